What follows belongs to an exercise in optimizing a design on an open flow for small area; a production flow would make more cautious choices. Where RTL was checked, it was by simulation tests only, not by an equivalence proof against the original. Order is by start time. A run may have started before the one above it ended, and the first run may already hold edits. The series may have gaps, and a smaller design here may also do less where the tests do not look. Function not checked in runs 3 to 10, 12 and 17: the RTL went through the layout flow alone. No driver is modelled on the clock port, so clock power and skew are understated where the tree is cut down; a real chip needs a root buffer or a tree. Power is estimated from default activity; no workload was simulated.

==> flow/design.v <==
module saat
 # (
    parameter BIR_SANIYE = 26'd12_000,
    parameter SIFIRLA = 26'd0
   )
   (
    input sys_clk,
    input rst_n,
    input button_1,
    input button_2,
    output reg[2:0] led,
    output reg[7:0] segment, 
    output reg[3:0] digit    
   );
reg [26:0] counter_clk;
reg [14:0] counter_digit_yenileme;
reg [26:0] counter_zamani_guncelleme;
reg clk_digit_yenileme;
wire [7:0] karakter [0:19];
reg [7:0] saniye;
reg [7:0] dakika;
reg [7:0] saat;
wire digit_yenile = (counter_digit_yenileme == BIR_SANIYE / 1000) && !clk_digit_yenileme;
assign karakter[0] = 8'b00111111;  
assign karakter[1] = 8'b00000110;  
assign karakter[2] = 8'b01011011;  
assign karakter[3] = 8'b01001111;  
assign karakter[4] = 8'b01100110;  
assign karakter[5] = 8'b01101101;  
assign karakter[6] = 8'b01111101;  
assign karakter[7] = 8'b00000111;  
assign karakter[8] = 8'b01111111;  
assign karakter[9] = 8'b01101111;  
assign karakter[10] = 8'b10111111;  
assign karakter[11] = 8'b10000110;  
assign karakter[12] = 8'b11011011;  
assign karakter[13] = 8'b11001111;  
assign karakter[14] = 8'b11100110;  
assign karakter[15] = 8'b11101101;  
assign karakter[16] = 8'b11111101;  
assign karakter[17] = 8'b10000111;  
assign karakter[18] = 8'b11111111;  
assign karakter[19] = 8'b11101111;  
always @(posedge sys_clk) begin
  if(!rst_n) begin
    counter_clk <= SIFIRLA;
    counter_zamani_guncelleme <= SIFIRLA;
    saniye <= 0;
    dakika <= 0;
    saat <= 0;
  end
  else begin
    if(!button_1 && !button_2) begin
        counter_clk <= SIFIRLA;
        saniye <= 0;
        dakika <= 0;
        saat <= 0;
    end
    else if(counter_clk < BIR_SANIYE / 600) begin
        counter_clk <= {counter_clk + 8'h1};
    end
    else begin
        counter_clk <= SIFIRLA;
        saniye <= {saniye + 8'h1};
    end
    if(saniye > 59) begin
        saniye <= 0;
        dakika <= {dakika + 8'h1};
    end
    if(dakika > 59) begin
        dakika <= 0;
        saat <= {saat + 8'h1};
    end
    if(saat > 23) begin
        saat <= 0;
    end
    if(!button_1) begin
        if(counter_zamani_guncelleme < BIR_SANIYE) begin
            counter_zamani_guncelleme <= {counter_zamani_guncelleme + 8'h1};
        end
        else begin
            counter_zamani_guncelleme <= SIFIRLA;
            saat <= {saat + 8'h1};
        end
    end
    if(!button_2) begin
        if(counter_zamani_guncelleme < BIR_SANIYE) begin
            counter_zamani_guncelleme <= {counter_zamani_guncelleme + 8'h1};
        end
        else begin
            counter_zamani_guncelleme <= SIFIRLA;
            dakika <= {dakika + 8'h1};
        end
    end
  end
end
always @(posedge sys_clk) begin
  if(!rst_n) begin
    segment <= 8'b00000000;
    digit <= 4'b1111;
  end
  else if(digit_yenile) begin
    if(digit == 4'b1110) begin
        if(dakika % 10 == 0)
            segment <= karakter[0];
        else if(dakika % 10 == 1)
            segment <= karakter[1];
        else if(dakika % 10 == 2)
            segment <= karakter[2];
        else if(dakika % 10 == 3)
            segment <= karakter[3];
        else if(dakika % 10 == 4)
            segment <= karakter[4];
        else if(dakika % 10 == 5)
            segment <= karakter[5];
        else if(dakika % 10 == 6)
            segment <= karakter[6];
        else if(dakika % 10 == 7)
            segment <= karakter[7];
        else if(dakika % 10 == 8)
            segment <= karakter[8];
        else if(dakika % 10 == 9)
            segment <= karakter[9];
        digit <= 4'b1101;
    end
    else if(digit == 4'b1101) begin
        if(0 <= dakika && dakika < 10)
            segment <= karakter[0];
        else if(10 <= dakika &&  dakika < 20)
            segment <= karakter[1];
        else if(20 <= dakika &&  dakika < 30)
            segment <= karakter[2];
        else if(30 <= dakika &&  dakika < 40)
            segment <= karakter[3];
        else if(40 <= dakika &&  dakika < 50)
            segment <= karakter[4];
        else if(50 <= dakika &&  dakika < 60)
            segment <= karakter[5];
        digit <= 4'b1011;
    end
    else if(digit == 4'b1011) begin
        if(saat % 10 == 0)
            segment <= karakter[10];
        else if(saat % 10 == 1)
            segment <= karakter[11];
        else if(saat % 10 == 2)
            segment <= karakter[12];
        else if(saat % 10 == 3)
            segment <= karakter[13];
        else if(saat % 10 == 4)
            segment <= karakter[14];
        else if(saat % 10 == 5)
            segment <= karakter[15];
        else if(saat % 10 == 6)
            segment <= karakter[16];
        else if(saat % 10 == 7)
            segment <= karakter[17];
        else if(saat % 10 == 8)
            segment <= karakter[18];
        else if(saat % 10 == 9)
            segment <= karakter[19];
        digit <= 4'b0111;
    end
    else if(digit == 4'b0111) begin
        if(0 <= saat && saat < 10)
            segment <= karakter[0];
        else if(10 <= saat &&  saat < 20)
            segment <= karakter[1];
        else if(20 <= saat &&  saat < 30)
            segment <= karakter[2];
        digit <= 4'b1110;
    end
    else
        digit <= 4'b1110;
  end
end
always @(posedge sys_clk) begin
    if(!rst_n) begin
        led <= 3'b000;
    end
    else if(!button_1 || !button_2) begin
        led <= 3'b000;
    end
    else begin
        led <= 3'b111;
    end
end
always @(posedge sys_clk) begin
  if(!rst_n) begin
    counter_digit_yenileme <= 0;
    clk_digit_yenileme <= 1'b0;
  end
  else begin
    counter_digit_yenileme <= {counter_digit_yenileme + 8'h1};
    if(counter_digit_yenileme == BIR_SANIYE / 1000) begin
        clk_digit_yenileme <= ~clk_digit_yenileme;
        counter_digit_yenileme <= 0;
    end
  end
end
endmodule
==> flow/run.sh <==
#!/bin/bash
# synth_recipe.tcl (not shown) runs the flow's synth.tcl, then flattens the netlist and writes it again
# the make line also repeats each setting of config.mk as NAME=value (left out here)
make -C /OpenROAD-flow-scripts/flow DESIGN_CONFIG=/design/flow/config.mk WORK_HOME=/design/flow/orfs CLKGATE_MAP_FILE= SYNTH_SCRIPT=/design/flow/synth_recipe.tcl finish
==> flow/config.mk <==
export PLATFORM = sky130hd
export DESIGN_NAME = saat
export DESIGN_NICKNAME = saat
export VERILOG_FILES = /design/flow/design.v
export SDC_FILE = /design/flow/constraint.sdc
export NUM_CORES = 4
export LEC_CHECK = 0
export CAP_MARGIN = 20
export CORE_MARGIN = 2
export CORE_UTILIZATION = 40
export SLEW_MARGIN = 20
==> flow/constraint.sdc <==
create_clock -name core_clock -period 10.0 [get_ports {sys_clk}]
set_input_delay 2.0000 -clock core_clock [delete_from_list [all_inputs] [get_ports {sys_clk}]]
set_output_delay 2.0000 -clock core_clock [all_outputs]
set_load 0.01 [all_outputs]
==> results of run 1 <==
-- path summary, 6_finish.rpt --
kind,endpoint,slack (ps),from
worst min register to register,counter_clk[0],450,counter_clk[0]
worst min-delay path,counter_clk[0],450,counter_clk[0]
worst max-delay path,segment[1],4690,saat[6]
worst max register to register,segment[1],4690,saat[6]
-- synth_stat cells (all sizes together) (5+ instances only) --
master | n | area, um2
nor2 | 115 | 442
dfxtp | 107 | 2140
nand2 | 78 | 293
a21oi | 53 | 269
o21ai | 53 | 280
nand3 | 38 | 195
xnor2 | 33 | 289
inv | 26 | 97.6
xor2 | 24 | 210
and3 | 23 | 150
buf | 23 | 153
clkbuf | 23 | 86.3
a31oi | 19 | 125
nand4 | 18 | 113
nor3 | 18 | 118
or3 | 17 | 106
nor2b | 16 | 105
a211oi | 15 | 140
ha | 15 | 188
nor4 | 14 | 93.8
mux2i | 13 | 130
o211ai | 13 | 97.6
nand2b | 10 | 62.6
and2 | 7 | 43.8
a2111oi | 6 | 77.6
nor3b | 6 | 45.0
o2111ai | 6 | 58.8
o31ai | 6 | 45.0
or4 | 6 | 45.0
a21o | 5 | 37.5
and4 | 5 | 43.8
-- power breakdown --
group	internal [mW]	switching [mW]
clock	0.172	0.159
combinational	0.0188	0.0250
sequential	0.435	0.00791
-- layout by cell type (no fill, tap or decap), types with 5 or more instances in the layout --
master           instances
ha_1                    15
nand4_1                 18
o31ai_1                  6
xnor2_1                 33
a211oi_1                11
a21o_1                   5
mux2i_1                 13
clkbuf_16                9
o211ai_1                13
a31oi_1                 18
nand2b_1                10
o21ai_1                  9
nor4_1                  13
clkdlybuf4s50_1         18
inv_1                   23
and3_1                  21
nand2_1                 78
nor3b_1                  6
or3_1                   17
o2111ai_1                5
a21oi_1                 52
nor2b_1                 14
nand3_1                 37
or4_1                    6
dfxtp_1                107
xor2_1                  24
o21ai_0                 42
nor3_1                  15
and2_1                   6
nor2_1                 113
and4_1                   5
conb_1                  24
-- routing by layer --
layer | share of wire | track usage | up-vias
met5 | 0 | 0 | -
met4 | 0.017 | 0.0515 | 0
met3 | 0.049 | 0.0381 | 23
met2 | 0.44 | 0.278 | 165
met1 | 0.50 | 0.260 | 2981
li1 | - | - | 3264
-- final cells by class --
cell class,instances,area [um2]
fillers,1718,9620
multi-input cells,738,4670
flip-flops and latches,107,2140
well taps,225,282
clock buffers,10,229
repair buffers,21,203
inverters,27,101
clock inverters,6,50.0
-- flip-flops by register name (all words and copies together), names as in the netlist --
name / count
led: 1
saniye: 8
counter_zamani_guncelleme: 27
saat: 8
counter_clk: 27
clk_digit_yenileme: 1
dakika: 8
counter_digit_yenileme: 15
digit: 4
segment: 8
-- critical path: stages (launching register included) --
cell,delay [ps]
dfxtp_1,800
nor2_1,210
inv_1,100
ha_1,340
nor2b_2,480
a21boi_1,160
o22a_1,300
nor3_4,550
mux2i_1,170
a211o_1,330
a211o_1,350
a2111oi_4,440
a21oi_1,120
a311o_1,430
nor2_4,250
mux2i_1,220
-- per-stage QoR --
| stage | utilization | power, mW | area [um2] |
|---|---|---|---|
| after floorplan | - | 0.484 | 7150 |
| after global placement | 0.428 | 0.496 | 7400 |
| after detailed placement | 0.428 | 0.496 | 7400 |
| after CTS | 0.444 | 0.829 | 7670 |
| after global routing | 0.444 | 0.852 | 7670 |
| final | 0.444 | 0.817 | 7670 |
-- cell families after synthesis --
| family | share of synthesized area |
|---|---|
| muxes | 0.0221 |
| adders and majority gates | 0.0294 |
| DFF | 0.303 |
| other | 0.000531 |
| buffers and inverters | 0.0482 |
| xor gates and xnor gates | 0.0770 |
| and+or+nand+nor | 0.284 |
| AOI/OAI and AO/OA | 0.235 |
==> flow_summary.json, run 1 <==
{
  "status": "finished clean",
  "n_antenna_cell": 0,
  "ys_seq_area_frac": 0.303,
  "grt.total_usage": 0.182,
  "post-route-min-period_ps": 5310,
  "antenna_found_initial": 0,
  "hold_class": "flip-flop to flip-flop",
  "endpoint_kind": "flip-flop",
  "drc": 0,
  "yosys_warnings": 1,
  "vias_per_cell": 5.67,
  "rows": 48,
  "tritoncts": "yes",
  "ys_types": 99,
  "io_buffers": 18,
  "rsz0062_at_grt": "false",
  "reg2reg_depth": 15,
  "cts_setup_buffers": 0,
  "postSynthAreaPerCell_um2": 7.89,
  "powerDensity_nw_per_um2": 106,
  "dp_hpwl_um": 12400,
  "grt_pass1_vias": 5651,
  "vias": 6433,
  "crit_arrival_ps": 5580,
  "ys_seq_elements": 107,
  "fin_setup_tns_ps": 0,
  "place_ws_ps": 4740,
  "cap_violations": 0,
  "synth_edf_count": 0,
  "holdPathStages": 1,
  "skew_ps": 4.52,
  "whs_ps": 453,
  "postSynthCellCount": 895,
  "io-pin-count": 19,
  "cts-root-buf": "clkbuf_16",
  "worstMarginPinSlew_ps": 1050,
  "grt-ovfl-total": 0,
  "grt_pass1_wl_um": 28000,
  "synth_area_um2": 7060,
  "die_w_um": 137,
  "die_y_um": 137,
  "cts_buffers": 9,
  "start_util": 0.408,
  "fin_crit_sh": 0.531,
  "grt_max_degree": 34,
  "clockBufferDepth": 2,
  "insertion_delay_ps": 340,
  "dp.cells": 1118,
  "maxSlewHeadroom": 0.301,
  "hold_buffers": 0,
  "drv_slew": 0,
  "core_region_area_um2": 17300,
  "worst_setup_path_start_kind": "flip-flop",
  "ir_drop_uv": 80.6,
  "criticalPathCategory": "flip-flop to flip-flop",
  "ys_async_sr_fraction": 0,
  "cts_sinks": 107,
  "power_leakage_nw": 2.75,
  "drt_iter0_markers": 483,
  "clk_pin_slew_ps": 70,
  "ctsResizeCount": 0,
  "nets": 923,
  "totalWireLength_um": 16900,
  "gp_congestion": 0.899,
  "area_growth_pct": 8.64,
  "worst_slack_ps": 4690,
  "avgRoutedWirePerCell_um": 14.9,
  "cp_max_fo": 25,
  "hold_violations": 0,
  "stdcell_count": 1134,
  "drtPass1Iterations": 5,
  "ant_nets": 0,
  "htreeDepth": 3,
  "ys.flop_type": "dfxtp_1",
  "required_ps": 10270,
  "fmax_ghz": 0.188,
  "dieArea_um2": 18700,
  "drive_gt1_frac": 0.0649,
  "setup_violations": 0
}
==> run 2: changes to the inputs <==
==> flow/design.v (replaced) <==
module saat
 # (
    parameter BIR_SANIYE = 12_000
   )
   (
    input sys_clk,
    input rst_n,
    input button_1,
    input button_2,
    output reg [2:0] led,
    output [7:0] segment,
    output reg [3:0] digit
   );
localparam CC_END = BIR_SANIYE / 600;
localparam RC_END = BIR_SANIYE / 1000;
function [13:0] lfsr;
  input integer w;
  input integer n;
  integer i;
  reg fb;
  begin
    lfsr = 0;
    for (i = 0; i < n; i = i + 1) begin
      case (w)
        5:  fb = ~(lfsr[4] ^ lfsr[2]);
        11: fb = ~(lfsr[10] ^ lfsr[8]);
        default: fb = ~(lfsr[13] ^ lfsr[12] ^ lfsr[11] ^ lfsr[1]);
      endcase
      lfsr = {lfsr[12:0], fb} & ((14'd1 << w) - 1);
    end
  end
endfunction
localparam [10:0] T_OVF = lfsr(11, 60 * (CC_END + 1));
localparam [13:0] Z_END = lfsr(14, BIR_SANIYE);
localparam [4:0]  R_END = lfsr(5, 2 * RC_END + 1);
localparam [4:0]  R_REF = lfsr(5, RC_END);
reg [10:0] t;
reg [13:0] z;
reg [4:0]  r;
reg [2:0] mt;
reg [3:0] mu;
reg [1:0] ht;
reg [3:0] hu;
reg [3:0] code;
wire b1 = ~button_1;
wire b2 = ~button_2;
wire both = b1 & b2;
wire any = b1 | b2;
wire s_ovf = (t == T_OVF);
wire z_end = (z == Z_END);
wire m_ovf = mt[2] & mt[1];
wire h_ovf = ht[1] & hu[2];
wire m_btn = b2 & z_end;
wire h_btn = b1 & z_end;
wire m_inc = m_btn | (~m_ovf & s_ovf);
wire m_clr = ~m_btn & (m_ovf | (both & ~s_ovf));
wire h_inc = h_btn | (~h_ovf & m_ovf);
wire h_clr = ~h_btn & (h_ovf | (both & ~m_ovf));
wire refresh = (r == R_REF);
wire t_fb = ~(t[10] ^ t[8]);
wire z_fb = ~(z[13] ^ z[12] ^ z[11] ^ z[1]);
wire r_fb = ~(r[4] ^ r[2]);
always @(posedge sys_clk) begin
  if (!rst_n) begin
    t <= 0; z <= 0; r <= 0;
    mt <= 0; mu <= 0; ht <= 0; hu <= 0;
    digit <= 4'b1111;
    code <= 4'd15;
    led <= 3'b000;
  end else begin
    led <= {3{~any}};
    if (both) t <= 0;
    else if (s_ovf) t <= (CC_END > 0) ? 11'd1 : 11'd0;
    else t <= {t[9:0], t_fb};
    if (any) begin
      if (z_end) z <= 0;
      else z <= {z[12:0], z_fb};
    end
    if (r == R_END) r <= 0;
    else r <= {r[3:0], r_fb};
    if (m_clr) begin
      mt <= 0; mu <= 0;
    end else if (m_inc) begin
      if (mu == 4'd9) begin mu <= 0; mt <= mt + 1'b1; end
      else mu <= mu + 1'b1;
    end
    if (h_clr) begin
      ht <= 0; hu <= 0;
    end else if (h_inc) begin
      if (hu == 4'd9) begin hu <= 0; ht <= ht + 1'b1; end
      else hu <= hu + 1'b1;
    end
    if (refresh) begin
      digit <= {digit[2:0], ~&digit[2:0]};
      case (digit)
        4'b1110: code <= mu;
        4'b1101: if (~m_ovf) code <= {1'b0, mt};
        4'b1011: code <= hu;
        4'b0111: code <= {2'b00, ht};
        default: ;
      endcase
    end
  end
end
localparam [15:0] SA = 16'b0000_0011_1110_1101;
localparam [15:0] SB = 16'b0000_0011_1001_1111;
localparam [15:0] SC = 16'b0000_0011_1111_1011;
localparam [15:0] SD = 16'b0000_0011_0110_1101;
localparam [15:0] SE = 16'b0000_0001_0100_0101;
localparam [15:0] SF = 16'b0000_0011_0111_0001;
localparam [15:0] SG = 16'b0000_0011_0111_1100;
wire [6:0] seg = {SG[code], SF[code], SE[code], SD[code], SC[code], SB[code], SA[code]};
assign segment = {~digit[3], seg};
endmodule
==> run 2 against run 1 <==
Highest routed layer unchanged. Hold slack gained 11 ps. Setup slack better by 1400 ps. Cell count is 67% lower. Synthesized cell count fell by 67%. Clock power shrank 64%. Clock-buffer cell count is 4 lower. Routed wire length shrank 72%. Design area down 64%. Global-route usage shrank 4.2 points. Sequential cell count shrank 55. Core utilization up 2.3 points.
==> flow_summary.json, run 2 <==
{
  "status": "finished clean",
  "skew_ps": 10.9,
  "reg.largest.list": "z: 14 flops, t: 11 flops, r: 5 flops",
  "cap_violations": 0,
  "synth_area_um2": 2520,
  "drtPass1Iterations": 4,
  "power_mw": 0.353,
  "n_antenna_cell": 0,
  "rsz0062_at_grt": "false",
  "crit_arrival_ps": 1920,
  "r2r-end": "mu[3]",
  "p_switching_mw": 0.0839,
  "endpoint_kind": "output pin",
  "core_region_area_um2": 5990,
  "synth_top_family_by_area": "simple AND/OR/NAND/NOR gates",
  "criticalPathCategory": "flip-flop to output pin",
  "fin_setup_tns_ps": 0,
  "rows": 28,
  "ys_seq_elements": 52,
  "fin_crit_sh": 0.392,
  "ys_seq_area_frac": 0.414,
  "swShare": 0.238,
  "die_w_um": 83.3,
  "reg2reg_depth": 5,
  "synth-compound-area-share": 0.210,
  "powerDensity_nw_per_um2": 126,
  "most-common-layout-cells": "dfxtp_1 (52), nand2_1 (36), a21oi_1 (21)",
  "ir_drop_uv": 59.2,
  "avgRoutedWirePerCell_um": 12.6,
  "io-pin-count": 19,
  "holdCritStartpoint": "t[6]",
  "synthMuxAreaShare": 0.00398,
  "clockBufferDepth": 2,
  "timing.rr.start": "t[1]",
  "drv_slew": 0,
  "gp_congestion": 0.815,
  "whs_ps": 463,
  "final_area_um2": 2800,
  "final_common_cell": "dfxtp_1",
  "yosysMostFrequentCell": "dfxtp_1",
  "synth_area_leaders": "dfxtp_1 (41%), nand2_1 (5.4%), a21oi_1 (4.2%)",
  "antenna_found_initial": 0,
  "yosysTopAreaCell": "dfxtp_1",
  "setup_violations": 0,
  "ys.flop_type": "dfxtp_1",
  "clk_pin_slew_ps": 90,
  "synth_edf_count": 0,
  "die_y_um": 83.3,
  "hold_violations": 0,
  "grt_max_degree": 26,
  "hold_buffers": 0,
  "fmax_ghz": 0.255,
  "insertion_delay_ps": 310,
  "cts_buffers": 5,
  "grt_pass1_wl_um": 8160,
  "drt_iter0_markers": 111,
  "synth_common_cells": "dfxtp_1 (52), nand2_1 (36), a21oi_1 (21), o21ai_0 (20), nor2_1 (14)",
  "power_leakage_nw": 1.02,
  "ant_nets": 0,
  "vias_per_cell": 5.39,
  "drive_gt1_frac": 0.0461,
  "synth-simple-area-share": 0.259,
  "clock_power_share": 0.338,
  "critPathLaunch": "code[1]",
  "largest_reg_flops": 14,
  "yosys_warnings": 1,
  "cts-root-buf": "clkbuf_8",
  "place_ws_ps": 5800,
  "cp_max_fo": 7,
  "nets": 315,
  "post-route-min-period_ps": 3920,
  "dieArea_um2": 6940,
  "htreeDepth": 2,
  "ctsResizeCount": 0,
  "totalWireLength_um": 4780,
  "combPwrFrac": 0.053,
  "required_ps": 8000,
  "ys_async_sr_fraction": 0,
  "postSynthAreaPerCell_um2": 8.53,
  "worst_setup_path_start_kind": "flip-flop",
  "cts_sinks": 52,
  "top_register": "z",
  "synth_xor_area_frac": 0.0278,
  "grt-ovfl-total": 0,
  "holdPathStages": 1,
  "nFillCells": 577,
  "worst_slack_ps": 6080,
  "io_buffers": 18,
  "grt.total_usage": 0.141,
  "start_util": 0.420,
  "p_seq_frac": 0.610,
  "ys_types": 52,
  "synthAdderAreaFrac": 0.0398,
  "tritoncts": "yes",
  "hold_end": "t[7]",
  "intPower_mw": 0.269,
  "drc": 0,
  "grt_pass1_vias": 1739,
  "area_growth_pct": 11.1,
  "cts_setup_buffers": 0,
  "placed_area_um2": 2710,
  "worstMarginPinSlew_ps": 793,
  "hold_class": "flip-flop to flip-flop",
  "synth_top_area_frac": 0.414,
  "maxSlewHeadroom": 0.467,
  "rrSetupSlack_ps": 8050,
  "postSynthCellCount": 295,
  "vias": 2044,
  "dp_hpwl_um": 3510
}
run 2: cell types whose count changed after synthesis, sizes merged, moves of 23 or more:
cell   previous run  this run
nor2            115        14
o21ai            53        21
xnor2            33         7
nand2            78        36
dfxtp           107        52
nand3            38        13
a21oi            53        21
xor2             24         1
run 2: power groups by stage:
stage / sequential, mW / clock [mW] / combinational (mW)
2_1_floorplan: 0.218 / 0 / 0.0144
3_3_place_gp: 0.220 / 0 / 0.0188
3_5_place_dp: 0.220 / 0 / 0.0188
4_1_cts: 0.215 / 0.125 / 0.0188
5_1_grt: 0.216 / 0.133 / 0.0209
6_report: 0.215 / 0.119 / 0.0186
run 2: cell type report:
cell class              count  area [um2]  share of cell area
flip-flops and latches     52        1040               0.372
clock buffers               6        72.6              0.0260
repair buffers             18         180              0.0644
inverters                   9        33.8              0.0121
well taps                  75        93.8              0.0336
clock inverters             2        13.8             0.00492
multi-input cells         217        1360               0.487
run 2: critical path, stage by stage (launching register included):
cell and delay [ps]:
dfxtp_1 440, inv_1 120, ha_1 310, a21oi_1 60, o21ai_0 150, clkdlybuf4s50_1 550
run 2: cells by family after synthesis:
kind of cell             Yosys count
flip-flops                        52
adder cells (fa/ha/maj)            8
AO/OA/AOI/OAI                     82
XOR/XNOR                           8
AND/OR/NAND/NOR                  118
buffers and inverters             26
multiplexers                       1
run 2: how the worst max path moves through the flow:
stage | endpoint | slack [ps] | cells after the start
final | segment[3] | 6080 | 5
after global routing | hu[0] | 5890 | 4
after CTS | segment[3] | 6050 | 5
after detailed placement | hu[0] | 5800 | 4
after global placement | hu[0] | 5870 | 4
after floorplan | ht[0] | 6760 | 5
run 2: through the flow:
stage | utilization | cells
finish | 0.467 | 379
global route | 0.467 | 379
CTS | 0.467 | 379
detailed placement | 0.452 | 371
global placement | 0.452 | 371
floorplan | - | 295
run 2: per-layer routing:
layer,vias up,share of wire,track usage
met2,27,0.42,0.194
met4,0,0.014,0.0447
met3,5,0.033,0.0318
met5,-,0,0
li1,1074,-,-
met1,938,0.53,0.214
==> run 3: changes to the inputs <==
--- a/flow/design.v
+++ b/flow/design.v
@@ -9,7 +9,7 @@
     input button_2,
     output reg [2:0] led,
     output [7:0] segment,
-    output reg [3:0] digit
+    output [3:0] digit
    );
 localparam CC_END = BIR_SANIYE / 600;
 localparam RC_END = BIR_SANIYE / 1000;
@@ -41,7 +41,10 @@
 reg [3:0] mu;
 reg [1:0] ht;
 reg [3:0] hu;
+reg       init;
+reg [1:0] p;
 reg [3:0] code;
+assign digit = init ? 4'b1111 : ~(4'b0001 << p);
 wire b1 = ~button_1;
 wire b2 = ~button_2;
 wire both = b1 & b2;
@@ -64,7 +67,8 @@
   if (!rst_n) begin
     t <= 0; z <= 0; r <= 0;
     mt <= 0; mu <= 0; ht <= 0; hu <= 0;
-    digit <= 4'b1111;
+    init <= 1'b1;
+    p <= 0;
     code <= 4'd15;
     led <= 3'b000;
   end else begin
@@ -91,14 +95,16 @@
       else hu <= hu + 1'b1;
     end
     if (refresh) begin
-      digit <= {digit[2:0], ~&digit[2:0]};
-      case (digit)
-        4'b1110: code <= mu;
-        4'b1101: if (~m_ovf) code <= {1'b0, mt};
-        4'b1011: code <= hu;
-        4'b0111: code <= {2'b00, ht};
-        default: ;
-      endcase
+      init <= 1'b0;
+      if (!init) begin
+        p <= p + 1'b1;
+        case (p)
+          2'd0: code <= mu;
+          2'd1: if (~m_ovf) code <= {1'b0, mt};
+          2'd2: code <= hu;
+          2'd3: code <= {2'b00, ht};
+        endcase
+      end
     end
   end
 end
==> flow/flow/run.sh (new file) <==
#!/bin/bash
# Own layout flow: the standard synthesis, then the combinational logic between
# the registers re-mapped by ABC for area (registers, their names and cells
# untouched), then the standard layout from floorplan to finish.
set -euo pipefail
cd "$(dirname "$0")/.."
W=$(pwd)
R=$W/orfs/results/$FLOW_PLATFORM/saat/base
YOSYS=$FLOW_HOME/../tools/install/yosys/bin/yosys
LIB=$FLOW_HOME/platforms/$FLOW_PLATFORM/lib/sky130_fd_sc_hd__tt_025C_1v80.lib

bash standard.sh synth > "$W/flow_synth.log" 2>&1
cp "$R/1_2_yosys.v" "$W/std_synth.v"

DONT_USE=$(sed -n '/^export DONT_USE_CELLS/,/^$/p' "$FLOW_HOME/platforms/$FLOW_PLATFORM/config.mk" \
  | tr ' \\' '\n\n' | grep '^sky130_fd_sc_hd__' | sed 's/^/-dont_use /' | tr '\n' ' ')

best=""
best_area=""
for s in flow/abc_a.script flow/abc_b.script flow/abc_c.script; do
  n=$(basename "$s" .script)
  cat > "$W/remap_$n.ys" <<EOY
read_liberty -ignore_miss_func $LIB
read_verilog $W/std_synth.v
hierarchy -top $FLOW_TOP
setattr -mod -set keep_hierarchy 1 sky130_fd_sc_hd__dfxtp_1 sky130_fd_sc_hd__conb_1
flatten
select $FLOW_TOP
rename -hide w:*.*
opt
abc -liberty $LIB $DONT_USE -script $W/$s
opt_clean -purge
hilomap -singleton -hicell sky130_fd_sc_hd__conb_1 HI -locell sky130_fd_sc_hd__conb_1 LO
insbuf -buf sky130_fd_sc_hd__buf_1 A X
splitnets
opt_clean -purge
tee -o $W/remap_$n.stat stat -liberty $LIB
write_verilog -noattr -noexpr -nohex -nodec -selected $W/remap_$n.v
EOY
  if "$YOSYS" -s "$W/remap_$n.ys" > "$W/remap_$n.log" 2>&1; then
    a=$(grep "Chip area" "$W/remap_$n.stat" | awk '{print $NF}')
    echo "$n $a" >> "$W/remap_areas.txt"
    if [[ -z "$best" ]] || awk "BEGIN{exit !($a < $best_area)}"; then
      best=$n; best_area=$a
    fi
  fi
done

if [[ -n "$best" ]]; then
  cp "$W/remap_$best.v" "$R/1_2_yosys.v"
  rm -f "$R/1_synth.odb" "$R/1_synth.sdc"
fi
echo "chosen: ${best:-standard} ${best_area}" >> "$W/remap_areas.txt"

bash standard.sh > "$W/flow_layout.log" 2>&1
==> flow/flow/abc_a.script (new file) <==
strash
dc2
dch -f
amap
==> flow/flow/abc_b.script (new file) <==
strash
dc2
&get -n
&dch -f
&nf -a
&put
==> flow/flow/abc_c.script (new file) <==
strash
dch -f
map -a
==> flow/standard.sh (new file) <==
#!/bin/bash
# synth_recipe.tcl (not shown) runs the flow's synth.tcl, then flattens the netlist and writes it again
# the make line also repeats each setting of config.mk as NAME=value (left out here)
make -C /OpenROAD-flow-scripts/flow DESIGN_CONFIG=/design/flow/config.mk WORK_HOME=/design/flow/orfs CLKGATE_MAP_FILE= SYNTH_SCRIPT=/design/flow/synth_recipe.tcl "${@:-finish}"
removed: flow/run.sh
==> run 3 against run 2 <==
Critical path depth is 1 lower. Routed wire length decreased by 13%. Combinational power down 27%. Setup slack improved by 99 ps.
==> flow_summary.json, run 3 <==
{
  "holdPathStages": 2,
  "fmax_ghz": 0.262,
  "hold_class": "flip-flop to flip-flop",
  "timing.rr.start": "t[6]",
  "avgRoutedWirePerCell_um": 12.8,
  "required_ps": 8000,
  "powerDensity_nw_per_um2": 138,
  "gp_congestion": 0.777,
  "ir_drop_uv": 67.7,
  "grt_pass1_wl_um": 7070,
  "grt_max_degree": 18,
  "die_y_um": 76.8,
  "critPathLaunch": "code[1]",
  "clk_pin_slew_ps": 90,
  "area_growth_pct": 16.8,
  "endpoint_kind": "output pin",
  "ctsResizeCount": 0,
  "drv_slew": 0,
  "rsz0062_at_grt": "false",
  "die_w_um": 76.8,
  "crit_arrival_ps": 1820,
  "skew_ps": 7.22,
  "worst_setup_path_start_kind": "flip-flop",
  "nets": 256,
  "fin_setup_tns_ps": 0,
  "postSynthAreaPerCell_um2": 9.29,
  "synth_area_um2": 2120,
  "clockBufferDepth": 2,
  "rrSetupSlack_ps": 7710,
  "grt_pass1_vias": 1453,
  "io-pin-count": 19,
  "top_register": "z",
  "dp_hpwl_um": 2920,
  "setup_violations": 0,
  "cts_buffers": 5,
  "drc": 0,
  "final_area_um2": 2470,
  "drtPass1Iterations": 4,
  "drt_iter0_markers": 88,
  "fin_crit_sh": 0.382,
  "cap_violations": 0,
  "hold_buffers": 0,
  "io_buffers": 18,
  "reg2reg_depth": 6,
  "totalWireLength_um": 4150,
  "htreeDepth": 2,
  "final_common_cell": "dfxtp_1",
  "holdCritStartpoint": "mt[2]",
  "cp_max_fo": 8,
  "yosys_warnings": 1,
  "cts-root-buf": "clkbuf_8",
  "worstMarginPinSlew_ps": 743,
  "most-common-layout-cells": "dfxtp_1 (51), clkdlybuf4s50_1 (18), nand2_1 (17)",
  "tritoncts": "yes",
  "n_antenna_cell": 0,
  "vias": 1711,
  "criticalPathCategory": "flip-flop to output pin",
  "dieArea_um2": 5890,
  "largest_reg_flops": 14,
  "grt-ovfl-total": 0,
  "maxSlewHeadroom": 0.499,
  "ant_nets": 0,
  "cts_sinks": 51,
  "reg.largest.list": "z: 14 flops, t: 11 flops, r: 5 flops",
  "insertion_delay_ps": 310,
  "grt.total_usage": 0.146,
  "antenna_found_initial": 0,
  "core_region_area_um2": 5110,
  "power_mw": 0.341,
  "rows": 26,
  "status": "finished clean",
  "power_leakage_nw": 0.896,
  "placed_area_um2": 2390,
  "hold_violations": 0,
  "post-route-min-period_ps": 3820,
  "cts_setup_buffers": 0,
  "postSynthCellCount": 228,
  "drive_gt1_frac": 0.0356,
  "start_util": 0.415,
  "vias_per_cell": 5.30
}
run 3: critical path: stages, from the launching register on:
cell and delay (ps):
dfxtp_1 480, nor2_1 140, a21o_1 200, o21ai_0 140
clkdlybuf4s50_1 560
run 3: worst paths after layout:
kind | endpoint
setup reg to reg | mt[2]
hold reg to reg | mt[2]
hold / removal | mt[2]
setup / recovery | segment[3]
run 3: routing by layer:
metal | share of wire | vias up | global-route usage
met1 | 0.54 | 789 | 0.214
met2 | 0.42 | 24 | 0.207
met5 | 0 | - | 0
met4 | 0.0051 | 0 | 0.0436
met3 | 0.031 | 2 | 0.0388
li1 | - | 896 | -
run 3: layout make-up:
cell class                 instances  area [um2]
tap                               70        87.6
inverter                           7        26.3
sequential                        51        1020
multi-input combinational        168        1060
clock buffer                       6        72.6
fill                             499        2630
clock inverter                     2        16.3
timing repair buffer              19         188
run 3: stage by stage:
| stage | setup WS, ps | cells | hold WS (ps) | utilization |
|---|---|---|---|---|
| final | 6180 | 323 | 467 | 0.485 |
| after global routing | 5990 | 323 | 493 | 0.485 |
| after CTS | 6170 | 323 | 465 | 0.485 |
| after detailed placement | 6240 | 315 | 450 | 0.467 |
| after global placement | 6260 | 315 | 452 | 0.467 |
| after floorplan | 6890 | 228 | 427 | - |
run 3: where the power goes:
part           switching (mW)  total, mW  internal (mW)
Clock                  0.0678      0.118         0.0503
Combinational         0.00738     0.0136        0.00619
Sequential            0.00285      0.209          0.206
Total                  0.0781      0.341          0.262
==> run 4: changes to the inputs <==
==> flow/design.v (replaced) <==
module saat
 # (
    parameter BIR_SANIYE = 12_000,
    parameter [10:0] M_T = 0,
    parameter [13:0] M_Z = 0,
    parameter [4:0]  M_R = 0,
    parameter [2:0]  M_MT = 0,
    parameter [3:0]  M_MU = 0,
    parameter [1:0]  M_HT = 0,
    parameter [3:0]  M_HU = 0,
    parameter [3:0]  M_C = 0,
    parameter [1:0]  M_P = 0,
    parameter        M_I = 0,
    parameter        M_L = 0
   )
   (
    input sys_clk,
    input rst_n,
    input button_1,
    input button_2,
    output [2:0] led,
    output [7:0] segment,
    output [3:0] digit
   );
localparam CC_END = BIR_SANIYE / 600;
localparam RC_END = BIR_SANIYE / 1000;
function [13:0] lfsr;
  input integer w;
  input integer n;
  integer i;
  reg fb;
  begin
    lfsr = 0;
    for (i = 0; i < n; i = i + 1) begin
      case (w)
        5:  fb = ~(lfsr[4] ^ lfsr[2]);
        11: fb = ~(lfsr[10] ^ lfsr[8]);
        default: fb = ~(lfsr[13] ^ lfsr[12] ^ lfsr[11] ^ lfsr[1]);
      endcase
      lfsr = {lfsr[12:0], fb} & ((14'd1 << w) - 1);
    end
  end
endfunction
localparam [10:0] T_OVF = lfsr(11, 60 * (CC_END + 1));
localparam [10:0] T_ONE = (CC_END > 0) ? 11'd1 : 11'd0;
localparam [13:0] Z_END = lfsr(14, BIR_SANIYE);
localparam [4:0]  R_END = lfsr(5, 2 * RC_END + 1);
localparam [4:0]  R_REF = lfsr(5, RC_END);
reg [10:0] t_q;
reg [13:0] z_q;
reg [4:0]  r_q;
reg [2:0]  mt_q;
reg [3:0]  mu_q;
reg [1:0]  ht_q;
reg [3:0]  hu_q;
reg [3:0]  c_q;
reg [1:0]  p_q;
reg        i_q;
reg        l_q;
wire [10:0] t  = t_q ^ M_T;
wire [13:0] z  = z_q ^ M_Z;
wire [4:0]  r  = r_q ^ M_R;
wire [2:0]  mt = mt_q ^ M_MT;
wire [3:0]  mu = mu_q ^ M_MU;
wire [1:0]  ht = ht_q ^ M_HT;
wire [3:0]  hu = hu_q ^ M_HU;
wire [3:0]  c  = c_q ^ M_C;
wire [1:0]  p  = p_q ^ M_P;
wire        init = i_q ^ M_I;
wire        l  = l_q ^ M_L;
wire b1 = ~button_1;
wire b2 = ~button_2;
wire both = b1 & b2;
wire any = b1 | b2;
wire s_ovf = (t == T_OVF);
wire z_end = (z == Z_END);
wire m_ovf = mt[2] & mt[1];
wire h_ovf = ht[1] & hu[2];
wire m_btn = b2 & z_end;
wire h_btn = b1 & z_end;
wire m_inc = m_btn | (~m_ovf & s_ovf);
wire m_clr = ~m_btn & (m_ovf | (both & ~s_ovf));
wire h_inc = h_btn | (~h_ovf & m_ovf);
wire h_clr = ~h_btn & (h_ovf | (both & ~m_ovf));
wire refresh = (r == R_REF);
wire t_fb = ~(t[10] ^ t[8]);
wire z_fb = ~(z[13] ^ z[12] ^ z[11] ^ z[1]);
wire r_fb = ~(r[4] ^ r[2]);
reg [10:0] t_n;
reg [13:0] z_n;
reg [4:0]  r_n;
reg [2:0]  mt_n;
reg [3:0]  mu_n;
reg [1:0]  ht_n;
reg [3:0]  hu_n;
reg [3:0]  c_n;
reg [1:0]  p_n;
reg        i_n;
always @* begin
  if (both) t_n = 0;
  else if (s_ovf) t_n = T_ONE;
  else t_n = {t[9:0], t_fb};
  z_n = z;
  if (any) begin
    if (z_end) z_n = 0;
    else z_n = {z[12:0], z_fb};
  end
  if (r == R_END) r_n = 0;
  else r_n = {r[3:0], r_fb};
  mt_n = mt; mu_n = mu;
  if (m_clr) begin
    mt_n = 0; mu_n = 0;
  end else if (m_inc) begin
    if (mu == 4'd9) begin mu_n = 0; mt_n = mt + 1'b1; end
    else mu_n = mu + 1'b1;
  end
  ht_n = ht; hu_n = hu;
  if (h_clr) begin
    ht_n = 0; hu_n = 0;
  end else if (h_inc) begin
    if (hu == 4'd9) begin hu_n = 0; ht_n = ht + 1'b1; end
    else hu_n = hu + 1'b1;
  end
  i_n = init; p_n = p; c_n = c;
  if (refresh) begin
    i_n = 1'b0;
    if (!init) begin
      p_n = p + 1'b1;
      case (p)
        2'd0: c_n = mu;
        2'd1: if (~m_ovf) c_n = {1'b0, mt};
        2'd2: c_n = hu;
        2'd3: c_n = {2'b00, ht};
      endcase
    end
  end
end
always @(posedge sys_clk) begin
  if (!rst_n) begin
    t_q <= M_T; z_q <= M_Z; r_q <= M_R;
    mt_q <= M_MT; mu_q <= M_MU; ht_q <= M_HT; hu_q <= M_HU;
    c_q <= 4'd15 ^ M_C; p_q <= M_P; i_q <= 1'b1 ^ M_I;
    l_q <= M_L;
  end else begin
    t_q <= t_n ^ M_T; z_q <= z_n ^ M_Z; r_q <= r_n ^ M_R;
    mt_q <= mt_n ^ M_MT; mu_q <= mu_n ^ M_MU; ht_q <= ht_n ^ M_HT; hu_q <= hu_n ^ M_HU;
    c_q <= c_n ^ M_C; p_q <= p_n ^ M_P; i_q <= i_n ^ M_I;
    l_q <= ~any ^ M_L;
  end
end
assign led = {3{l}};
assign digit = init ? 4'b1111 : ~(4'b0001 << p);
localparam [15:0] SA = 16'b0000_0011_1110_1101;
localparam [15:0] SB = 16'b0000_0011_1001_1111;
localparam [15:0] SC = 16'b0000_0011_1111_1011;
localparam [15:0] SD = 16'b0000_0011_0110_1101;
localparam [15:0] SE = 16'b0000_0001_0100_0101;
localparam [15:0] SF = 16'b0000_0011_0111_0001;
localparam [15:0] SG = 16'b0000_0011_0111_1100;
assign segment = {~digit[3], SG[c], SF[c], SE[c], SD[c], SC[c], SB[c], SA[c]};
endmodule
--- a/flow/flow/run.sh
+++ b/flow/flow/run.sh
@@ -52,4 +52,4 @@
 fi
 echo "chosen: ${best:-standard} ${best_area}" >> "$W/remap_areas.txt"
 
-bash standard.sh > "$W/flow_layout.log" 2>&1
+bash standard.sh "BUFFER_PORTS_ARGS=-buffer_cell sky130_fd_sc_hd__buf_1" "CTS_ARGS=-sink_clustering_enable -repair_clock_nets -dont_use_dummy_load" finish > "$W/flow_layout.log" 2>&1
==> run 4 against run 3 <==
Sequential share of layout area up 4.4 points. Power shrank 5.2%. Routed wire length fell by 11%. Clock skew rose by 11 ps. Sequential power barely moved. Still clean on timing, DRC and antenna. Highest routed layer unchanged.
==> flow_summary.json, run 4 <==
{
  "status": "finished clean",
  "worstMarginPinSlew_ps": 655,
  "swShare": 0.208,
  "drive_gt1_frac": 0.0298,
  "hold_violations": 0,
  "use_met3": 0.0361,
  "p_switching_mw": 0.0671,
  "gp_congestion": 0.712,
  "die_w_um": 75.1,
  "fin_crit_sh": 0.340,
  "yosys_warnings": 1,
  "skew_ps": 17.8,
  "clock_power_share": 0.319,
  "clockBufferDepth": 2,
  "grt_use_met2": 0.216,
  "setup_violations": 0,
  "post-route-util": 0.467,
  "synth_area_um2": 2020,
  "avgRoutedWirePerCell_um": 12.2,
  "cts_setup_buffers": 0,
  "grt_pass1_vias": 1406,
  "core_region_area_um2": 4790,
  "crit_path_cell_trace": "nor2b_1 -> nand2b_1 -> buf_1",
  "ant_nets": 0,
  "endpoint_kind": "output pin",
  "rsz0062_at_grt": "false",
  "post-route-min-period_ps": 3400,
  "reg.largest.list": "z_q: 14 flops, t_q: 11 flops, r_q: 5 flops",
  "final_common_cell": "dfxtp_1",
  "fmax_ghz": 0.294,
  "required_ps": 8000,
  "top_register": "z_q",
  "cp_max_fo": 10,
  "drtPass1Iterations": 4,
  "vias": 1553,
  "start_util": 0.422,
  "most-common-layout-cells": "dfxtp_1 (51), nor2_1 (18), buf_1 (18)",
  "power_mw": 0.323,
  "intPower_mw": 0.256,
  "rows": 25,
  "cts-root-buf": "clkbuf_8",
  "largest_reg_flops": 14,
  "power_leakage_nw": 0.820,
  "p_seq_frac": 0.645,
  "grt-ovfl-total": 0,
  "n_antenna_cell": 0,
  "worst_setup_path_start_kind": "flip-flop",
  "clk_pin_slew_ps": 90,
  "drv_slew": 0,
  "gr-max-usage-layer": "met2",
  "criticalPathCategory": "flip-flop to output pin",
  "grt_max_degree": 18,
  "io_buffers": 18,
  "area_growth_pct": 10.7,
  "ctsResizeCount": 0,
  "insertion_delay_ps": 290,
  "grt_use_met1": 0.215,
  "drt_iter0_markers": 132,
  "hold_class": "flip-flop to flip-flop",
  "cts_buffers": 5,
  "cts_sinks": 51,
  "cpMaxStageDelayCell": "dfxtp_1",
  "io-pin-count": 19,
  "maxSlewHeadroom": 0.563,
  "antenna_found_initial": 0,
  "dp_hpwl_um": 2650,
  "crit_path_max_incr_delay_ps": 510,
  "nets": 241,
  "cap_violations": 0,
  "tritoncts": "yes",
  "hold_buffers": 0,
  "grt.total_usage": 0.150,
  "totalWireLength_um": 3700,
  "postSynthCellCount": 214,
  "fin_setup_tns_ps": 0,
  "dieArea_um2": 5630,
  "die_y_um": 75.1,
  "drc": 0,
  "vias_per_cell": 5.14,
  "htreeDepth": 2,
  "postSynthAreaPerCell_um2": 9.44,
  "ir_drop_uv": 56.4,
  "crit_arrival_ps": 1400,
  "grt_pass1_wl_um": 6470,
  "combPwrFrac": 0.036,
  "powerDensity_nw_per_um2": 144
}
==> run 4: worst max-delay path: cells and delay by family, from the launching register on <==
family	cells	cell delay (ps)
buffers and inverters	1	140
flip-flops	1	510
AND/OR/NAND/NOR	2	460
==> run 4: final timing paths <==
kind / start / to / slack [ps] / depth (start not counted)
max: p_q[0] / digit[1] / 6600 / 3
min: t_q[1] / t_q[2] / 440 / 1
max reg2reg: z_q[11] / hu_q[2] / 7870 / 6
min reg2reg: t_q[1] / t_q[2] / 440 / 1
==> run 4: per-stage QoR <==
step | instances | setup WS (ps) | instance area, um2 | hold WS, ps
2_1_floorplan | 214 | 6890 | 2020 | 414
4_1_cts | 302 | 6580 | 2240 | 442
3_5_place_dp | 297 | 6400 | 2170 | 432
6_report | 302 | 6600 | 2240 | 442
3_3_place_gp | 297 | 6440 | 2170 | 433
5_1_grt | 302 | 6450 | 2240 | 486
==> run 4: cell type report <==
cell class | instances | area (um2)
Fill cell | 468 | 2550
Sequential cell | 51 | 1020
Multi-Input combinational cell | 156 | 972
Tap cell | 67 | 83.8
Timing Repair Buffer | 19 | 75.1
Clock buffer | 5 | 68.8
Inverter | 4 | 15.0
==> run 4: power by group through the flow <==
| stage | Sequential (mW) | Combinational, mW | Clock [mW] |
|---|---|---|---|
| 5_1_grt | 0.209 | 0.0136 | 0.116 |
| 4_1_cts | 0.208 | 0.0120 | 0.108 |
| 3_3_place_gp | 0.213 | 0.0118 | 0 |
| 6_report | 0.208 | 0.0118 | 0.103 |
| 2_1_floorplan | 0.212 | 0.00811 | 0 |
| 3_5_place_dp | 0.213 | 0.0119 | 0 |
==> run 4: layer usage <==
metal,wire length [um],vias up
li1,-,820
met1,1920,713
met2,1630,16
met3,92,4
met4,48,0
met5,0,-
==> run 5: changes to the inputs <==
--- a/flow/flow/run.sh
+++ b/flow/flow/run.sh
@@ -52,4 +52,4 @@
 fi
 echo "chosen: ${best:-standard} ${best_area}" >> "$W/remap_areas.txt"
 
-bash standard.sh "BUFFER_PORTS_ARGS=-buffer_cell sky130_fd_sc_hd__buf_1" "CTS_ARGS=-sink_clustering_enable -repair_clock_nets -dont_use_dummy_load" finish > "$W/flow_layout.log" 2>&1
+bash standard.sh "BUFFER_PORTS_ARGS=-buffer_cell sky130_fd_sc_hd__buf_1" "CTS_ARGS=-sink_clustering_enable -repair_clock_nets -dont_use_dummy_load -buf_list sky130_fd_sc_hd__clkbuf_8 -sink_clustering_size 60 -sink_clustering_max_diameter 200" finish > "$W/flow_layout.log" 2>&1
==> run 5 against run 4 <==
Still clean. First-iteration DRC count did not move. Routed wire length is the same. Register-to-register slack hardly changed. Clock skew is the same. Combinational power about the same. Design area unchanged. Critical endpoint unchanged. Largest power group unchanged.
==> flow_summary.json, run 5 <==
{
  "swShare": 0.208,
  "vias_per_cell": 5.14,
  "fin_setup_tns_ps": 0,
  "grt_use_met2": 0.216,
  "fmax_ghz": 0.294,
  "drive_gt1_frac": 0.0298,
  "die_y_um": 75.1,
  "reg2reg_depth": 6,
  "synth_area_um2": 2020,
  "final_common_cell": "dfxtp_1",
  "gp_congestion": 0.712,
  "ant_nets": 0,
  "cp_top_family": "flip-flops",
  "vias": 1553,
  "cts_sinks": 51,
  "crit_path_max_incr_delay_ps": 510,
  "r2r-end": "hu_q[2]",
  "yosys_warnings": 1,
  "most-common-layout-cells": "dfxtp_1 (51), nor2_1 (18), buf_1 (18)",
  "cpMaxStageDelayCell": "dfxtp_1",
  "antenna_found_initial": 0,
  "grt_pass1_wl_um": 6470,
  "n_antenna_cell": 0,
  "p_switching_mw": 0.0671,
  "core_region_area_um2": 4790,
  "grt_use_met1": 0.215,
  "criticalPathCategory": "flip-flop to output pin",
  "grt-ovfl-total": 0,
  "powerDensity_nw_per_um2": 144,
  "reg.largest.list": "z_q: 14 flops, t_q: 11 flops, r_q: 5 flops",
  "clk_pin_slew_ps": 90,
  "ir_drop_uv": 56.4,
  "rsz0062_at_grt": "false",
  "intPower_mw": 0.256,
  "rows": 25,
  "endpoint": "digit[1]",
  "start_util": 0.422,
  "largest_reg_flops": 14,
  "htreeDepth": 2,
  "crit_arrival_ps": 1400,
  "combPwrFrac": 0.036,
  "required_ps": 8000,
  "timing.rr.start": "z_q[11]",
  "nets": 241,
  "critPathLaunch": "p_q[0]",
  "endpoint_kind": "output pin",
  "skew_ps": 17.8,
  "ctsResizeCount": 0,
  "use_met3": 0.0361,
  "grt_pass1_vias": 1406,
  "fin_crit_sh": 0.340,
  "cts-root-buf": "clkbuf_8",
  "postSynthCellCount": 214,
  "worst_setup_path_start_kind": "flip-flop",
  "dp_hpwl_um": 2650,
  "cp_max_fo": 10,
  "post-route-min-period_ps": 3400,
  "grt.total_usage": 0.150,
  "postSynthAreaPerCell_um2": 9.44,
  "avgRoutedWirePerCell_um": 12.2,
  "cap_violations": 0,
  "insertion_delay_ps": 290,
  "path_buf_inv": 1,
  "area_growth_pct": 10.7,
  "cts_setup_buffers": 0,
  "status": "finished clean",
  "drt_iter0_markers": 132,
  "nFillCells": 468,
  "power_leakage_nw": 0.820,
  "crit_path_cell_trace": "nor2b_1 -> nand2b_1 -> buf_1",
  "totalWireLength_um": 3700,
  "cts_buffers": 5,
  "setup_violations": 0,
  "p_seq_frac": 0.645,
  "io_buffers": 18,
  "hold_class": "flip-flop to flip-flop",
  "drv_slew": 0,
  "clock_power_share": 0.319,
  "gr-max-usage-layer": "met2",
  "hold_violations": 0,
  "grt_max_degree": 18,
  "rrSetupSlack_ps": 7870,
  "hold_buffers": 0,
  "worstMarginPinSlew_ps": 655,
  "top_register": "z_q",
  "maxSlewHeadroom": 0.563,
  "drtPass1Iterations": 4,
  "die_w_um": 75.1,
  "cp.depth": 3,
  "io-pin-count": 19,
  "dieArea_um2": 5630,
  "post-route-util": 0.467,
  "tritoncts": "yes",
  "drc": 0,
  "clockBufferDepth": 2
}
run 5: worst min-delay path by stage:
stage	startpoint	end	slack, ps	cells past startpoint
floorplan	r_q[0]	r_q[1]	410	2
global placement	r_q[0]	r_q[1]	430	2
detailed placement	r_q[0]	r_q[1]	430	2
CTS	t_q[1]	t_q[2]	440	1
global route	t_q[1]	t_q[2]	490	1
finish	t_q[1]	t_q[2]	440	1
run 5: cell type report:
class	instances	area, um2	area share
multi-input combinational	156	972	0.435
tap	67	83.8	0.0375
sequential	51	1020	0.457
timing repair buffer	19	75.1	0.0336
inverter	4	15.0	0.00672
clock buffer	5	68.8	0.0308
run 5: worst register-to-register path, cell delays in order (launching register included):
cell and delay (ps):
dfxtp_1 350, nor4b_1 360, nand4_1 210, o21ai_0 420, and2_0 370, and3_1 250
nor3_1 50
run 5: routing by layer:
layer / up-vias / part of all wire
met5: - / 0
met4: 0 / 0.013
met3: 4 / 0.025
met2: 16 / 0.44
met1: 713 / 0.52
li1: 820 / -
run 5: power groups by stage:
stage / combinational, mW / clock (mW) / sequential, mW
final: 0.0118 / 0.103 / 0.208
after global routing: 0.0136 / 0.116 / 0.209
after CTS: 0.0120 / 0.108 / 0.208
after detailed placement: 0.0119 / 0 / 0.213
after global placement: 0.0118 / 0 / 0.213
after floorplan: 0.00811 / 0 / 0.212
run 5: through the flow:
step	instances	total power, mW	setup slack (ps)	cell area, um2	hold slack (ps)
floorplan	214	0.220	6890	2020	414
global placement	297	0.225	6440	2170	433
detailed placement	297	0.225	6400	2170	432
CTS	302	0.328	6580	2240	442
global route	302	0.338	6450	2240	486
finish	302	0.323	6600	2240	442
==> run 6: changes to the inputs <==
--- a/flow/flow/run.sh
+++ b/flow/flow/run.sh
@@ -52,4 +52,4 @@
 fi
 echo "chosen: ${best:-standard} ${best_area}" >> "$W/remap_areas.txt"
 
-bash standard.sh "BUFFER_PORTS_ARGS=-buffer_cell sky130_fd_sc_hd__buf_1" "CTS_ARGS=-sink_clustering_enable -repair_clock_nets -dont_use_dummy_load -buf_list sky130_fd_sc_hd__clkbuf_8 -sink_clustering_size 60 -sink_clustering_max_diameter 200" finish > "$W/flow_layout.log" 2>&1
+bash standard.sh "BUFFER_PORTS_ARGS=-buffer_cell sky130_fd_sc_hd__buf_1" "CTS_ARGS=-repair_clock_nets -dont_use_dummy_load -buf_list sky130_fd_sc_hd__clkbuf_16" finish > "$W/flow_layout.log" 2>&1
==> run 6 against run 5 <==
Still clean. Non-clock buffer count is the same. Cell count is the same. Sequential cell count is the same. Synthesized cell count is the same. Clock skew shrank 7.8 ps. Register-to-register slack gained 20 ps. Maximum frequency grew 0.29%. Via count shrank 0.84%. Sequential share of layout area shrank 1.1 points. Core utilization grew 1.2 points. Critical endpoint unchanged.
==> flow_summary.json, run 6 <==
{
  "start_util": 0.422,
  "grt-ovfl-total": 0,
  "ir_drop_uv": 83.5,
  "crit_arrival_ps": 1390,
  "final_common_cell": "dfxtp_1",
  "timing.rr.start": "z_q[11]",
  "dieArea_um2": 5630,
  "powerDensity_nw_per_um2": 162,
  "crit_path_max_incr_delay_ps": 500,
  "hold_class": "flip-flop to flip-flop",
  "top_register": "z_q",
  "postSynthCellCount": 214,
  "post-route-min-period_ps": 3390,
  "worstMarginPinSlew_ps": 654,
  "power_mw": 0.372,
  "dp.cells": 297,
  "criticalPathCategory": "flip-flop to output pin",
  "htreeDepth": 2,
  "crit_path_cell_trace": "nor2b_1 -> nand2b_1 -> buf_1",
  "cp_top_family": "flip-flops",
  "cts_buffers": 5,
  "stdcell_count": 302,
  "required_ps": 8000,
  "drtPass1Iterations": 4,
  "reg.largest.list": "z_q: 14 flops, t_q: 11 flops, r_q: 5 flops",
  "rrSetupSlack_ps": 7890,
  "vias_per_cell": 5.10,
  "fin_setup_tns_ps": 0,
  "io-pin-count": 19,
  "core_region_area_um2": 4790,
  "reg2reg_depth": 6,
  "drive_gt1_frac": 0.0298,
  "n_antenna_cell": 0,
  "cts-root-buf": "clkbuf_16",
  "grt.total_usage": 0.150,
  "vias": 1540,
  "gp_congestion": 0.712,
  "yosys_warnings": 1,
  "cp.depth": 3,
  "dp_hpwl_um": 2650,
  "cp_max_fo": 10,
  "insertion_delay_ps": 280,
  "power_leakage_nw": 0.845,
  "whs_ps": 444,
  "largest_reg_flops": 14,
  "regArea_um2": 1020,
  "ant_nets": 0,
  "r2r-end": "mu_q[3]",
  "skew_ps": 10.0,
  "fmax_ghz": 0.295,
  "hold_buffers": 0,
  "drc": 0,
  "multi_input_area_um2": 972,
  "endpoint": "digit[1]",
  "antenna_found_initial": 0,
  "nets": 241,
  "tritoncts": "yes",
  "post-route-util": 0.479,
  "status": "finished clean",
  "die_w_um": 75.1,
  "worst_slack_ps": 6610,
  "totalWireLength_um": 3680,
  "cts_sinks": 51,
  "clk_pin_slew_ps": 60,
  "grt_pass1_vias": 1402,
  "clockBufferDepth": 2,
  "area_growth_pct": 13.5,
  "grt_pass1_wl_um": 6470,
  "endpoint_kind": "output pin",
  "setup_violations": 0,
  "avgRoutedWirePerCell_um": 12.2,
  "grt_max_degree": 18,
  "rsz0062_at_grt": "false",
  "cap_violations": 0,
  "synth_area_um2": 2020,
  "nFillCells": 458,
  "rows": 25,
  "final_area_um2": 2290,
  "ctsResizeCount": 0,
  "io_buffers": 18,
  "maxSlewHeadroom": 0.564,
  "drt_iter0_markers": 150,
  "path_buf_inv": 1,
  "place_ws_ps": 6400,
  "worst_setup_path_start_kind": "flip-flop",
  "drv_slew": 0,
  "hold_violations": 0,
  "most-common-layout-cells": "dfxtp_1 (51), nor2_1 (18), buf_1 (18)",
  "postSynthAreaPerCell_um2": 9.44,
  "cts_setup_buffers": 0,
  "die_y_um": 75.1,
  "fin_crit_sh": 0.339,
  "cpMaxStageDelayCell": "dfxtp_1",
  "placed_area_um2": 2170,
  "critPathLaunch": "p_q[0]"
}
[run 6: report_power, final]
group	leakage, nW	total, mW	internal [mW]	switching, mW
sequential	0.413	0.208	0.206	0.00220
combinational	0.370	0.0118	0.00454	0.00721
clock	0.0616	0.152	0.0884	0.0636
[run 6: area by class of cell]
class / instances / area share
Timing Repair Buffer: 19 / 0.0328
Sequential cell: 51 / 0.445
Tap cell: 67 / 0.0366
Multi-Input combinational cell: 156 / 0.424
Clock buffer: 5 / 0.0546
Inverter: 4 / 0.00655
[run 6: per-layer routing]
metal,vias up,share of wire,GRT usage
met5,-,0,0
met4,0,0.018,0.0595
met3,6,0.031,0.0402
met2,17,0.43,0.216
met1,698,0.52,0.214
li1,819,-,-
[run 6: how the worst min path moves through the flow]
stage	start	endpoint	slack, ps	cells after the start
2_1_floorplan	r_q[0]	r_q[1]	410	2
3_3_place_gp	r_q[0]	r_q[1]	430	2
3_5_place_dp	r_q[0]	r_q[1]	430	2
4_1_cts	r_q[0]	r_q[1]	450	2
5_1_grt	t_q[9]	t_q[10]	490	1
6_report	r_q[0]	r_q[1]	440	2
[run 6: worst reg2reg max path, delay by kind of cell (launching register included)]
family / cells / cell delay [ps]
flip-flops: 1 / 340
AND/OR/NAND/NOR: 3 / 940
AO/OA/AOI/OAI: 3 / 730
==> run 7: changes to the inputs <==
--- a/flow/flow/run.sh
+++ b/flow/flow/run.sh
@@ -52,4 +52,4 @@
 fi
 echo "chosen: ${best:-standard} ${best_area}" >> "$W/remap_areas.txt"
 
-bash standard.sh "BUFFER_PORTS_ARGS=-buffer_cell sky130_fd_sc_hd__buf_1" "CTS_ARGS=-repair_clock_nets -dont_use_dummy_load -buf_list sky130_fd_sc_hd__clkbuf_16" finish > "$W/flow_layout.log" 2>&1
+bash standard.sh "BUFFER_PORTS_ARGS=-buffer_cell sky130_fd_sc_hd__buf_1" "CTS_ARGS=-sink_clustering_enable -repair_clock_nets -dont_use_dummy_load -buf_list sky130_fd_sc_hd__clkbuf_16" finish > "$W/flow_layout.log" 2>&1
==> run 7 against run 6 <==
Combinational power is essentially flat. Routed wire length unchanged. Largest cell class unchanged. Global-route usage is the same. Largest power group unchanged. Clock skew did not move. Non-clock buffer count stayed put. Synthesized cell count stayed put. Design area is the same. Setup slack did not move.
==> flow_summary.json, run 7 <==
{
  "status": "finished clean",
  "ctsResizeCount": 0,
  "cp_max_fo": 10,
  "worst_setup_path_start_kind": "flip-flop",
  "endpoint_kind": "output pin",
  "insertion_delay_ps": 280,
  "critPathLaunch": "p_q[0]",
  "final_area_um2": 2290,
  "drtPass1Iterations": 4,
  "setup_violations": 0,
  "worstMarginPinSlew_ps": 654,
  "holdCritStartpoint": "r_q[0]",
  "grt-ovfl-total": 0,
  "cts-root-buf": "clkbuf_16",
  "cpMaxStageDelayCell": "dfxtp_1",
  "reg2reg_depth": 6,
  "htreeDepth": 2,
  "ir_drop_uv": 83.5,
  "cts_sinks": 51,
  "fmax_ghz": 0.295,
  "tritoncts": "yes",
  "most-common-layout-cells": "dfxtp_1 (51), nor2_1 (18), buf_1 (18)",
  "drv_slew": 0,
  "clk_pin_slew_ps": 60,
  "antenna_found_initial": 0,
  "postSynthAreaPerCell_um2": 9.44,
  "vias_per_cell": 5.10,
  "nets": 241,
  "criticalPathCategory": "flip-flop to output pin",
  "dp_hpwl_um": 2650,
  "die_w_um": 75.1,
  "fin_crit_sh": 0.339,
  "avgRoutedWirePerCell_um": 12.2,
  "vias": 1540,
  "grt.total_usage": 0.150,
  "cts_setup_buffers": 0,
  "postSynthCellCount": 214,
  "dieArea_um2": 5630,
  "hold_class": "flip-flop to flip-flop",
  "io_buffers": 18,
  "rsz0062_at_grt": "false",
  "hold_violations": 0,
  "core_region_area_um2": 4790,
  "powerDensity_nw_per_um2": 162,
  "drive_gt1_frac": 0.0298,
  "final_common_cell": "dfxtp_1",
  "rows": 25,
  "fin_setup_tns_ps": 0,
  "synth_area_um2": 2020,
  "crit_path_max_incr_delay_ps": 500,
  "power_leakage_nw": 0.845,
  "place_ws_ps": 6400,
  "gp_congestion": 0.712,
  "grt_pass1_wl_um": 6470,
  "rrSetupSlack_ps": 7890,
  "dp.cells": 297,
  "timing.rr.start": "z_q[11]",
  "maxSlewHeadroom": 0.564,
  "placed_area_um2": 2170,
  "die_y_um": 75.1,
  "drt_iter0_markers": 150,
  "largest_reg_flops": 14,
  "hold_buffers": 0,
  "reg.largest.list": "z_q: 14 flops, t_q: 11 flops, r_q: 5 flops",
  "worst_slack_ps": 6610,
  "crit_path_cell_trace": "nor2b_1 -> nand2b_1 -> buf_1",
  "cts_buffers": 5,
  "post-route-min-period_ps": 3390,
  "r2r-end": "mu_q[3]",
  "area_growth_pct": 13.5,
  "totalWireLength_um": 3680,
  "start_util": 0.422,
  "skew_ps": 10.0,
  "crit_arrival_ps": 1390,
  "grt_max_degree": 18,
  "stdcell_count": 302,
  "clockBufferDepth": 2,
  "grt_pass1_vias": 1402,
  "top_register": "z_q",
  "cap_violations": 0,
  "hold_end": "r_q[1]",
  "drc": 0,
  "required_ps": 8000,
  "io-pin-count": 19,
  "holdPathStages": 2,
  "yosys_warnings": 1,
  "n_antenna_cell": 0,
  "ant_nets": 0
}
-- run 7: metal layers --
layer / GRT usage / share of wire / up-vias
met3: 0.0402 / 0.031 / 6
li1: - / - / 819
met5: 0 / 0 / -
met2: 0.216 / 0.43 / 17
met1: 0.214 / 0.52 / 698
met4: 0.0595 / 0.018 / 0
-- run 7: power by group --
group	total, mW	internal (mW)	switching [mW]	leakage [nW]
Combinational	0.0118	0.00454	0.00721	0.370
Clock	0.152	0.0884	0.0636	0.0616
Sequential	0.208	0.206	0.00220	0.413
-- run 7: critical path: cells and delay by family, from the launching register on --
kind / cells / cell delay, ps
flip-flops: 1 / 500
buffers and inverters: 1 / 140
AND/OR/NAND/NOR: 2 / 470
-- run 7: metrics by stage --
step | util | power [mW] | hold WS, ps
floorplan | - | 0.220 | 414
global placement | 0.453 | 0.225 | 433
detailed placement | 0.453 | 0.225 | 432
CTS | 0.479 | 0.376 | 445
global route | 0.479 | 0.387 | 492
finish | 0.479 | 0.372 | 444
-- run 7: final cells by class --
type / count / area (um2)
Sequential cell: 51 / 1020
Fill cell: 458 / 2490
Clock buffer: 5 / 125
Inverter: 4 / 15.0
Multi-Input combinational cell: 156 / 972
Tap cell: 67 / 83.8
Timing Repair Buffer: 19 / 75.1
-- run 7: worst max path at each step --
stage | cells past startpoint | end | slack, ps
5_1_grt | 4 | segment[4] | 6470
2_1_floorplan | 3 | z_q[0] | 6890
6_report | 3 | digit[1] | 6610
3_5_place_dp | 4 | mu_q[3] | 6400
3_3_place_gp | 5 | hu_q[3] | 6440
4_1_cts | 3 | digit[1] | 6610
==> run 8: changes to the inputs <==
--- a/flow/flow/run.sh
+++ b/flow/flow/run.sh
@@ -52,4 +52,4 @@
 fi
 echo "chosen: ${best:-standard} ${best_area}" >> "$W/remap_areas.txt"
 
-bash standard.sh "BUFFER_PORTS_ARGS=-buffer_cell sky130_fd_sc_hd__buf_1" "CTS_ARGS=-sink_clustering_enable -repair_clock_nets -dont_use_dummy_load -buf_list sky130_fd_sc_hd__clkbuf_16" finish > "$W/flow_layout.log" 2>&1
+bash standard.sh "BUFFER_PORTS_ARGS=-buffer_cell sky130_fd_sc_hd__buf_1" "CTS_ARGS=-sink_clustering_enable -repair_clock_nets -dont_use_dummy_load -buf_list sky130_fd_sc_hd__clkbuf_16 -sink_buffer_max_cap_derate 1.0 -sink_clustering_size 60" finish > "$W/flow_layout.log" 2>&1
==> run 8 against run 7 <==
Still clean. Core utilization unchanged. Register-to-register slack about the same. Via count unchanged. Clock-buffer cell count unchanged. Synthesized cell count unchanged. Die area unchanged. Routed wire length unchanged. Critical path type unchanged. Largest cell class unchanged. Largest power group unchanged.
==> flow_summary.json, run 8 <==
{
  "status": "finished clean",
  "insertion_delay_ps": 280,
  "drc": 0,
  "cts_setup_buffers": 0,
  "grt_max_degree": 18,
  "post-route-min-period_ps": 3390,
  "grt_pass1_wl_um": 6470,
  "reg2reg_depth": 6,
  "crit_path_max_incr_delay_ps": 500,
  "holdPathStages": 2,
  "most-common-layout-cells": "dfxtp_1 (51), nor2_1 (18), buf_1 (18)",
  "worstMarginPinSlew_ps": 654,
  "crit_arrival_ps": 1390,
  "cts-root-buf": "clkbuf_16",
  "fin_setup_tns_ps": 0,
  "hold_violations": 0,
  "reg.largest.list": "z_q: 14 flops, t_q: 11 flops, r_q: 5 flops",
  "synth_area_um2": 2020,
  "final_area_um2": 2290,
  "setup_violations": 0,
  "yosys_warnings": 1,
  "grt_pass1_vias": 1402,
  "io-pin-count": 19,
  "core_region_area_um2": 4790,
  "grt.total_usage": 0.150,
  "hold_buffers": 0,
  "postSynthAreaPerCell_um2": 9.44,
  "cpMaxStageDelayCell": "dfxtp_1",
  "drtPass1Iterations": 4,
  "nFillCells": 458,
  "required_ps": 8000,
  "top_register": "z_q",
  "vias_per_cell": 5.10,
  "p_switching_mw": 0.0730,
  "power_mw": 0.372,
  "ant_nets": 0,
  "rows": 25,
  "avgRoutedWirePerCell_um": 12.2,
  "powerDensity_nw_per_um2": 162,
  "drv_slew": 0,
  "io_buffers": 18,
  "criticalPathCategory": "flip-flop to output pin",
  "die_y_um": 75.1,
  "place_ws_ps": 6400,
  "cp_max_fo": 10,
  "tritoncts": "yes",
  "skew_ps": 10.0,
  "antenna_found_initial": 0,
  "postSynthCellCount": 214,
  "nets": 241,
  "dp_hpwl_um": 2650,
  "area_growth_pct": 13.5,
  "totalWireLength_um": 3680,
  "clk_pin_slew_ps": 60,
  "ir_drop_uv": 83.5,
  "power_leakage_nw": 0.845,
  "clockBufferDepth": 2,
  "placed_area_um2": 2170,
  "crit_path_cell_trace": "nor2b_1 -> nand2b_1 -> buf_1",
  "rsz0062_at_grt": "false",
  "cap_violations": 0,
  "vias": 1540,
  "die_w_um": 75.1,
  "dieArea_um2": 5630,
  "gp_congestion": 0.712,
  "ctsResizeCount": 0,
  "intPower_mw": 0.299,
  "combPwrFrac": 0.032,
  "drt_iter0_markers": 150,
  "hold_class": "flip-flop to flip-flop",
  "final_common_cell": "dfxtp_1",
  "maxSlewHeadroom": 0.564,
  "grt-ovfl-total": 0,
  "fmax_ghz": 0.295,
  "endpoint_kind": "output pin",
  "worst_slack_ps": 6610,
  "swShare": 0.196,
  "n_antenna_cell": 0,
  "start_util": 0.422,
  "p_seq_frac": 0.560,
  "cts_buffers": 5,
  "worst_setup_path_start_kind": "flip-flop",
  "drive_gt1_frac": 0.0298,
  "fin_crit_sh": 0.339,
  "htreeDepth": 2,
  "clock_power_share": 0.408,
  "largest_reg_flops": 14,
  "cts_sinks": 51
}
-- run 8: area by class of cell --
type                       count  area [um2]  area share
sequential                    51        1020       0.445
multi-input combinational    156         972       0.424
clock buffer                   5         125      0.0546
tap                           67        83.8      0.0366
timing repair buffer          19        75.1      0.0328
inverter                       4        15.0     0.00655
-- run 8: power by group through the flow --
stage	sequential [mW]	combinational, mW	clock (mW)
2_1_floorplan	0.212	0.00811	0
3_5_place_dp	0.213	0.0119	0
5_1_grt	0.209	0.0136	0.165
6_report	0.208	0.0118	0.152
4_1_cts	0.208	0.0120	0.155
3_3_place_gp	0.213	0.0118	0
-- run 8: final timing paths --
check        startpoint       end  slack (ps)
max reg2reg     z_q[11]   mu_q[3]        7890
min              r_q[0]    r_q[1]         440
max              p_q[0]  digit[1]        6610
min reg2reg      r_q[0]    r_q[1]         440
-- run 8: per-layer routing --
metal	up-vias	wire, um	global-route usage
met3	6	116	0.0402
met1	698	1900	0.214
met5	-	0	0
li1	819	-	-
met2	17	1600	0.216
met4	0	65	0.0595
-- run 8: critical path: cells and delay by family, from the launching register on --
family	cells	cell delay, ps
flip-flops	1	500
AND/OR/NAND/NOR	2	470
buffers and inverters	1	140
-- run 8: stage by stage --
| stage | std cells | hold slack [ps] | utilization |
|---|---|---|---|
| 3_5_place_dp | 297 | 432 | 0.453 |
| 2_1_floorplan | 214 | 414 | - |
| 6_report | 302 | 444 | 0.479 |
| 3_3_place_gp | 297 | 433 | 0.453 |
| 4_1_cts | 302 | 445 | 0.479 |
| 5_1_grt | 302 | 492 | 0.479 |
==> run 9: changes to the inputs <==
--- a/flow/flow/run.sh
+++ b/flow/flow/run.sh
@@ -52,4 +52,4 @@
 fi
 echo "chosen: ${best:-standard} ${best_area}" >> "$W/remap_areas.txt"
 
-bash standard.sh "BUFFER_PORTS_ARGS=-buffer_cell sky130_fd_sc_hd__buf_1" "CTS_ARGS=-sink_clustering_enable -repair_clock_nets -dont_use_dummy_load -buf_list sky130_fd_sc_hd__clkbuf_16 -sink_buffer_max_cap_derate 1.0 -sink_clustering_size 60" finish > "$W/flow_layout.log" 2>&1
+bash standard.sh "BUFFER_PORTS_ARGS=-buffer_cell sky130_fd_sc_hd__buf_1" "CTS_ARGS=-sink_clustering_enable -repair_clock_nets -dont_use_dummy_load -buf_list sky130_fd_sc_hd__clkbuf_8 -sink_buffer_max_cap_derate 1.0" finish > "$W/flow_layout.log" 2>&1
==> run 9 against run 8 <==
Critical endpoint unchanged. Clock-buffer cell count is the same. Largest power group unchanged. Highest routed layer unchanged. Global-route usage shrank 0.056 points. Maximum frequency shrank 0.29%. Routed wire length grew 0.35%.
==> flow_summary.json, run 9 <==
{
  "status": "finished clean",
  "io_buffers": 18,
  "hold_violations": 0,
  "fin_setup_tns_ps": 0,
  "cap_violations": 0,
  "powerDensity_nw_per_um2": 144,
  "insertion_delay_ps": 290,
  "clockBufferDepth": 2,
  "drc": 0,
  "criticalPathCategory": "flip-flop to output pin",
  "path_buf_inv": 1,
  "rows": 25,
  "power_mw": 0.323,
  "drive_gt1_frac": 0.0298,
  "power_leakage_nw": 0.820,
  "fin_crit_sh": 0.340,
  "most-common-layout-cells": "dfxtp_1 (51), nor2_1 (18), buf_1 (18)",
  "largest_reg_flops": 14,
  "grt.total_usage": 0.150,
  "synth_area_um2": 2020,
  "skew_ps": 17.8,
  "grt_max_degree": 18,
  "endpoint_kind": "output pin",
  "nets": 241,
  "grt-ovfl-total": 0,
  "drtPass1Iterations": 4,
  "multi_input_area_um2": 972,
  "hold_class": "flip-flop to flip-flop",
  "cts_sinks": 51,
  "io-pin-count": 19,
  "dp_hpwl_um": 2650,
  "worst_setup_path_start_kind": "flip-flop",
  "antenna_found_initial": 0,
  "hold_buffers": 0,
  "totalWireLength_um": 3700,
  "core_region_area_um2": 4790,
  "dieArea_um2": 5630,
  "ant_nets": 0,
  "cp_top_family": "flip-flops",
  "tritoncts": "yes",
  "required_ps": 8000,
  "die_y_um": 75.1,
  "htreeDepth": 2,
  "crit_arrival_ps": 1400,
  "drv_slew": 0,
  "avgRoutedWirePerCell_um": 12.2,
  "place_ws_ps": 6400,
  "drt_iter0_markers": 132,
  "crit_path_cell_trace": "nor2b_1 -> nand2b_1 -> buf_1",
  "vias": 1553,
  "worstMarginPinSlew_ps": 655,
  "cts_setup_buffers": 0,
  "post-route-min-period_ps": 3400,
  "fmax_ghz": 0.294,
  "cpMaxStageDelayCell": "dfxtp_1",
  "postSynthCellCount": 214,
  "start_util": 0.422,
  "final_common_cell": "dfxtp_1",
  "clk_pin_slew_ps": 90,
  "grt_pass1_vias": 1406,
  "n_antenna_cell": 0,
  "cts-root-buf": "clkbuf_8",
  "reg.largest.list": "z_q: 14 flops, t_q: 11 flops, r_q: 5 flops",
  "postSynthAreaPerCell_um2": 9.44,
  "maxSlewHeadroom": 0.563,
  "die_w_um": 75.1,
  "ctsResizeCount": 0,
  "crit_path_max_incr_delay_ps": 510,
  "gp_congestion": 0.712,
  "grt_pass1_wl_um": 6470,
  "vias_per_cell": 5.14,
  "setup_violations": 0,
  "area_growth_pct": 10.7,
  "rsz0062_at_grt": "false",
  "worst_slack_ps": 6600,
  "post-route-util": 0.467,
  "rrSetupSlack_ps": 7870,
  "cp_max_fo": 10,
  "yosys_warnings": 1,
  "top_register": "z_q",
  "cts_buffers": 5,
  "regArea_um2": 1020,
  "ir_drop_uv": 56.4,
  "nFillCells": 468
}
[run 9: area by class of cell]
cell class	instances	share of cell area
inverters	4	0.00672
multi-input cells	156	0.435
clock buffers	5	0.0308
flip-flops and latches	51	0.457
well taps	67	0.0375
repair buffers	19	0.0336
[run 9: worst paths after layout]
kind | startpoint | endpoint | cells after the start
max | p_q[0] | digit[1] | 3
min reg2reg | t_q[1] | t_q[2] | 1
min | t_q[1] | t_q[2] | 1
max reg2reg | z_q[11] | hu_q[2] | 6
[run 9: where the power goes]
part           internal [mW]  switching (mW)  leakage [nW]
logic                0.00454         0.00724         0.370
clock network         0.0452          0.0577        0.0359
registers              0.206         0.00219         0.413
[run 9: stage by stage]
stage | cell area [um2] | hold WS, ps | cells
after floorplan | 2020 | 414 | 214
after global routing | 2240 | 486 | 302
after CTS | 2240 | 442 | 302
after detailed placement | 2170 | 432 | 297
after global placement | 2170 | 433 | 297
final | 2240 | 442 | 302
[run 9: routing by layer]
metal  part of all wire  GRT usage
met2               0.44      0.216
met4              0.013     0.0595
met3              0.025     0.0361
met1               0.52      0.215
met5                  0          0
[run 9: worst register-to-register path, stage by stage (launching register included)]
cell	delay (ps)
dfxtp_1	350
nor4b_1	360
nand4_1	210
o21ai_0	420
and2_0	370
and3_1	250
nor3_1	50
==> run 10: changes to the inputs <==
--- a/flow/design.v
+++ b/flow/design.v
@@ -1,17 +1,9 @@
 module saat
  # (
     parameter BIR_SANIYE = 12_000,
-    parameter [10:0] M_T = 0,
-    parameter [13:0] M_Z = 0,
-    parameter [4:0]  M_R = 0,
-    parameter [2:0]  M_MT = 0,
-    parameter [3:0]  M_MU = 0,
-    parameter [1:0]  M_HT = 0,
-    parameter [3:0]  M_HU = 0,
-    parameter [3:0]  M_C = 0,
-    parameter [1:0]  M_P = 0,
-    parameter        M_I = 0,
-    parameter        M_L = 0
+    parameter [10:0] T_CMP = 11'b01111001111,
+    parameter [13:0] Z_CMP = 14'b11100111111111,
+    parameter [4:0]  R_CMP = 5'b01111
    )
    (
     input sys_clk,
@@ -33,8 +25,8 @@
     lfsr = 0;
     for (i = 0; i < n; i = i + 1) begin
       case (w)
-        5:  fb = ~(lfsr[4] ^ lfsr[2]);
-        11: fb = ~(lfsr[10] ^ lfsr[8]);
+        5:  fb = ~(lfsr[4] ^ lfsr[1]);
+        11: fb = ~(lfsr[10] ^ lfsr[9]);
         default: fb = ~(lfsr[13] ^ lfsr[12] ^ lfsr[11] ^ lfsr[1]);
       endcase
       lfsr = {lfsr[12:0], fb} & ((14'd1 << w) - 1);
@@ -46,34 +38,23 @@
 localparam [13:0] Z_END = lfsr(14, BIR_SANIYE);
 localparam [4:0]  R_END = lfsr(5, 2 * RC_END + 1);
 localparam [4:0]  R_REF = lfsr(5, RC_END);
-reg [10:0] t_q;
-reg [13:0] z_q;
-reg [4:0]  r_q;
-reg [2:0]  mt_q;
-reg [3:0]  mu_q;
-reg [1:0]  ht_q;
-reg [3:0]  hu_q;
-reg [3:0]  c_q;
-reg [1:0]  p_q;
-reg        i_q;
-reg        l_q;
-wire [10:0] t  = t_q ^ M_T;
-wire [13:0] z  = z_q ^ M_Z;
-wire [4:0]  r  = r_q ^ M_R;
-wire [2:0]  mt = mt_q ^ M_MT;
-wire [3:0]  mu = mu_q ^ M_MU;
-wire [1:0]  ht = ht_q ^ M_HT;
-wire [3:0]  hu = hu_q ^ M_HU;
-wire [3:0]  c  = c_q ^ M_C;
-wire [1:0]  p  = p_q ^ M_P;
-wire        init = i_q ^ M_I;
-wire        l  = l_q ^ M_L;
+reg [10:0] t;
+reg [13:0] z;
+reg [4:0]  r;
+reg [2:0]  mt;
+reg [3:0]  mu;
+reg [1:0]  ht;
+reg [3:0]  hu;
+reg [3:0]  c;
+reg [1:0]  p;
+reg        init;
+reg        l;
 wire b1 = ~button_1;
 wire b2 = ~button_2;
 wire both = b1 & b2;
 wire any = b1 | b2;
-wire s_ovf = (t == T_OVF);
-wire z_end = (z == Z_END);
+wire s_ovf = ((t & T_CMP) == (T_OVF & T_CMP));
+wire z_end = ((z & Z_CMP) == (Z_END & Z_CMP));
 wire m_ovf = mt[2] & mt[1];
 wire h_ovf = ht[1] & hu[2];
 wire m_btn = b2 & z_end;
@@ -82,10 +63,10 @@
 wire m_clr = ~m_btn & (m_ovf | (both & ~s_ovf));
 wire h_inc = h_btn | (~h_ovf & m_ovf);
 wire h_clr = ~h_btn & (h_ovf | (both & ~m_ovf));
-wire refresh = (r == R_REF);
-wire t_fb = ~(t[10] ^ t[8]);
+wire refresh = ((r & R_CMP) == (R_REF & R_CMP));
+wire t_fb = ~(t[10] ^ t[9]);
 wire z_fb = ~(z[13] ^ z[12] ^ z[11] ^ z[1]);
-wire r_fb = ~(r[4] ^ r[2]);
+wire r_fb = ~(r[4] ^ r[1]);
 reg [10:0] t_n;
 reg [13:0] z_n;
 reg [4:0]  r_n;
@@ -137,15 +118,15 @@
 end
 always @(posedge sys_clk) begin
   if (!rst_n) begin
-    t_q <= M_T; z_q <= M_Z; r_q <= M_R;
-    mt_q <= M_MT; mu_q <= M_MU; ht_q <= M_HT; hu_q <= M_HU;
-    c_q <= 4'd15 ^ M_C; p_q <= M_P; i_q <= 1'b1 ^ M_I;
-    l_q <= M_L;
+    t <= 0; z <= 0; r <= 0;
+    mt <= 0; mu <= 0; ht <= 0; hu <= 0;
+    c <= 4'd15; p <= 0; init <= 1'b1;
+    l <= 1'b0;
   end else begin
-    t_q <= t_n ^ M_T; z_q <= z_n ^ M_Z; r_q <= r_n ^ M_R;
-    mt_q <= mt_n ^ M_MT; mu_q <= mu_n ^ M_MU; ht_q <= ht_n ^ M_HT; hu_q <= hu_n ^ M_HU;
-    c_q <= c_n ^ M_C; p_q <= p_n ^ M_P; i_q <= i_n ^ M_I;
-    l_q <= ~any ^ M_L;
+    t <= t_n; z <= z_n; r <= r_n;
+    mt <= mt_n; mu <= mu_n; ht <= ht_n; hu <= hu_n;
+    c <= c_n; p <= p_n; init <= i_n;
+    l <= ~any;
   end
 end
 assign led = {3{l}};
==> flow/flow/run.sh (replaced) <==
#!/bin/bash
# Own layout flow: the standard synthesis, then the combinational logic between
# the registers re-mapped by ABC for area (registers, their names and cells
# untouched; the smallest of several ABC scripts is kept), then the standard
# layout from floorplan to finish, with buf_1 port buffers and no CTS dummy
# loads.
set -euo pipefail
cd "$(dirname "$0")/.."
W=$(pwd)
R=$W/orfs/results/$FLOW_PLATFORM/saat/base
YOSYS=$FLOW_HOME/../tools/install/yosys/bin/yosys
LIB=$FLOW_HOME/platforms/$FLOW_PLATFORM/lib/sky130_fd_sc_hd__tt_025C_1v80.lib

bash standard.sh synth > "$W/flow_synth.log" 2>&1
cp "$R/1_2_yosys.v" "$W/std_synth.v"

DONT_USE=$(sed -n '/^export DONT_USE_CELLS/,/^$/p' "$FLOW_HOME/platforms/$FLOW_PLATFORM/config.mk" \
  | tr ' \\' '\n\n' | grep '^sky130_fd_sc_hd__' | sed 's/^/-dont_use /' | tr '\n' ' ')

remap() {
  local n=$1 s=$2
  cat > "$W/remap_$n.ys" <<EOY
read_liberty -ignore_miss_func $LIB
read_verilog $W/std_synth.v
hierarchy -top $FLOW_TOP
setattr -mod -set keep_hierarchy 1 sky130_fd_sc_hd__dfxtp_1 sky130_fd_sc_hd__conb_1
flatten
select $FLOW_TOP
rename -hide w:*.*
opt
abc -liberty $LIB $DONT_USE -script $W/$s
opt_clean -purge
hilomap -singleton -hicell sky130_fd_sc_hd__conb_1 HI -locell sky130_fd_sc_hd__conb_1 LO
insbuf -buf sky130_fd_sc_hd__buf_1 A X
splitnets
opt_clean -purge
tee -o $W/remap_$n.stat stat -liberty $LIB
write_verilog -noattr -noexpr -nohex -nodec -selected $W/remap_$n.v
EOY
  "$YOSYS" -s "$W/remap_$n.ys" > "$W/remap_$n.log" 2>&1 || true
}

pids=()
for s in flow/abc_*.script; do
  remap "$(basename "$s" .script)" "$s" &
  pids+=($!)
  if (( ${#pids[@]} >= 4 )); then wait "${pids[0]}"; pids=("${pids[@]:1}"); fi
done
wait

best=""
best_area=""
for st in "$W"/remap_*.stat; do
  n=$(basename "$st" .stat); n=${n#remap_}
  a=$(grep "Chip area" "$st" | awk '{print $NF}') || continue
  [[ -n "$a" ]] || continue
  echo "$n $a" >> "$W/remap_areas.txt"
  if [[ -z "$best" ]] || awk "BEGIN{exit !($a < $best_area)}"; then
    best=$n; best_area=$a
  fi
done

if [[ -n "$best" ]]; then
  cp "$W/remap_$best.v" "$R/1_2_yosys.v"
  rm -f "$R/1_synth.odb" "$R/1_synth.sdc"
fi
echo "chosen: ${best:-standard} ${best_area}" >> "$W/remap_areas.txt"

bash standard.sh "BUFFER_PORTS_ARGS=-buffer_cell sky130_fd_sc_hd__buf_1" \
  "CTS_ARGS=-sink_clustering_enable -repair_clock_nets -dont_use_dummy_load" \
  finish > "$W/flow_layout.log" 2>&1
==> flow/flow/abc_d1.script (new file) <==
&get -n
&deepsyn -T 150 -S 1
&put
dch -f
amap
==> flow/flow/abc_d2.script (new file) <==
&get -n
&deepsyn -T 150 -S 2
&put
dch -f
amap
==> flow/flow/abc_d3.script (new file) <==
&get -n
&deepsyn -T 150 -S 3
&put
dch -f
amap
==> flow/flow/abc_d4.script (new file) <==
&get -n
&deepsyn -T 150 -S 4
&put
dch -f
amap
==> flow/flow/abc_d5.script (new file) <==
&get -n
&deepsyn -T 150 -S 5
&put
dch -f
amap
==> flow/flow/abc_d6.script (new file) <==
&get -n
&deepsyn -T 150 -S 6
&put
dch -f
amap
==> run 10 against run 9 <==
Maximum frequency shrank 5.0%. Combinational power rose by 3%. Sequential share of layout area up 1.7 points. Design area fell by 3.6%. Core utilization down 1.1 points. Clock-buffer cell count unchanged. Routed wire length shrank 0.24%. Register-to-register slack worse by 630 ps. Clock power about the same.
==> flow_summary.json, run 10 <==
{
  "setup_violations": 0,
  "die_w_um": 73.8,
  "die_y_um": 73.8,
  "grt.total_usage": 0.149,
  "endpoint_kind": "output pin",
  "whs_ps": 423,
  "io_buffers": 18,
  "worstMarginPinSlew_ps": 680,
  "avgRoutedWirePerCell_um": 11.2,
  "grt_use_met1": 0.190,
  "post-route-min-period_ps": 3580,
  "drtPass1Iterations": 4,
  "fin_crit_sh": 0.358,
  "totalWireLength_um": 3690,
  "cap_violations": 0,
  "fmax_ghz": 0.280,
  "required_ps": 8000,
  "htreeDepth": 2,
  "cts_sinks": 51,
  "fin_setup_tns_ps": 0,
  "postSynthAreaPerCell_um2": 8.04,
  "criticalPathCategory": "flip-flop to output pin",
  "vias": 1631,
  "most-common-layout-cells": "dfxtp_1 (51), clkinv_1 (45), nor2_1 (32)",
  "drc": 0,
  "n_antenna_cell": 0,
  "clk_pin_slew_ps": 80,
  "synth_area_um2": 1950,
  "cts_setup_buffers": 0,
  "rrSetupSlack_ps": 7240,
  "clockBufferDepth": 2,
  "hold_buffers": 0,
  "gr-max-usage-layer": "met2",
  "postSynthCellCount": 242,
  "ir_drop_uv": 102,
  "hold_class": "flip-flop to flip-flop",
  "insertion_delay_ps": 300,
  "drive_gt1_frac": 0.0191,
  "rows": 25,
  "powerDensity_nw_per_um2": 150,
  "power_leakage_nw": 0.706,
  "dp_hpwl_um": 2850,
  "drv_slew": 0,
  "area_growth_pct": 10.7,
  "cp_max_fo": 5,
  "start_util": 0.412,
  "hold_violations": 0,
  "largest_reg_flops": 14,
  "core_region_area_um2": 4720,
  "final_common_cell": "dfxtp_1",
  "final_area_um2": 2160,
  "crit_arrival_ps": 1580,
  "reg2reg_depth": 11,
  "ctsResizeCount": 0,
  "cts-root-buf": "clkbuf_8",
  "use_met3": 0.0370,
  "rsz0062_at_grt": "false",
  "nets": 268,
  "vias_per_cell": 4.96,
  "reg.largest.list": "z: 14 flops, t: 11 flops, r: 5 flops",
  "worst_setup_path_start_kind": "flip-flop",
  "gp_congestion": 0.742,
  "endpoint": "segment[1]",
  "post-route-util": 0.456,
  "drt_iter0_markers": 92,
  "top_register": "z",
  "critPathLaunch": "c[0]",
  "maxSlewHeadroom": 0.542,
  "dieArea_um2": 5440,
  "timing.rr.start": "z[3]",
  "tritoncts": "yes",
  "io-pin-count": 19,
  "grt_pass1_vias": 1402,
  "antenna_found_initial": 0,
  "yosys_warnings": 1,
  "ant_nets": 0,
  "placed_area_um2": 2090,
  "status": "finished clean",
  "cts_buffers": 5,
  "r2r-end": "ht[1]",
  "grt-ovfl-total": 0,
  "grt_pass1_wl_um": 6220,
  "grt_use_met2": 0.245,
  "grt_max_degree": 15,
  "skew_ps": 9.80
}
==> run 10: routing by layer <==
layer,share of wire,vias to the layer above,routed length (um)
li1,-,866,-
met1,0.48,745,1790
met2,0.47,15,1740
met3,0.030,5,111
met4,0.012,0,46
met5,0,-,0
==> run 10: worst min path at each step <==
stage,to,slack [ps],start,depth (start not counted)
floorplan,t[1],400,t[0],2
global placement,t[1],420,t[0],2
detailed placement,t[1],420,t[0],2
CTS,t[1],430,t[0],2
global route,t[1],440,t[0],2
finish,t[1],420,t[0],2
==> run 10: layout make-up <==
type | instances | area (um2)
inverters | 45 | 169
clock buffers | 5 | 68.8
repair buffers | 18 | 67.6
multi-input cells | 143 | 746
flip-flops and latches | 51 | 1020
well taps | 67 | 83.8
fillers | 466 | 2570
==> run 10: worst max-delay path: stages (launching register included) <==
cell and delay, ps:
dfxtp_1 390, clkinv_1 90, o21ai_0 220, o21ai_0 160, clkinv_1 80, nor2_1 50, a21oi_1 130, buf_1 160
==> run 10: per-stage QoR <==
stage | power, mW | cells | setup WS, ps
floorplan | 0.220 | 242 | 6650
global placement | 0.224 | 324 | 6300
detailed placement | 0.224 | 324 | 6280
CTS | 0.328 | 329 | 6410
global route | 0.337 | 329 | 6180
finish | 0.323 | 329 | 6420
==> run 10: where the power goes <==
part	leakage [nW]	total (mW)	switching, mW	internal (mW)
combinational	0.257	0.0122	0.00882	0.00334
clock	0.0359	0.104	0.0590	0.0452
sequential	0.413	0.207	0.00127	0.206
total	0.706	0.323	0.0691	0.254
==> run 11: changes to the inputs <==
--- a/flow/design.v
+++ b/flow/design.v
@@ -131,12 +131,12 @@
 end
 assign led = {3{l}};
 assign digit = init ? 4'b1111 : ~(4'b0001 << p);
-localparam [15:0] SA = 16'b0000_0011_1110_1101;
-localparam [15:0] SB = 16'b0000_0011_1001_1111;
-localparam [15:0] SC = 16'b0000_0011_1111_1011;
-localparam [15:0] SD = 16'b0000_0011_0110_1101;
-localparam [15:0] SE = 16'b0000_0001_0100_0101;
-localparam [15:0] SF = 16'b0000_0011_0111_0001;
-localparam [15:0] SG = 16'b0000_0011_0111_1100;
+localparam [15:0] SA = 16'b0000_1111_1110_1101;
+localparam [15:0] SB = 16'b0001_1111_1001_1111;
+localparam [15:0] SC = 16'b0011_0011_1111_1011;
+localparam [15:0] SD = 16'b0110_0111_0110_1101;
+localparam [15:0] SE = 16'b0100_0101_0100_0101;
+localparam [15:0] SF = 16'b0111_0111_0111_0001;
+localparam [15:0] SG = 16'b0111_1111_0111_1100;
 assign segment = {~digit[3], SG[c], SF[c], SE[c], SD[c], SC[c], SB[c], SA[c]};
 endmodule
==> run 11 against run 10 <==
Still clean. Register-to-register slack better by 480 ps. Clock power hardly changed. First-iteration DRC count is 66% lower. Design area is 1.3% lower. Sequential share of layout area is 0.64 points higher. Critical path type is now input port to flip-flop.
==> flow_summary.json, run 11 <==
{
  "status": "finished clean",
  "path_buf_inv": 3,
  "drt_iter0_markers": 31,
  "drive_gt1_frac": 0.0198,
  "vias": 1565,
  "cp_top_family": "buffers and inverters",
  "clockBufferDepth": 2,
  "tritoncts": "yes",
  "worst_slack_ps": 6390,
  "endpoint_kind": "flip-flop",
  "htreeDepth": 2,
  "grt_max_degree": 16,
  "hold_class": "flip-flop to flip-flop",
  "cts_sinks": 51,
  "fmax_ghz": 0.277,
  "postSynthAreaPerCell_um2": 8.30,
  "worstMarginPinSlew_ps": 762,
  "fin_crit_sh": 0.361,
  "setup_violations": 0,
  "area_growth_pct": 9.96,
  "reg.largest.list": "z: 14 flops, t: 11 flops, r: 5 flops",
  "cts-root-buf": "clkbuf_8",
  "rrSetupSlack_ps": 7720,
  "largest_reg_flops": 14,
  "nets": 259,
  "criticalPathCategory": "input port to flip-flop",
  "totalWireLength_um": 3510,
  "insertion_delay_ps": 290,
  "dp_hpwl_um": 2660,
  "cap_violations": 0,
  "ctsResizeCount": 0,
  "top_register": "z",
  "grt_pass1_vias": 1423,
  "cp.depth": 8,
  "reg2reg_depth": 9,
  "cts_setup_buffers": 0,
  "io_buffers": 18,
  "hold_buffers": 0,
  "holdPathStages": 2,
  "synth_area_um2": 1930,
  "drtPass1Iterations": 4,
  "cpMaxStageDelayCell": "o32a_1",
  "antenna_found_initial": 0,
  "worst_path_most_repeated_cell": "clkinv_1",
  "ir_drop_uv": 85.7,
  "postSynthCellCount": 233,
  "vias_per_cell": 5.10,
  "drc": 0,
  "cts_buffers": 5,
  "io-pin-count": 19,
  "maxSlewHeadroom": 0.487,
  "gp_congestion": 0.789,
  "grt-ovfl-total": 0,
  "final_common_cell": "dfxtp_1",
  "avgRoutedWirePerCell_um": 11.4,
  "crit_path_cell_trace": "buf_1 -> clkinv_1 -> nor2_1 -> nand2_1 -> or2_0 -> a31oi_1 -> clkinv_1 -> o32a_1",
  "drv_slew": 0,
  "worst_setup_path_start_kind": "input port",
  "place_ws_ps": 6090,
  "hold_violations": 0,
  "n_antenna_cell": 0,
  "cp_max_fo": 7,
  "skew_ps": 12.8,
  "post-route-min-period_ps": 3610,
  "clk_pin_slew_ps": 90,
  "core_region_area_um2": 4690,
  "start_util": 0.412,
  "powerDensity_nw_per_um2": 152,
  "die_y_um": 73.5,
  "dieArea_um2": 5410,
  "rows": 25,
  "required_ps": 10170,
  "fin_setup_tns_ps": 0,
  "die_w_um": 73.5,
  "grt_pass1_wl_um": 6110,
  "ant_nets": 0,
  "power_leakage_nw": 0.710,
  "most-common-layout-cells": "dfxtp_1 (51), clkinv_1 (40), nor2_1 (30)",
  "grt.total_usage": 0.145,
  "crit_path_max_incr_delay_ps": 360,
  "crit_arrival_ps": 3780,
  "yosys_warnings": 1,
  "rsz0062_at_grt": "false",
  "stdcell_count": 307,
  "dp.cells": 302
}
## run 11: cell count changes in the layout (fill, tap and decap cells not counted), moves of 2 or more
cell	before	now
a211oi_1	3	5
o21ai_0	18	16
a2111oi_0	0	2
or3_1	0	3
o32ai_1	2	0
nand3_1	3	1
o22ai_1	20	16
clkinv_1	45	40
nor3_1	13	9
o221ai_1	0	3
nor2_1	32	30
## run 11: area by class of cell
class | instances | area, um2
Clock buffer | 5 | 68.8
Fill cell | 474 | 2560
Inverter | 40 | 150
Multi-Input combinational cell | 139 | 752
Sequential cell | 51 | 1020
Tap cell | 54 | 67.6
Timing Repair Buffer | 18 | 67.6
## run 11: through the flow
| stage | instance area [um2] | power (mW) | hold WS, ps | util |
|---|---|---|---|---|
| after floorplan | 1930 | 0.220 | 404 | - |
| after detailed placement | 2060 | 0.224 | 415 | 0.439 |
| after global routing | 2130 | 0.335 | 444 | 0.453 |
| after global placement | 2060 | 0.224 | 412 | 0.439 |
| after CTS | 2130 | 0.327 | 431 | 0.453 |
| final | 2130 | 0.323 | 424 | 0.453 |
## run 11: final timing paths
kind | startpoint | endpoint
setup / recovery | rst_n | c[2]
hold / removal | r[0] | r[1]
setup reg to reg | z[1] | hu[3]
hold reg to reg | r[0] | r[1]
## run 11: per-layer routing
| layer | global-route usage | vias up | part of all wire | routed length (um) |
|---|---|---|---|---|
| met3 | 0.0439 | 2 | 0.046 | 163 |
| met2 | 0.217 | 29 | 0.42 | 1470 |
| li1 | - | 846 | - | - |
| met5 | 0 | - | 0 | 0 |
| met1 | 0.196 | 688 | 0.53 | 1870 |
| met4 | 0.0525 | 0 | 0.0043 | 15 |
## run 11: report_power, final
group / switching, mW / leakage [nW] / internal (mW)
clock: 0.0587 / 0.0359 / 0.0452
sequential: 0.00114 / 0.413 / 0.206
combinational: 0.00852 / 0.261 / 0.00327
total: 0.0684 / 0.710 / 0.254
## run 11: worst min-delay path, delay by kind of cell, from the launching register on
kind	cells	cell delay [ps]
buffers and inverters	1	50
flip-flops	1	310
AND/OR/NAND/NOR	1	40
==> run 12: changes to the inputs <==
--- a/flow/design.v
+++ b/flow/design.v
@@ -47,7 +47,6 @@
 reg [3:0]  hu;
 reg [3:0]  c;
 reg [1:0]  p;
-reg        init;
 reg        l;
 wire b1 = ~button_1;
 wire b2 = ~button_2;
@@ -63,6 +62,7 @@
 wire m_clr = ~m_btn & (m_ovf | (both & ~s_ovf));
 wire h_inc = h_btn | (~h_ovf & m_ovf);
 wire h_clr = ~h_btn & (h_ovf | (both & ~m_ovf));
+wire init = (c == 4'd15);
 wire refresh = ((r & R_CMP) == (R_REF & R_CMP));
 wire t_fb = ~(t[10] ^ t[9]);
 wire z_fb = ~(z[13] ^ z[12] ^ z[11] ^ z[1]);
@@ -76,7 +76,6 @@
 reg [3:0]  hu_n;
 reg [3:0]  c_n;
 reg [1:0]  p_n;
-reg        i_n;
 always @* begin
   if (both) t_n = 0;
   else if (s_ovf) t_n = T_ONE;
@@ -102,10 +101,10 @@
     if (hu == 4'd9) begin hu_n = 0; ht_n = ht + 1'b1; end
     else hu_n = hu + 1'b1;
   end
-  i_n = init; p_n = p; c_n = c;
+  p_n = p; c_n = c;
   if (refresh) begin
-    i_n = 1'b0;
-    if (!init) begin
+    if (init) c_n = 4'd14;
+    else begin
       p_n = p + 1'b1;
       case (p)
         2'd0: c_n = mu;
@@ -120,12 +119,12 @@
   if (!rst_n) begin
     t <= 0; z <= 0; r <= 0;
     mt <= 0; mu <= 0; ht <= 0; hu <= 0;
-    c <= 4'd15; p <= 0; init <= 1'b1;
+    c <= 4'd15; p <= 0;
     l <= 1'b0;
   end else begin
     t <= t_n; z <= z_n; r <= r_n;
     mt <= mt_n; mu <= mu_n; ht <= ht_n; hu <= hu_n;
-    c <= c_n; p <= p_n; init <= i_n;
+    c <= c_n; p <= p_n;
     l <= ~any;
   end
 end
@@ -134,9 +133,9 @@
 localparam [15:0] SA = 16'b0000_1111_1110_1101;
 localparam [15:0] SB = 16'b0001_1111_1001_1111;
 localparam [15:0] SC = 16'b0011_0011_1111_1011;
-localparam [15:0] SD = 16'b0110_0111_0110_1101;
-localparam [15:0] SE = 16'b0100_0101_0100_0101;
-localparam [15:0] SF = 16'b0111_0111_0111_0001;
-localparam [15:0] SG = 16'b0111_1111_0111_1100;
+localparam [15:0] SD = 16'b0011_0011_0110_1101;
+localparam [15:0] SE = 16'b0000_0101_0100_0101;
+localparam [15:0] SF = 16'b0011_0011_0111_0001;
+localparam [15:0] SG = 16'b0011_1111_0111_1100;
 assign segment = {~digit[3], SG[c], SF[c], SE[c], SD[c], SC[c], SB[c], SA[c]};
 endmodule
==> run 12 against run 11 <==
First-iteration DRC count is 90% higher. Setup slack worse by 180 ps. Combinational power is 4% higher. Power is 1.2% lower. Critical path depth is 4 lower. Area after synthesis is 0.84% higher. Critical endpoint is now digit[1]. Largest cell class unchanged.
==> flow_summary.json, run 12 <==
{
  "drv_slew": 0,
  "hold_buffers": 0,
  "criticalPathCategory": "flip-flop to output pin",
  "drtPass1Iterations": 4,
  "htreeDepth": 2,
  "io_buffers": 18,
  "grt_pass1_vias": 1458,
  "placed_area_um2": 2090,
  "timing.rr.start": "z[7]",
  "yosys_warnings": 1,
  "drt_iter0_markers": 59,
  "vias": 1602,
  "synth_area_um2": 1950,
  "rrSetupSlack_ps": 7190,
  "cts_buffers": 5,
  "ctsResizeCount": 0,
  "clockBufferDepth": 2,
  "core_region_area_um2": 4720,
  "status": "finished clean",
  "setup_violations": 0,
  "most-common-layout-cells": "dfxtp_1 (50), clkinv_1 (48), nor2_1 (33)",
  "cts_sinks": 50,
  "n_antenna_cell": 0,
  "die_w_um": 73.8,
  "totalWireLength_um": 3620,
  "power_mw": 0.319,
  "final_common_cell": "dfxtp_1",
  "power_leakage_nw": 0.706,
  "top_register": "z",
  "r2r-end": "ht[1]",
  "rows": 25,
  "die_y_um": 73.8,
  "area_growth_pct": 10.7,
  "ir_drop_uv": 100,
  "cts_setup_buffers": 0,
  "worst_setup_path_start_kind": "flip-flop",
  "rsz0062_at_grt": "false",
  "reg2reg_depth": 11,
  "cap_violations": 0,
  "endpoint": "digit[1]",
  "drc": 0,
  "antenna_found_initial": 0,
  "maxSlewHeadroom": 0.407,
  "required_ps": 8000,
  "tritoncts": "yes",
  "gp_congestion": 0.803,
  "fmax_ghz": 0.264,
  "hold_violations": 0,
  "grt_max_degree": 16,
  "io-pin-count": 19,
  "reg.largest.list": "z: 14 flops, t: 11 flops, r: 5 flops",
  "vias_per_cell": 4.85,
  "cts-root-buf": "clkbuf_8",
  "grt-ovfl-total": 0,
  "fin_setup_tns_ps": 0,
  "insertion_delay_ps": 300,
  "powerDensity_nw_per_um2": 148,
  "fin_crit_sh": 0.378,
  "cp_max_fo": 5,
  "post-route-util": 0.457,
  "largest_reg_flops": 14,
  "postSynthCellCount": 243,
  "critPathLaunch": "c[1]",
  "post-route-min-period_ps": 3780,
  "dieArea_um2": 5450,
  "worstMarginPinSlew_ps": 880,
  "postSynthAreaPerCell_um2": 8.03,
  "dp_hpwl_um": 2730,
  "clk_pin_slew_ps": 70,
  "crit_arrival_ps": 1780,
  "drive_gt1_frac": 0.0190,
  "nets": 269,
  "grt.total_usage": 0.148,
  "ant_nets": 0,
  "skew_ps": 19.6,
  "final_area_um2": 2160,
  "grt_pass1_wl_um": 6280,
  "start_util": 0.413,
  "avgRoutedWirePerCell_um": 11.0,
  "endpoint_kind": "output pin",
  "hold_class": "flip-flop to flip-flop"
}
-- run 12: power by group --
group / switching [mW] / internal [mW]
registers: 0.00121 / 0.202
clock network: 0.0581 / 0.0452
logic: 0.00888 / 0.00343
-- run 12: area by class of cell --
class / count / area, um2
Fill cell: 493 / 2560
Sequential cell: 50 / 1000
Multi-Input combinational cell: 142 / 758
Inverter: 48 / 180
Tap cell: 67 / 83.8
Clock buffer: 5 / 68.8
Timing Repair Buffer: 18 / 67.6
-- run 12: worst min path at each step --
stage | cells after the start | end | startpoint
floorplan | 2 | r[4] | r[3]
global placement | 2 | t[1] | t[0]
detailed placement | 2 | t[1] | t[0]
CTS | 2 | r[4] | r[3]
global route | 2 | r[4] | r[3]
finish | 2 | r[4] | r[3]
-- run 12: layer usage --
layer | vias up | global-route usage | wire length [um]
li1 | 871 | - | -
met1 | 703 | 0.192 | 1820
met2 | 24 | 0.239 | 1630
met3 | 4 | 0.0412 | 127
met4 | 0 | 0.0485 | 36
met5 | - | 0 | 0
-- run 12: worst max-delay path: stages, from the launching register on --
cell and delay (ps):
dfxtp_1 390, clkinv_1 150, nor4b_1 550, or3_1 240
buf_1 170
-- run 12: through the flow --
step                      hold WS (ps)  setup slack, ps  cells
after floorplan                    403             6510    243
after global placement             418             6330    325
after detailed placement           419             6370    325
after CTS                          431             6190    330
after global routing               444             5930    330
final                              426             6220    330
==> run 13: changes to the inputs <==
--- a/flow/design.v
+++ b/flow/design.v
@@ -47,6 +47,7 @@
 reg [3:0]  hu;
 reg [3:0]  c;
 reg [1:0]  p;
+reg        init;
 reg        l;
 wire b1 = ~button_1;
 wire b2 = ~button_2;
@@ -62,7 +63,6 @@
 wire m_clr = ~m_btn & (m_ovf | (both & ~s_ovf));
 wire h_inc = h_btn | (~h_ovf & m_ovf);
 wire h_clr = ~h_btn & (h_ovf | (both & ~m_ovf));
-wire init = (c == 4'd15);
 wire refresh = ((r & R_CMP) == (R_REF & R_CMP));
 wire t_fb = ~(t[10] ^ t[9]);
 wire z_fb = ~(z[13] ^ z[12] ^ z[11] ^ z[1]);
@@ -76,6 +76,7 @@
 reg [3:0]  hu_n;
 reg [3:0]  c_n;
 reg [1:0]  p_n;
+reg        i_n;
 always @* begin
   if (both) t_n = 0;
   else if (s_ovf) t_n = T_ONE;
@@ -101,10 +102,10 @@
     if (hu == 4'd9) begin hu_n = 0; ht_n = ht + 1'b1; end
     else hu_n = hu + 1'b1;
   end
-  p_n = p; c_n = c;
+  i_n = init; p_n = p; c_n = c;
   if (refresh) begin
-    if (init) c_n = 4'd14;
-    else begin
+    i_n = 1'b0;
+    if (!init) begin
       p_n = p + 1'b1;
       case (p)
         2'd0: c_n = mu;
@@ -119,12 +120,12 @@
   if (!rst_n) begin
     t <= 0; z <= 0; r <= 0;
     mt <= 0; mu <= 0; ht <= 0; hu <= 0;
-    c <= 4'd15; p <= 0;
+    c <= 4'd15; p <= 0; init <= 1'b1;
     l <= 1'b0;
   end else begin
     t <= t_n; z <= z_n; r <= r_n;
     mt <= mt_n; mu <= mu_n; ht <= ht_n; hu <= hu_n;
-    c <= c_n; p <= p_n;
+    c <= c_n; p <= p_n; init <= i_n;
     l <= ~any;
   end
 end
@@ -133,9 +134,9 @@
 localparam [15:0] SA = 16'b0000_1111_1110_1101;
 localparam [15:0] SB = 16'b0001_1111_1001_1111;
 localparam [15:0] SC = 16'b0011_0011_1111_1011;
-localparam [15:0] SD = 16'b0011_0011_0110_1101;
-localparam [15:0] SE = 16'b0000_0101_0100_0101;
-localparam [15:0] SF = 16'b0011_0011_0111_0001;
-localparam [15:0] SG = 16'b0011_1111_0111_1100;
+localparam [15:0] SD = 16'b0110_0111_0110_1101;
+localparam [15:0] SE = 16'b0100_0101_0100_0101;
+localparam [15:0] SF = 16'b0111_0111_0111_0001;
+localparam [15:0] SG = 16'b0111_1111_0111_1100;
 assign segment = {~digit[3], SG[c], SF[c], SE[c], SD[c], SC[c], SB[c], SA[c]};
 endmodule
==> flow/flow/abc_a.script (replaced) <==
strash
dc2
dch -f
amap -F 5 -A 5
==> flow/flow/abc_b.script (replaced) <==
strash
dc2
&get -n
&dch -f
&nf -R 1000
&put
==> flow/flow/abc_m7.script (new file) <==
&get -n
&deepsyn -T 150 -S 7
&put
dch -f
amap -F 5 -A 5
==> flow/flow/abc_m8.script (new file) <==
&get -n
&deepsyn -T 150 -S 8
&put
dch -f
amap -F 5 -A 5
==> flow/flow/abc_n1.script (new file) <==
&get -n
&deepsyn -T 150 -S 1
&dch -f
&nf -R 1000
&put
==> flow/flow/abc_n2.script (new file) <==
&get -n
&deepsyn -T 150 -S 2
&dch -f
&nf -R 1000
&put
==> flow/flow/abc_n3.script (new file) <==
&get -n
&deepsyn -T 150 -S 3
&dch -f
&nf -R 1000
&put
==> flow/flow/abc_n4.script (new file) <==
&get -n
&deepsyn -T 150 -S 4
&dch -f
&nf -R 1000
&put
==> flow/flow/abc_n5.script (new file) <==
&get -n
&deepsyn -T 150 -S 5
&dch -f
&nf -R 1000
&put
==> flow/flow/abc_n6.script (new file) <==
&get -n
&deepsyn -T 150 -S 6
&dch -f
&nf -R 1000
&put
removed: flow/flow/abc_c.script
removed: flow/flow/abc_d1.script
removed: flow/flow/abc_d2.script
removed: flow/flow/abc_d3.script
removed: flow/flow/abc_d4.script
removed: flow/flow/abc_d5.script
removed: flow/flow/abc_d6.script
==> run 13 against run 12 <==
Sequential cell count increased by 1. First-iteration DRC count decreased by 29%. Critical path type unchanged. Largest power group unchanged. Maximum frequency increased by 9.5%.
==> flow_summary.json, run 13 <==
{
  "top_register": "z",
  "postSynthCellCount": 194,
  "grt_pass1_vias": 1241,
  "dieArea_um2": 5340,
  "insertion_delay_ps": 300,
  "nets": 220,
  "rsz0062_at_grt": "false",
  "most-common-layout-cells": "dfxtp_1 (51), buf_1 (18), nor2_1 (17)",
  "antenna_found_initial": 0,
  "clk_pin_slew_ps": 90,
  "grt_pass1_wl_um": 5400,
  "ir_drop_uv": 77.7,
  "synth_area_um2": 1910,
  "power_mw": 0.320,
  "drv_slew": 0,
  "htreeDepth": 2,
  "final_area_um2": 2100,
  "grt-ovfl-total": 0,
  "cpMaxStageDelayCell": "dfxtp_1",
  "dp_hpwl_um": 2390,
  "worst_setup_path_start_kind": "flip-flop",
  "rows": 25,
  "place_ws_ps": 6240,
  "totalWireLength_um": 3270,
  "powerDensity_nw_per_um2": 152,
  "grt_max_degree": 16,
  "whs_ps": 426,
  "crit_arrival_ps": 1460,
  "drtPass1Iterations": 4,
  "reg.largest.list": "z: 14 flops, t: 11 flops, r: 5 flops",
  "cts_setup_buffers": 0,
  "vias": 1391,
  "die_w_um": 73.1,
  "die_y_um": 73.1,
  "path_buf_inv": 1,
  "ant_nets": 0,
  "avgRoutedWirePerCell_um": 12.2,
  "gp_congestion": 0.751,
  "holdCritStartpoint": "r[0]",
  "r2r-end": "mu[1]",
  "hold_end": "r[1]",
  "required_ps": 8000,
  "setup_violations": 0,
  "n_antenna_cell": 0,
  "crit_path_max_incr_delay_ps": 370,
  "multi_input_area_um2": 857,
  "skew_ps": 20.8,
  "reg2reg_depth": 9,
  "rrSetupSlack_ps": 7630,
  "fin_setup_tns_ps": 0,
  "holdPathStages": 2,
  "cts_buffers": 5,
  "nFillCells": 466,
  "worst_slack_ps": 6540,
  "tritoncts": "yes",
  "status": "finished clean",
  "worstMarginPinSlew_ps": 1090,
  "vias_per_cell": 5.19,
  "cp_max_fo": 7,
  "yosys_warnings": 1,
  "post-route-min-period_ps": 3460,
  "hold_violations": 0,
  "cp.depth": 4,
  "placed_area_um2": 2030,
  "drt_iter0_markers": 42,
  "final_common_cell": "dfxtp_1",
  "hold_buffers": 0,
  "criticalPathCategory": "flip-flop to output pin",
  "maxSlewHeadroom": 0.263,
  "fmax_ghz": 0.289,
  "io-pin-count": 19,
  "regArea_um2": 1020,
  "drive_gt1_frac": 0.0327,
  "io_buffers": 18,
  "core_region_area_um2": 4660,
  "area_growth_pct": 10.1,
  "crit_path_cell_trace": "or2_0 -> a211oi_1 -> a31oi_1 -> buf_1",
  "endpoint_kind": "output pin",
  "postSynthAreaPerCell_um2": 9.84,
  "largest_reg_flops": 14,
  "start_util": 0.409,
  "clockBufferDepth": 2,
  "drc": 0,
  "cts-root-buf": "clkbuf_8",
  "power_leakage_nw": 0.798,
  "fin_crit_sh": 0.346,
  "cp_top_family": "flip-flops",
  "cap_violations": 0,
  "ctsResizeCount": 0,
  "hold_class": "flip-flop to flip-flop",
  "timing.rr.start": "z[5]",
  "grt.total_usage": 0.129,
  "cts_sinks": 51
}
==> run 13: final cells by class <==
class / count / share of cell area
Clock buffer: 5 / 0.0328
Inverter: 5 / 0.00893
Multi-Input combinational cell: 135 / 0.408
Sequential cell: 51 / 0.486
Tap cell: 54 / 0.0322
Timing Repair Buffer: 18 / 0.0322
==> run 13: where the power goes <==
group | internal [mW] | switching (mW) | leakage, nW
registers | 0.206 | 0.00184 | 0.413
clock network | 0.0452 | 0.0570 | 0.0359
logic | 0.00342 | 0.00654 | 0.349
total | 0.254 | 0.0654 | 0.798
==> run 13: per-layer routing <==
metal | routed length, um | up-vias | GRT usage
met5 | 0 | - | 0
met1 | 1690 | 634 | 0.168
met3 | 117 | 4 | 0.0401
li1 | - | 736 | -
met4 | 34 | 0 | 0.0432
met2 | 1430 | 17 | 0.204
==> run 13: through the flow <==
| stage | util | instances |
|---|---|---|
| 6_report | 0.451 | 268 |
| 5_1_grt | 0.451 | 268 |
| 4_1_cts | 0.451 | 268 |
| 3_5_place_dp | 0.436 | 263 |
| 3_3_place_gp | 0.436 | 263 |
| 2_1_floorplan | - | 194 |
==> run 13: worst max-delay path by stage <==
stage / startpoint / endpoint / slack, ps
global route: rst_n / z[10] / 6340
global placement: rst_n / z[13] / 6330
detailed placement: button_2 / mu[1] / 6240
floorplan: button_2 / mt[2] / 6760
finish: c[2] / segment[3] / 6540
CTS: c[2] / segment[3] / 6520
==> run 13: tightest hold or removal path, stage by stage, from the launching register on <==
cell and delay, ps:
dfxtp_1 310, clkinv_1 50, nor2_1 40
==> run 14: changes to the inputs <==
--- a/flow/flow/run.sh
+++ b/flow/flow/run.sh
@@ -68,4 +68,5 @@
 
 bash standard.sh "BUFFER_PORTS_ARGS=-buffer_cell sky130_fd_sc_hd__buf_1" \
   "CTS_ARGS=-sink_clustering_enable -repair_clock_nets -dont_use_dummy_load" \
+  "POST_CTS_TCL=$W/flow/post_cts.tcl" "FLOW_CLK_PORT=sys_clk" \
   finish > "$W/flow_layout.log" 2>&1
==> flow/flow/post_cts.tcl (new file) <==
set block [ord::get_db_block]
set clk_port [$block findBTerm $::env(FLOW_CLK_PORT)]
set clk_net [$clk_port getNet]
set loads [$clk_net getITerms]
if { [llength $loads] == 1 } {
  set root [[lindex $loads 0] getInst]
  set root_out ""
  foreach it [$root getITerms] {
    if { [$it isOutputSignal] } { set root_out [$it getNet] }
  }
  if { $root_out != "" } {
    set leaves [$root_out getITerms]
    set ok 1
    set n 0
    foreach it $leaves {
      if { [$it isOutputSignal] } { continue }
      incr n
      set m [[$it getInst] getMaster]
      if { ![string match "sky130_fd_sc_hd__clkbuf_*" [$m getName]] } { set ok 0 }
    }
    if { $ok && $n >= 1 && $n <= 4 } {
      puts "post_cts: removing root clock buffer [$root getName], $n buffers now on the clock port"
      foreach it $leaves {
        if { [$it isOutputSignal] } { continue }
        $it disconnect
        $it connect $clk_net
      }
      odb::dbInst_destroy $root
      odb::dbNet_destroy $root_out
      estimate_parasitics -placement
    } else {
      puts "post_cts: clock tree left as is (ok=$ok, leaves=$n)"
    }
  }
}
removed: flow/flow/abc_m7.script
removed: flow/flow/abc_m8.script
removed: flow/flow/abc_n1.script
removed: flow/flow/abc_n2.script
removed: flow/flow/abc_n3.script
removed: flow/flow/abc_n4.script
removed: flow/flow/abc_n5.script
removed: flow/flow/abc_n6.script
==> run 14 against run 13 <==
Still clean. Non-clock buffer count stayed put. Combinational power hardly changed. Design area is 3.9% higher. First-iteration DRC count is 110% higher. Global-route usage is 0.83 points higher. Core utilization is 0.85 points higher. Critical endpoint is now z[10]. Largest cell class unchanged.
==> flow_summary.json, run 14 <==
{
  "drc": 0,
  "nFillCells": 491,
  "cp_max_fo": 17,
  "top_register": "z",
  "hold_class": "flip-flop to flip-flop",
  "synth_area_um2": 1990,
  "required_ps": 10090,
  "worstMarginPinSlew_ps": 766,
  "ant_nets": 0,
  "ir_drop_uv": 86.1,
  "io_buffers": 18,
  "endpoint_kind": "flip-flop",
  "nets": 249,
  "dp_hpwl_um": 2600,
  "drtPass1Iterations": 4,
  "stdcell_count": 310,
  "crit_arrival_ps": 3790,
  "grt.total_usage": 0.138,
  "most-common-layout-cells": "dfxtp_1 (51), nor2_1 (22), nand2_1 (20)",
  "drt_iter0_markers": 88,
  "cap_violations": 0,
  "drv_slew": 0,
  "rsz0062_at_grt": "false",
  "die_w_um": 74.5,
  "avgRoutedWirePerCell_um": 11.4,
  "antenna_found_initial": 0,
  "insertion_delay_ps": 140,
  "vias_per_cell": 5.10,
  "largest_reg_flops": 14,
  "status": "finished clean",
  "drive_gt1_frac": 0.0165,
  "io-pin-count": 19,
  "final_common_cell": "dfxtp_1",
  "dieArea_um2": 5550,
  "fmax_ghz": 0.270,
  "rows": 25,
  "clk_pin_slew_ps": 80,
  "hold_violations": 0,
  "die_y_um": 74.5,
  "yosys_warnings": 1,
  "reg.largest.list": "z: 14 flops, t: 11 flops, r: 5 flops",
  "grt-ovfl-total": 0,
  "start_util": 0.418,
  "maxSlewHeadroom": 0.484,
  "criticalPathCategory": "input port to flip-flop",
  "postSynthCellCount": 224,
  "powerDensity_nw_per_um2": 139,
  "grt_max_degree": 18,
  "n_antenna_cell": 0,
  "area_growth_pct": 9.82,
  "setup_violations": 0,
  "fin_crit_sh": 0.370,
  "grt_pass1_vias": 1329,
  "grt_pass1_wl_um": 5930,
  "core_region_area_um2": 4750,
  "worst_setup_path_start_kind": "input port",
  "post-route-min-period_ps": 3700,
  "fin_setup_tns_ps": 0,
  "vias": 1581,
  "skew_ps": 8.45,
  "totalWireLength_um": 3530,
  "gp_congestion": 0.724,
  "dp.cells": 306,
  "cts_sinks": 51,
  "power_leakage_nw": 0.823,
  "postSynthAreaPerCell_um2": 8.88
}
## run 14: worst max-delay path: stages
cell and delay (ps):
buf_1 480, a21boi_0 590, and2_0 510, a22o_1 200
## run 14: final timing paths
path / from / endpoint / slack (ps) / depth (start not counted)
hold reg to reg: t[5] / t[6] / 460 / 1
setup reg to reg: t[9] / mt[2] / 7710 / 11
hold / removal: t[5] / t[6] / 460 / 1
setup / recovery: rst_n / z[10] / 6300 / 4
## run 14: stage by stage
| step | worst slack (ps) | hold slack [ps] | power (mW) | util | area [um2] |
|---|---|---|---|---|---|
| after detailed placement | 6160 | 438 | 0.223 | 0.448 | 2130 |
| after floorplan | 6890 | 429 | 0.220 | - | 1990 |
| final | 6300 | 456 | 0.304 | 0.459 | 2180 |
| after global placement | 6220 | 435 | 0.223 | 0.448 | 2130 |
| after global routing | 6130 | 489 | 0.317 | 0.459 | 2180 |
## run 14: report_power, final
group | switching, mW | internal (mW)
clock network | 0.0490 | 0.0367
registers | 0.00250 | 0.206
logic | 0.00658 | 0.00372
## run 14: metal layers
metal,GRT usage,vias to the layer above,wire (um)
met1,0.200,720,1940
met4,0.0417,0,52
met5,0,-,0
li1,-,843,-
met3,0.0285,6,70
met2,0.206,12,1470
## run 14: cell type report
type	instances	area, um2	share of cell area
sequential	51	1020	0.468
multi-input combinational	164	933	0.428
tap	67	83.8	0.0384
timing repair buffer	18	67.6	0.0309
clock buffer	4	55.1	0.0252
inverter	6	22.5	0.0103
==> run 15: changes to the inputs <==
==> flow/flow/abc_m7.script (new file) <==
&get -n
&deepsyn -T 150 -S 7
&put
dch -f
amap -F 5 -A 5
==> flow/flow/abc_m8.script (new file) <==
&get -n
&deepsyn -T 150 -S 8
&put
dch -f
amap -F 5 -A 5
==> flow/flow/abc_n1.script (new file) <==
&get -n
&deepsyn -T 150 -S 1
&dch -f
&nf -R 1000
&put
==> flow/flow/abc_n2.script (new file) <==
&get -n
&deepsyn -T 150 -S 2
&dch -f
&nf -R 1000
&put
==> flow/flow/abc_n3.script (new file) <==
&get -n
&deepsyn -T 150 -S 3
&dch -f
&nf -R 1000
&put
==> flow/flow/abc_n4.script (new file) <==
&get -n
&deepsyn -T 150 -S 4
&dch -f
&nf -R 1000
&put
==> flow/flow/abc_n5.script (new file) <==
&get -n
&deepsyn -T 150 -S 5
&dch -f
&nf -R 1000
&put
==> flow/flow/abc_n6.script (new file) <==
&get -n
&deepsyn -T 150 -S 6
&dch -f
&nf -R 1000
&put
==> run 15 against run 14 <==
Sequential power barely moved. Clock skew grew 14 ps. Setup slack better by 110 ps. Design area shrank 4.4%. Still clean on timing, DRC and antenna. First-iteration DRC count shrank 39%. Sequential cell count is the same. Global-route usage shrank 1.0 points. Critical path type unchanged. Hold slack got worse by 29 ps.
==> flow_summary.json, run 15 <==
{
  "endpoint_kind": "flip-flop",
  "cts_sinks": 51,
  "skew_ps": 22.4,
  "final_common_cell": "dfxtp_1",
  "crit_path_cell_trace": "buf_1 -> o21ai_0 -> o311ai_0 -> a211oi_1 -> o21ai_0 -> nor2_1",
  "fin_setup_tns_ps": 0,
  "powerDensity_nw_per_um2": 145,
  "drv_slew": 0,
  "place_ws_ps": 6240,
  "nFillCells": 465,
  "vias_per_cell": 5.18,
  "io-pin-count": 19,
  "start_util": 0.409,
  "area_growth_pct": 9.38,
  "drc": 0,
  "postSynthAreaPerCell_um2": 9.84,
  "crit_arrival_ps": 3640,
  "ir_drop_uv": 77.9,
  "die_w_um": 73.1,
  "dieArea_um2": 5340,
  "postSynthCellCount": 194,
  "grt_max_degree": 16,
  "cap_violations": 0,
  "avgRoutedWirePerCell_um": 12.2,
  "hold_class": "flip-flop to flip-flop",
  "ant_nets": 0,
  "yosys_warnings": 1,
  "n_antenna_cell": 0,
  "drt_iter0_markers": 54,
  "worst_slack_ps": 6410,
  "synth_area_um2": 1910,
  "final_area_um2": 2090,
  "setup_violations": 0,
  "cpMaxStageDelayCell": "o311ai_0",
  "dp_hpwl_um": 2390,
  "post-route-util": 0.448,
  "largest_reg_flops": 14,
  "post-route-min-period_ps": 3590,
  "nets": 219,
  "grt_pass1_wl_um": 5390,
  "drive_gt1_frac": 0.0282,
  "most-common-layout-cells": "dfxtp_1 (51), buf_1 (18), nor2_1 (17)",
  "vias": 1384,
  "whs_ps": 426,
  "grt_pass1_vias": 1234,
  "rsz0062_at_grt": "false",
  "reg.largest.list": "z: 14 flops, t: 11 flops, r: 5 flops",
  "required_ps": 10050,
  "drtPass1Iterations": 4,
  "fin_crit_sh": 0.359,
  "antenna_found_initial": 0,
  "clk_pin_slew_ps": 90,
  "placed_area_um2": 2030,
  "grt-ovfl-total": 0,
  "crit_path_max_incr_delay_ps": 930,
  "fmax_ghz": 0.279,
  "status": "finished clean",
  "grt.total_usage": 0.128,
  "hold_violations": 0,
  "gp_congestion": 0.751,
  "worst_setup_path_start_kind": "input port",
  "worstMarginPinSlew_ps": 1090,
  "die_y_um": 73.1,
  "rows": 25,
  "criticalPathCategory": "input port to flip-flop",
  "io_buffers": 18,
  "worst_path_most_repeated_cell": "o21ai_0",
  "cp_max_fo": 6,
  "insertion_delay_ps": 150,
  "power_leakage_nw": 0.791,
  "top_register": "z",
  "maxSlewHeadroom": 0.264,
  "core_region_area_um2": 4660,
  "totalWireLength_um": 3250
}
-- run 15: worst max-delay path: cells and delay by family --
kind                   cells  cell delay, ps
and+or+nand+nor            1              60
AOI/OAI and AO/OA          4            1400
buffers and inverters      1             180
-- run 15: path summary, 6_finish.rpt --
path / cells past startpoint / slack (ps) / startpoint / endpoint
min reg2reg: 2 / 430 / r[0] / r[1]
max reg2reg: 9 / 7630 / z[5] / mu[1]
min: 2 / 430 / r[0] / r[1]
max: 6 / 6410 / button_2 / mu[1]
-- run 15: cell type report --
class | instances | area [um2] | share of cell area
multi-input combinational | 135 | 857 | 0.411
sequential | 51 | 1020 | 0.489
clock buffer | 4 | 55.1 | 0.0264
tap | 54 | 67.6 | 0.0324
inverter | 5 | 18.8 | 0.00899
timing repair buffer | 18 | 67.6 | 0.0324
-- run 15: report_power, final --
part           internal [mW]  switching [mW]
logic                0.00342         0.00654
registers              0.206         0.00184
clock network         0.0366          0.0481
-- run 15: per-layer routing --
metal	global-route usage	vias up	share of wire
li1	-	735	-
met1	0.168	633	0.52
met2	0.204	14	0.44
met3	0.0359	2	0.031
met4	0.0370	0	0.0037
met5	0	-	0
-- run 15: through the flow --
stage,instances,power (mW)
final,267,0.302
after floorplan,194,0.219
after global placement,263,0.222
after detailed placement,263,0.222
after global routing,267,0.314
==> run 16: changes to the inputs <==
==> flow/flow/abc_n10.script (new file) <==
&get -n
&deepsyn -T 150 -S 10
&dch -f
&nf -R 1000
&put
==> flow/flow/abc_n11.script (new file) <==
&get -n
&deepsyn -T 150 -S 11
&dch -f
&nf -R 1000
&put
==> flow/flow/abc_n12.script (new file) <==
&get -n
&deepsyn -T 150 -S 12
&dch -f
&nf -R 1000
&put
==> flow/flow/abc_n7.script (new file) <==
&get -n
&deepsyn -T 150 -S 7
&dch -f
&nf -R 1000
&put
==> flow/flow/abc_n8.script (new file) <==
&get -n
&deepsyn -T 150 -S 8
&dch -f
&nf -R 1000
&put
==> flow/flow/abc_n9.script (new file) <==
&get -n
&deepsyn -T 150 -S 9
&dch -f
&nf -R 1000
&put
removed: flow/flow/abc_m7.script
removed: flow/flow/abc_m8.script
==> run 16 against run 15 <==
Still clean on timing, DRC and antenna. Sequential share of layout area is the same. Sequential power is essentially flat. Clock power is essentially flat. Combinational power is essentially flat. Critical path type unchanged. Critical endpoint unchanged. Largest cell class unchanged.
==> flow_summary.json, run 16 <==
{
  "antenna_found_initial": 0,
  "dieArea_um2": 5340,
  "crit_arrival_ps": 3640,
  "grt_max_degree": 16,
  "io-pin-count": 19,
  "grt_pass1_wl_um": 5390,
  "worstMarginPinSlew_ps": 1090,
  "path_buf_inv": 1,
  "avgRoutedWirePerCell_um": 12.2,
  "clk_pin_slew_ps": 90,
  "status": "finished clean",
  "endpoint_kind": "flip-flop",
  "required_ps": 10050,
  "drc": 0,
  "final_common_cell": "dfxtp_1",
  "fmax_ghz": 0.279,
  "setup_violations": 0,
  "nFillCells": 465,
  "core_region_area_um2": 4660,
  "largest_reg_flops": 14,
  "io_buffers": 18,
  "drtPass1Iterations": 4,
  "grt_pass1_vias": 1234,
  "synth_area_um2": 1910,
  "crit_path_cell_trace": "buf_1 -> o21ai_0 -> o311ai_0 -> a211oi_1 -> o21ai_0 -> nor2_1",
  "maxSlewHeadroom": 0.264,
  "cts_sinks": 51,
  "drv_slew": 0,
  "totalWireLength_um": 3250,
  "powerDensity_nw_per_um2": 145,
  "n_antenna_cell": 0,
  "placed_area_um2": 2030,
  "top_register": "z",
  "cp_max_fo": 6,
  "rsz0062_at_grt": "false",
  "most-common-layout-cells": "dfxtp_1 (51), buf_1 (18), nor2_1 (17)",
  "area_growth_pct": 9.38,
  "skew_ps": 22.4,
  "power_leakage_nw": 0.791,
  "worst_slack_ps": 6410,
  "yosys_warnings": 1,
  "fin_crit_sh": 0.359,
  "grt.total_usage": 0.128,
  "worst_setup_path_start_kind": "input port",
  "criticalPathCategory": "input port to flip-flop",
  "insertion_delay_ps": 150,
  "gp_congestion": 0.751,
  "drive_gt1_frac": 0.0282,
  "postSynthCellCount": 194,
  "drt_iter0_markers": 54,
  "dp_hpwl_um": 2390,
  "postSynthAreaPerCell_um2": 9.84,
  "vias_per_cell": 5.18,
  "die_y_um": 73.1,
  "reg.largest.list": "z: 14 flops, t: 11 flops, r: 5 flops",
  "start_util": 0.409,
  "crit_path_max_incr_delay_ps": 930,
  "vias": 1384,
  "hold_class": "flip-flop to flip-flop",
  "cp_top_family": "compound AO/OA/AOI/OAI gates",
  "rows": 25,
  "grt-ovfl-total": 0,
  "final_area_um2": 2090,
  "cpMaxStageDelayCell": "o311ai_0",
  "cap_violations": 0,
  "hold_violations": 0,
  "place_ws_ps": 6240,
  "worst_path_most_repeated_cell": "o21ai_0",
  "fin_setup_tns_ps": 0,
  "die_w_um": 73.1,
  "ir_drop_uv": 77.9,
  "nets": 219,
  "post-route-min-period_ps": 3590,
  "ant_nets": 0
}
run 16: worst register-to-register path, delay by kind of cell, from the launching register on:
kind             cells  cell delay (ps)
AO/OA/AOI/OAI        3              780
flip-flops           1              340
AND/OR/NAND/NOR      6             1200
run 16: cell type report:
| class | count | area [um2] | area share |
|---|---|---|---|
| Clock buffer | 4 | 55.1 | 0.0264 |
| Inverter | 5 | 18.8 | 0.00899 |
| Sequential cell | 51 | 1020 | 0.489 |
| Timing Repair Buffer | 18 | 67.6 | 0.0324 |
| Tap cell | 54 | 67.6 | 0.0324 |
| Multi-Input combinational cell | 135 | 857 | 0.411 |
run 16: per-stage QoR:
step,utilization,hold slack [ps],power [mW],instances
floorplan,-,404,0.219,194
global placement,0.436,416,0.222,263
detailed placement,0.436,419,0.222,263
global route,0.448,457,0.314,267
finish,0.448,426,0.302,267
run 16: per-layer routing:
metal / routed length, um / share of wire / track usage
met5: 0 / 0 / 0
met4: 12 / 0.0037 / 0.0370
met3: 101 / 0.031 / 0.0359
met2: 1440 / 0.44 / 0.204
met1: 1690 / 0.52 / 0.168
run 16: path summary, 6_finish.rpt:
kind | endpoint | depth (start not counted) | slack, ps | from
min | r[1] | 2 | 430 | r[0]
min reg2reg | r[1] | 2 | 430 | r[0]
max | mu[1] | 6 | 6410 | button_2
max reg2reg | mu[1] | 9 | 7630 | z[5]
run 16: report_power, final:
part / switching [mW] / total, mW / internal (mW)
Combinational: 0.00654 / 0.00997 / 0.00342
Sequential: 0.00184 / 0.208 / 0.206
Clock: 0.0481 / 0.0847 / 0.0366
==> run 17: changes to the inputs <==
--- a/flow/design.v
+++ b/flow/design.v
@@ -47,7 +47,6 @@
 reg [3:0]  hu;
 reg [3:0]  c;
 reg [1:0]  p;
-reg        init;
 reg        l;
 wire b1 = ~button_1;
 wire b2 = ~button_2;
@@ -63,6 +62,7 @@
 wire m_clr = ~m_btn & (m_ovf | (both & ~s_ovf));
 wire h_inc = h_btn | (~h_ovf & m_ovf);
 wire h_clr = ~h_btn & (h_ovf | (both & ~m_ovf));
+wire init = (c == 4'd15);
 wire refresh = ((r & R_CMP) == (R_REF & R_CMP));
 wire t_fb = ~(t[10] ^ t[9]);
 wire z_fb = ~(z[13] ^ z[12] ^ z[11] ^ z[1]);
@@ -76,7 +76,6 @@
 reg [3:0]  hu_n;
 reg [3:0]  c_n;
 reg [1:0]  p_n;
-reg        i_n;
 always @* begin
   if (both) t_n = 0;
   else if (s_ovf) t_n = T_ONE;
@@ -102,10 +101,10 @@
     if (hu == 4'd9) begin hu_n = 0; ht_n = ht + 1'b1; end
     else hu_n = hu + 1'b1;
   end
-  i_n = init; p_n = p; c_n = c;
+  p_n = p; c_n = c;
   if (refresh) begin
-    i_n = 1'b0;
-    if (!init) begin
+    if (init) c_n = 4'd14;
+    else begin
       p_n = p + 1'b1;
       case (p)
         2'd0: c_n = mu;
@@ -120,12 +119,12 @@
   if (!rst_n) begin
     t <= 0; z <= 0; r <= 0;
     mt <= 0; mu <= 0; ht <= 0; hu <= 0;
-    c <= 4'd15; p <= 0; init <= 1'b1;
+    c <= 4'd15; p <= 0;
     l <= 1'b0;
   end else begin
     t <= t_n; z <= z_n; r <= r_n;
     mt <= mt_n; mu <= mu_n; ht <= ht_n; hu <= hu_n;
-    c <= c_n; p <= p_n; init <= i_n;
+    c <= c_n; p <= p_n;
     l <= ~any;
   end
 end
@@ -134,9 +133,9 @@
 localparam [15:0] SA = 16'b0000_1111_1110_1101;
 localparam [15:0] SB = 16'b0001_1111_1001_1111;
 localparam [15:0] SC = 16'b0011_0011_1111_1011;
-localparam [15:0] SD = 16'b0110_0111_0110_1101;
-localparam [15:0] SE = 16'b0100_0101_0100_0101;
-localparam [15:0] SF = 16'b0111_0111_0111_0001;
-localparam [15:0] SG = 16'b0111_1111_0111_1100;
+localparam [15:0] SD = 16'b0011_0011_0110_1101;
+localparam [15:0] SE = 16'b0000_0101_0100_0101;
+localparam [15:0] SF = 16'b0011_0011_0111_0001;
+localparam [15:0] SG = 16'b0011_1111_0111_1100;
 assign segment = {~digit[3], SG[c], SF[c], SE[c], SD[c], SC[c], SB[c], SA[c]};
 endmodule
==> run 17 against run 16 <==
Sequential power is 2% lower. Clock skew down 13 ps. Routed wire length fell by 0.71%. Via count grew 4.0%. Setup slack worse by 97 ps.
==> flow_summary.json, run 17 <==
{
  "status": "finished clean",
  "drive_gt1_frac": 0.0183,
  "postSynthCellCount": 200,
  "use_met3": 0.0456,
  "core_region_area_um2": 4660,
  "final_common_cell": "dfxtp_1",
  "grt_pass1_wl_um": 5400,
  "largest_reg_flops": 14,
  "grt_use_met1": 0.174,
  "rows": 25,
  "antenna_found_initial": 0,
  "r2r-end": "mt[2]",
  "die_y_um": 73.2,
  "critPathLaunch": "rst_n",
  "worstMarginPinSlew_ps": 839,
  "grt.total_usage": 0.129,
  "io-pin-count": 19,
  "start_util": 0.411,
  "vias": 1440,
  "drc": 0,
  "top_register": "z",
  "grt_use_met2": 0.198,
  "rrSetupSlack_ps": 7790,
  "synth_area_um2": 1920,
  "die_w_um": 73.2,
  "reg2reg_depth": 7,
  "hold_violations": 0,
  "stdcell_count": 273,
  "required_ps": 10090,
  "ant_nets": 0,
  "yosys_warnings": 1,
  "powerDensity_nw_per_um2": 142,
  "timing.rr.start": "z[11]",
  "vias_per_cell": 5.27,
  "grt_max_degree": 16,
  "clk_pin_slew_ps": 80,
  "n_antenna_cell": 0,
  "crit_arrival_ps": 3780,
  "post-route-min-period_ps": 3690,
  "endpoint_kind": "flip-flop",
  "criticalPathCategory": "input port to flip-flop",
  "area_growth_pct": 9.34,
  "fin_setup_tns_ps": 0,
  "drt_iter0_markers": 88,
  "nets": 225,
  "grt_pass1_vias": 1207,
  "totalWireLength_um": 3230,
  "nFillCells": 461,
  "io_buffers": 18,
  "drv_slew": 0,
  "gp_congestion": 0.746,
  "avgRoutedWirePerCell_um": 11.8,
  "fin_crit_sh": 0.369,
  "dieArea_um2": 5360,
  "cp_max_fo": 14,
  "postSynthAreaPerCell_um2": 9.58,
  "insertion_delay_ps": 140,
  "setup_violations": 0,
  "drtPass1Iterations": 4,
  "ir_drop_uv": 73.6,
  "rsz0062_at_grt": "false",
  "gr-max-usage-layer": "met2",
  "dp.cells": 269,
  "cts_sinks": 50,
  "most-common-layout-cells": "dfxtp_1 (50), and2_0 (18), buf_1 (18)",
  "cap_violations": 0,
  "power_leakage_nw": 0.771,
  "dp_hpwl_um": 2330,
  "endpoint": "z[4]",
  "worst_setup_path_start_kind": "input port",
  "reg.largest.list": "z: 14 flops, t: 11 flops, r: 5 flops",
  "maxSlewHeadroom": 0.435,
  "hold_class": "flip-flop to flip-flop",
  "grt-ovfl-total": 0,
  "fmax_ghz": 0.271,
  "skew_ps": 9.44
}
run 17: worst min-delay path by stage:
stage          endpoint  start  cells after the start  slack [ps]
2_1_floorplan      t[5]   t[4]                      1         410
3_3_place_gp       t[6]   t[5]                      1         410
3_5_place_dp       t[5]   t[4]                      1         420
5_1_grt            t[5]   t[4]                      1         450
6_report           t[5]   t[4]                      1         430
run 17: metrics by stage:
stage	utilization	setup WS, ps	hold WS [ps]	instance area [um2]	total power [mW]
5_1_grt	0.449	6120	445	2090	0.311
3_3_place_gp	0.438	6220	409	2040	0.219
3_5_place_dp	0.438	6240	416	2040	0.219
6_report	0.449	6310	432	2090	0.298
2_1_floorplan	-	6490	407	1920	0.215
run 17: final cells by class:
cell class / count / area, um2 / share of cell area
inverters: 3 / 11.3 / 0.00538
well taps: 54 / 67.6 / 0.0323
flip-flops and latches: 50 / 1000 / 0.478
clock buffers: 4 / 55.1 / 0.0263
multi-input cells: 144 / 892 / 0.426
repair buffers: 18 / 67.6 / 0.0323
run 17: worst max-delay path, cell delays in order:
cell and delay, ps:
buf_1 390, a21boi_0 740, and2_0 440, a22o_1 200
run 17: metal layers:
layer	share of wire	vias to the layer above	routed length, um
met2	0.43	25	1370
li1	-	762	-
met3	0.031	2	99
met4	0.0071	0	23
met5	0	-	0
met1	0.54	651	1730
run 17: where the power goes:
part           internal, mW  total (mW)  switching, mW
Combinational       0.00376      0.0102        0.00648
Sequential            0.202       0.204        0.00211
Clock                0.0366      0.0843         0.0477
Total                 0.242       0.298         0.0563

## afterwards: timing with drivers on the ports
How much do the figures lean on ideal ports? The routed layouts below were timed once more, with nothing changed but the port constraints.
Step 1 (the two cells are an assumption about what drives the block):
set clk [get_ports {sys_clk}]
set_driving_cell -lib_cell sky130_fd_sc_hd__clkbuf_16 $clk
set_driving_cell -lib_cell sky130_fd_sc_hd__buf_2 [delete_from_list [all_inputs] $clk]
Step 2 times the ports against the registers' clock, not the clock port: input delays grow and output delays shrink by t, the midpoint of the rising clock arrivals with the driver on.
Slacks: ideal ports / drivers / drivers and shift; pairs: ideal ports / drivers.
run | shift t [ns] | slack for setup (ns) | worst setup path at the end | pins driven straight from the clock port
run 1 | 0.383 | 4.693 / 4.693 / 4.693 | register to register | 1
run 2 | 0.329 | 6.078 / 6.050 / 5.843 | input to register | 1
run 3 | 0.327 | 6.176 / 6.151 / 6.239 | input to register | 1
run 4 | 0.314 | 6.602 / 6.572 / 6.413 | input to register | 1
run 5 | 0.314 | 6.602 / 6.572 / 6.413 | input to register | 1
run 6 | 0.311 | 6.612 / 6.577 / 6.417 | input to register | 1
run 7 | 0.311 | 6.612 / 6.577 / 6.417 | input to register | 1
run 8 | 0.311 | 6.612 / 6.577 / 6.417 | input to register | 1
run 9 | 0.314 | 6.602 / 6.572 / 6.413 | input to register | 1
run 10 | 0.321 | 6.424 / 6.394 / 6.298 | input to register | 1
run 11 | 0.310 | 6.392 / 6.391 / 6.081 | input to register | 1
run 12 | 0.315 | 6.216 / 6.191 / 6.335 | input to register | 1
run 13 | 0.310 | 6.543 / 6.517 / 6.244 | input to register | 1
run 14 | 0.191 | 6.301 / 6.326 / 6.135 | input to register | 4
run 15 | 0.187 | 6.412 / 6.432 / 6.245 | input to register | 4
run 16 | 0.187 | 6.412 / 6.432 / 6.245 | input to register | 4
run 17 | 0.189 | 6.315 / 6.340 / 6.151 | input to register | 4
After both steps setup and hold are still met in every run listed. The setup slack of run 11, which loses most, moves by -0.001 ns with the drivers and by -0.311 ns with both steps.
